Source: an optimization exercise on an open RTL-to-GDS flow (aim: small area). Production flows keep margins and buffers that such runs may drop. Only simulation tests tie the RTL to the original design; equivalence was not proved. Order is by start time. A run may have started before the one above it ended, and the first run may already hold edits. Not every run is shown, and edits may drop behaviour that the tests do not exercise. No driver is modelled on the clock port, so clocking that relies on it looks cheaper here than on a real chip.

==> flow/run.sh <==
#!/bin/bash
# synth_recipe.tcl (not shown) runs the flow's synth.tcl, then flattens the netlist and writes it again
# the make line also repeats each setting of config.mk as NAME=value (left out here)
make -C /OpenROAD-flow-scripts/flow DESIGN_CONFIG=/design/flow/config.mk WORK_HOME=/design/flow/orfs CLKGATE_MAP_FILE= SYNTH_SCRIPT=/design/flow/synth_recipe.tcl finish
==> flow/config.mk <==
export PLATFORM = sky130hd
export DESIGN_NAME = keyboard
export DESIGN_NICKNAME = keyboard
export VERILOG_FILES = /design/flow/design.v
export SDC_FILE = /design/flow/constraint.sdc
export NUM_CORES = 4
export LEC_CHECK = 0
export CAP_MARGIN = 20
export CORE_MARGIN = 2
export CORE_UTILIZATION = 40
export SLEW_MARGIN = 20
==> flow/design.v <==
`timescale 1ns / 1ps
 module keyboard(
    input clk,
	 input rst,
	 input semitone,
    input [3:0] row,
    output [3:0] col,
    output [7:0] diods,
	 output waveR,
	 output waveL
    );
	wire slow_clk;
	clockdiv clkdiv(.rst(rst), .clk(clk), .slow_clk(slow_clk));
	keypad kypd(.clk(clk), .rst(rst), .en(slow_clk), .row(row), .col(col), .diods(diods));
	wavegen wavgn(.clk(clk), .semitone(semitone), .diods(diods), .rst(rst), .wave(waveR));
	assign waveL = waveR;
endmodule
`timescale 1ns / 1ps
module clockdiv #(parameter div = 10000)(
    input clk,
    input rst,
    output reg slow_clk
    );
    localparam nbits = clogb2(div);
    reg [nbits-1:0] cnt;
    wire comp;
    assign comp = (cnt == div-1);
    always @(posedge clk, posedge rst)
        if(rst)
                cnt <= {nbits{1'b0}};
        else if(comp)
                cnt <= {nbits{1'b0}};
        else
                cnt <= cnt + 1;
    always @(posedge clk, posedge rst)
        if(rst)
                slow_clk <= 1'b0;
        else if(comp)
                slow_clk <= 1'b1;
			 else
				slow_clk <= 1'b0;
    function integer clogb2;
        input reg [31:0] val;
        begin
                val = val-1;
                for(clogb2 = 0; val > 0;  clogb2 = clogb2+1)
                        val = val >> 1;
        end
    endfunction
endmodule
`timescale 1ns / 1ps
module keypad(
	 input clk,
	 input rst,
	 input en,
	 input [3:0] row,
	 output [3:0] col,
    output reg [7:0] diods
    );
	 localparam [3:0] C1 = 4'b0111, C2 = 4'b1011, C3 = 4'b1101, C4 = 4'b1110, idle = 4'b1111;
	 (*fsm_encoding = "user"*)
	 reg [3:0] st, nst;
	 always @(posedge clk, posedge rst)
		if(rst)
			st <= C1;
		else if(en)
			st <= nst;
	 always @(posedge clk, posedge rst)
	 begin
		if(rst)
			diods <= ~{idle, idle};
		else if(en)
		begin
		if(row == C1 || row == C2 || row == C3 || row == C4)
			diods <= ~{row, col};
		else
			diods <= ~{idle, idle};
		end
	 end
	 always @*
	 begin
		case(st)
			C1: 
				nst = C2;
			C2: 
				nst = C3;
			C3: 
				nst = C4;
			C4: 
				nst = C1;
			default:
				nst = C1;
		endcase
	 end
	assign col = st;
endmodule
`timescale 1ns / 1ps
module wavegen(
	input clk,
	input rst,
	input semitone,
	input [7:0] diods,
   output reg wave
   );
	localparam 	c = 500000000/(2626*2),
					cis = 500000000/(2771*2),
					d = 500000000/(2947*2), 
					dis = 500000000/(3111*2),
					e = 500000000/(3306*2),
					f = 500000000/(3492*2),
					fis = 500000000/(3700*2),
					g = 500000000/(3920*2),
					gis = 500000000/(4153*2),
					a = 500000000/(4400*2),
					ais = 500000000/(4662*2),
					h = 500000000/(4949*2),
					C = 500000000/(5232*2),
					Cis = 500000000/(5544*2),
					D = 500000000/(5873*2),
					Dis = 500000000/(6223*2),
					E = 500000000/(6593*2),
					F = 500000000/(6985*2),
					Fis = 500000000/(7400*2),
					G = 500000000/(7840*2),
					Gis = 500000000/(8306*2),
					A = 500000000/(8800*2),
					Ais = 500000000/(9323*2),
					H = 500000000/(9888*2),
					C3 = 500000000/(10465*2),
					C3is = 500000000/(11087*2);
	reg [25:0] counter;
	reg [25:0] counter2;
	reg [25:0] counter3;
	reg [25:0] div;
	reg make_semitone;
	always @(posedge rst or posedge clk)
	if(rst)
	begin
		make_semitone <= 1'b0;
		counter3 <= 0;
	end
	else
		if(semitone)
		begin
			make_semitone <= 1'b1;
			counter3 <= 0;
		end
		else
		begin
			counter3 <= counter3 + 1;
			if(counter3 >= 2500000)
			begin
				counter3 <= 0;
				make_semitone <= 1'b0;
			end
		end
	always @(posedge rst or posedge clk)
	begin
		if (rst)
		begin
            div <= 0;
			counter2 <= 0;
		end
		else
		begin
			case(~diods)
				8'b11101110:
				begin
					if(make_semitone)
						div <= cis;
					else
						div <= c;
					counter2 <= 0;
				end
				8'b11101101:
				begin
					if(make_semitone)
						div <= dis;
					else
						div <= d;
					counter2 <= 0;
				end
				8'b11101011:
				begin
					div <= e;
					counter2 <= 0;
				end
				8'b11100111:
				begin
					if(make_semitone)
						div <= fis;
					else
						div <= f;
					counter2 <= 0;
				end
				8'b11011110:
				begin
					if(make_semitone)
						div <= gis;
					else
						div <= g;
					counter2 <= 0;
				end
				8'b11011101:
				begin
					if(make_semitone)
						div <= ais;
					else
						div <= a;
					counter2 <= 0;
				end
				8'b11011011:
				begin
					div <= h;
					counter2 <= 0;
				end
				8'b11010111:
				begin
					if(make_semitone)
						div <= Cis;
					else
						div <= C;
					counter2 <= 0;
				end
				8'b10111110:
				begin
					if(make_semitone)
						div <= Cis;
					else
						div <= C;
					counter2 <= 0;
				end
				8'b10111101:
				begin
					if(make_semitone)
						div <= Dis;
					else
						div <= D;
					counter2 <= 0;
				end
				8'b10111011:
				begin
					div <= E;
					counter2 <= 0;
				end
				8'b10110111:
				begin
					if(make_semitone)
						div <= Fis;
					else
						div <= F;
					counter2 <= 0;
				end
				8'b01111110:
				begin
					if(make_semitone)
						div <= Gis;
					else
						div <= G;
					counter2 <= 0;
				end
				8'b01111101:
				begin
					if(make_semitone)
						div <= Ais;
					else
						div <= A;
					counter2 <= 0;
				end
				8'b01111011:
				begin
					div <= H;
					counter2 <= 0;
				end
				8'b01110111:
				begin
					if(make_semitone)
						div <= C3is;
					else
						div <= C3;
					counter2 <= 0;
				end
				default:
				begin
					counter2 <= counter2 + 1;
					if(counter2 >= 2500000)
					begin
						counter2 <= 0;
						div <= 25'b1111111111111111111111111;
					end
				end
			endcase
		end
	end	
	always@(posedge rst or posedge clk)
	begin
		if (rst)
		begin
			wave <= 0;
			counter <= 0;
		end
		else
		begin
			counter <= counter + 1;
         if (counter >= div)
         begin
				counter <= 0;
            wave <= ~wave;
         end
		end
	end
endmodule
==> flow/constraint.sdc <==
create_clock -name core_clock -period 20.0 [get_ports {clk}]
set_input_delay 4.0000 -clock core_clock [delete_from_list [all_inputs] [get_ports {clk}]]
set_output_delay 4.0000 -clock core_clock [all_outputs]
set_load 0.01 [all_outputs]
==> metrics.md, run 1 <==
| Metric | Value |
|---|---|
| Status | no timing/DRC/antenna violations |
| Postcts setup bufs | 0 |
| Reg2reg end | wavgn.div[1] |
| Maximum clock path buffer count | 2 |
| WHS Path Cells | 1 |
| Hold path endpoint | clkdiv.cnt[0] |
| Cell count after synthesis | around 760 |
| Die width | about 140 um |
| Core area | 0.0172 mm2 |
| Top cell type's share of synthesized area | 43.9% |
| Max-slew violations | 0 |
| FF-to-FF path depth | 6 |
| Antenna Cells | 0 |
| Number of enable flip-flop cells after synthesis | 0 |
| R2R setup slack | 16850 ps |
| Critical path cell sequence | clkdlybuf4s50_1 |
| Routed Antenna Nets | 0 |
| Vias in the first global route | between 5000 and 6000 |
| Clock slew at reported path FFs | 60 ps |
| Area leader, netlist | dfrtp_1 |
| Synth Flop Type | dfrtp_1 |
| Worst path required time | between 15000 and 20000 ps |
| # resized after CTS | 0 |
| CTS hold repair buffers | 0 |
| Proportion of layout cells with a drive suffix above 1 | 6.60% |
| Clock buffer count from CTS | 17 |
| Measured slew at the worst slew-check pin | approximately 1100 ps |
| DPL Wire Length | between 10 and 15 mm |
| Drc violations | 0 |
| Largest net degree at the start of global routing | 65 |
| RSZ-0062 raised after global routing | no |
| Nets | ~820 |
| Synthesized flop and latch total | around 130 |
| Tcrit/Tclk final | 28.6% |
| Worst hold start | clkdiv.cnt[0] |
| CP Class | flop to output pin |
| First-pass GRT wire length | between 20 and 30 mm |
| Die Y | 136 um |
| Commonest cells post-synth | nor2_1, dfrtp_1, nand2_1 |
| Area growth from synthesis to layout | 15.0% |
| Layout Skew | 5.54 ps |
| Largest cells by area after synthesis | dfrtp_1, nor2_1, xor2_1 |
| Final min period | 5730 ps |
| RR Startpoint | kypd.diods[7] |
| Clk sinks | around 130 |
| I/O pins | 21 |
| Sum of buffers and inverters on the critical path | 1 |
| CP delay by family, top | flip-flops |
| Max FO, Critical Path | 15 |
| Setup-failing EPs final | 0 |
| Ys async rst share | 100% |
| DR vias | 5503 |
| PortBufs | 20 |
| GR Util All Layers | between 15 and 20% |
| CP max stage delay | 670 ps |
| Effective utilization at floorplan | 40.5% |
| Synthesized cell area | 0.00696 mm2 |
| Die ar. | 0.0185 mm2 |
| Vias/cell | 5.43 |
| Critical Path Sink Type | output pin |
| Hold Vio Cnt, Final | 0 |
| Slew headroom | 25.3% |
| Clock latency (worst-skew pair) | 410 ps |
| Router iterations before antenna repair | 5 |
| Initial DRC count | ~500 |
| CP Launch Type | flop |
| Yosys Warn Count | 3 |
| Mean routed wirelength per cell | roughly 15 um |
| Library cells used by synthesis | 61 |
| Post-Route Setup TNS | 0 ps |
| H-Tree Depth | 4 |
| Top-count cell post-synth | nor2_1 |
| Routed WL | about 15 mm |
| Mapped Avg Cell Area | 9.22 um2 |
| Slowest cell on the critical path | dfrtp_1 |
| Max Clk Rate | approximately 170 MHz |
| Rows | 48 |
| Initial antenna violation count | 0 |
| Root Driver | clkbuf_16 |
| Routability congestion estimate | 0.862 |
| Total grt overflow | 0 |
| Worst EP arrival | 1730 ps |
| Max Cap Viol | 0 |
| Sequential area share after synthesis | between 40 and 50% |
| Hold Path Class | flop to flop |
| CTS tree | done |
cell families (layout without fill, tap and decap cells):
family	count (synthesis)	after routing	share of synthesized area, %
and+or+nand+nor	321	321	22.7
AOI/OAI and AO/OA	125	125	12.1
DFF	125	125	45.0
xor gates and xnor gates	80	80	10.1
buffers and inverters	71	97	4.41
adders and majority gates	31	31	5.57
other	1	8	0.0539
muxes	1	1	0.144
per-layer routing:
metal	wire [um]	GRT usage (%)	vias up
met3	638	4.14	28
met2	7100	27.4	139
met5	0	0	-
met4	363	7.41	0
li1	-	-	2673
met1	7270	24.5	2663
sequential cells by signal (all words and copies together), names as in the netlist:
name,flops
wavgn.counter,26
wavgn.div,18
wavgn.counter2,26
kypd.st,4
clkdiv.cnt,14
clkdiv.slow_clk,1
wavgn.wave,1
wavgn.counter3,26
kypd.diods,8
wavgn.make_semitone,1
area by class of cell:
| type | count | area, um2 |
|---|---|---|
| repair buffers | 24 | 230 |
| inverters | 43 | 164 |
| flip-flops and latches | 125 | 3130 |
| multi-input cells | 566 | 3570 |
| clock inverters | 8 | 130 |
| well taps | 225 | 282 |
| clock buffers | 22 | 494 |
| fillers | 1682 | 9170 |
per-stage QoR:
step	area (um2)	hold WS, ps	instances	worst slack (ps)	utilization (%)
after global routing	8000	523	1013	14180	46.6
after floorplan	6980	455	762	12680	-
after global placement	7350	475	983	14140	42.8
after detailed placement	7360	482	983	14060	42.8
final	8000	489	1013	14270	46.6
after CTS	7980	490	1013	14250	46.5
cells in the final DEF (no fill, tap or decap), types with 4 or more instances in the layout:
| master | synthesis | layout |
|---|---|---|
| nand3_1 | 42 | 41 |
| conb_1 | 1 | 8 |
| ha_1 | 31 | 31 |
| nor4_1 | 5 | 5 |
| o32a_1 | 6 | 6 |
| nor4b_2 | 7 | 7 |
| a31oi_1 | 7 | 7 |
| clkdlybuf4s50_1 | 0 | 20 |
| xor2_1 | 51 | 51 |
| nor3_1 | 16 | 15 |
| o22ai_1 | 13 | 13 |
| o22a_1 | 5 | 5 |
| a22oi_1 | 4 | 4 |
| a2111oi_0 | 4 | 4 |
| buf_4 | 2 | 4 |
| nand2_1 | 61 | 61 |
| o21ai_0 | 24 | 24 |
| inv_1 | 43 | 42 |
| nand4_1 | 20 | 20 |
| clkbuf_8 | 0 | 5 |
| and4_1 | 8 | 8 |
| nor2_1 | 123 | 123 |
| a21oi_1 | 28 | 28 |
| nor2b_1 | 9 | 9 |
| xnor2_1 | 29 | 29 |
| dfrtp_1 | 122 | 122 |
| clkbuf_16 | 0 | 17 |
| and3_1 | 17 | 17 |
worst max path at each step:
stage                  start               end  depth (start not counted)
4_1_cts        kypd.diods[1]          diods[1]                          1
5_1_grt        kypd.diods[1]          diods[1]                          1
6_report       kypd.diods[1]          diods[1]                          1
3_3_place_gp             rst        kypd.st[3]                          3
3_5_place_dp             rst  wavgn.counter[0]                          3
2_1_floorplan            rst     clkdiv.cnt[0]                          1
worst reg2reg max path: stages, from the launching register on:
cell,delay [ps]
dfrtp_1,670
nor4b_2,990
a32o_1,250
a32oi_1,80
and3_1,410
nor4_1,540
a31oi_1,80
Power of run 1 is not shown: the default activity estimate is doubtful for this run.
==> inputs of run 2 (changes only) <==
==> flow/design.v (replaced) <==
module keyboard (
    input        clk,
    input        rst,
    input        semitone,
    input  [3:0] row,
    output [3:0] col,
    output [7:0] diods,
    output       waveR,
    output       waveL
    );
    wire       slow_clk;
    wire [1:0] q, ri;
    wire       valid;
    clockdiv clkdiv (.clk(clk), .rst(rst), .slow_clk(slow_clk));
    keypad kypd (.clk(clk), .rst(rst), .en(slow_clk), .row(row), .col(col),
                 .diods(diods), .q(q), .valid(valid), .ri(ri));
    wavegen wavgn (.clk(clk), .rst(rst), .semitone(semitone), .p(slow_clk),
                   .valid(valid), .ri(ri), .q(q), .wave(waveR));
    assign waveL = waveR;
endmodule
module clockdiv (
    input  clk,
    input  rst,
    output slow_clk
    );
    reg [13:0] s;
    assign slow_clk = (s == 14'h21b5);
    always @(posedge clk, posedge rst)
        if (rst)
            s <= 14'h2000;
        else if (slow_clk)
            s <= 14'h0000;
        else
            s <= {s[12:0], ~(s[13] ^ s[12] ^ s[11] ^ s[1])};
endmodule
module keypad (
    input        clk,
    input        rst,
    input        en,
    input  [3:0] row,
    output [3:0] col,
    output [7:0] diods,
    output reg [1:0] q,
    output reg       valid,
    output reg [1:0] ri
    );
    wire onecold = (row == 4'b0111) | (row == 4'b1011) |
                   (row == 4'b1101) | (row == 4'b1110);
    always @(posedge clk, posedge rst)
        if (rst) begin
            q     <= 2'd3;
            valid <= 1'b0;
        end else if (en) begin
            q     <= q - 2'd1;
            valid <= onecold;
        end
    always @(posedge clk)
        if (en)
            ri <= {~(row[2] & row[3]), ~(row[1] & row[3])};
    wire [1:0] qp = q + 2'd1;
    assign col = ~(4'b0001 << q);
    assign diods[7:4] = {4{valid}} & (4'b0001 << ri);
    assign diods[3:0] = {4{valid}} & (4'b0001 << qp);
endmodule
module wavegen (
    input        clk,
    input        rst,
    input        semitone,
    input        p,
    input        valid,
    input  [1:0] ri,
    input  [1:0] q,
    output reg   wave
    );
    reg [21:0] c3;
    reg        make_semitone;
    always @(posedge clk)
        if (semitone)
            c3 <= 22'd0;
        else
            c3 <= {c3[20:0], ~(c3[21] ^ c3[20])};
    always @(posedge clk, posedge rst)
        if (rst)
            make_semitone <= 1'b0;
        else if (semitone)
            make_semitone <= 1'b1;
        else if (c3 == 22'h378139)
            make_semitone <= 1'b0;
    reg       pd;
    reg [7:0] k;
    reg       z, sil;
    wire ev = z ? p : pd;
    wire fire = ~valid & ev & (k == 8'd250);
    always @(posedge clk)
        pd <= p;
    always @(posedge clk, posedge rst)
        if (rst)
            k <= 8'd1;
        else if (valid)
            k <= 8'd0;
        else if (ev)
            k <= k + 8'd1;
    always @(posedge clk, posedge rst)
        if (rst) begin
            z   <= 1'b1;
            sil <= 1'b0;
        end else if (valid) begin
            z   <= 1'b0;
            sil <= 1'b0;
        end else if (fire) begin
            z   <= 1'b0;
            sil <= 1'b1;
        end
    reg [1:0] dv_ri, dv_q;
    reg       dv_sh;
    always @(posedge clk)
        if (valid) begin
            dv_ri <= ri;
            dv_q  <= q;
            dv_sh <= make_semitone;
        end
    wire [4:0] sel = {dv_ri, dv_q, dv_sh};
    wire [16:0] lim =
        ({17{sel == 5'b00000}} & 17'd84832) |   
        ({17{sel == 5'b00001}} & 17'd80360) |   
        ({17{sel == 5'b00010}} & 17'd75620) |   
        ({17{sel == 5'b00011}} & 17'd75620) |   
        ({17{sel == 5'b00100}} & 17'd71592) |   
        ({17{sel == 5'b00101}} & 17'd67567) |   
        ({17{sel == 5'b00110}} & 17'd95201) |   
        ({17{sel == 5'b00111}} & 17'd90220) |   
        ({17{sel == 5'b01000}} & 17'd56818) |   
        ({17{sel == 5'b01001}} & 17'd53625) |   
        ({17{sel == 5'b01010}} & 17'd50515) |   
        ({17{sel == 5'b01011}} & 17'd50515) |   
        ({17{sel == 5'b01100}} & 17'd47782) |   
        ({17{sel == 5'b01101}} & 17'd45093) |   
        ({17{sel == 5'b01110}} & 17'd63775) |   
        ({17{sel == 5'b01111}} & 17'd60197) |   
        ({17{sel == 5'b10000}} & 17'd42567) |   
        ({17{sel == 5'b10001}} & 17'd40173) |   
        ({17{sel == 5'b10010}} & 17'd37919) |   
        ({17{sel == 5'b10011}} & 17'd37919) |   
        ({17{sel == 5'b10100}} & 17'd35790) |   
        ({17{sel == 5'b10101}} & 17'd33783) |   
        ({17{sel == 5'b10110}} & 17'd47782) |   
        ({17{sel == 5'b10111}} & 17'd45093) |   
        ({17{sel == 5'b11000}} & 17'd28409) |   
        ({17{sel == 5'b11001}} & 17'd26815) |   
        ({17{sel == 5'b11010}} & 17'd25283) |   
        ({17{sel == 5'b11011}} & 17'd25283) |   
        ({17{sel == 5'b11100}} & 17'd23889) |   
        ({17{sel == 5'b11101}} & 17'd22548) |   
        ({17{sel == 5'b11110}} & 17'd31887) |   
        ({17{sel == 5'b11111}} & 17'd30098);   
    reg [24:0] counter;
    wire ge = z | (sil ? (&counter) : ((|counter[24:17]) | (counter[16:0] >= lim)));
    always @(posedge clk)
        if (ge)
            counter <= 25'd0;
        else
            counter <= counter + 25'd1;
    always @(posedge clk, posedge rst)
        if (rst)
            wave <= 1'b0;
        else if (ge)
            wave <= ~wave;
endmodule
==> run 2 against run 1 <==
Synthesized area down 40%. Global-route usage decreased by 2.6 points. Core utilization decreased by 1.4 points. Worst setup slack worse by 300 ps. Still clean. Synthesized cell count decreased by 39%. Critical path type unchanged. Register-to-register slack got worse by 880 ps. Flip-flop and latch count shrank 41.
==> metrics.md, run 2 <==
| Metric | Value |
|---|---|
| Die width | 106 um |
| Clock buffer count from CTS | 9 |
| Sequential area share after synthesis | ~45% |
| Slowest cell on the critical path | dfrtp_1 |
| Routability congestion estimate | 0.818 |
| Layout Skew | 10.0 ps |
| Slew headroom | a little over a third |
| Ys async rst share | around a third |
| Total grt overflow | 0 |
| Status | no timing/DRC/antenna violations |
| Die Y | 106 um |
| Mean routed wirelength per cell | approximately 13 um |
| Hold Vio Cnt, Final | 0 |
| Worst hold start | clkdiv.s[9] |
| Root Driver | clkbuf_8 |
| Rows | 37 |
| Top flop regs | wavgn.counter: 25 flops, wavgn.c3: 22 flops, clkdiv.s: 14 flops |
| Initial DRC count | 114 |
| Yosys Warn Count | 3 |
| Routed Antenna Nets | 0 |
| Max FO, Critical Path | 24 |
| Clock slew at reported path FFs | 80 ps |
| Compound-Gate Fraction of Synth Area | 10.7% |
| CP Launch Type | flop |
| I/O pins | 21 |
| Worst EP arrival | a little over 2000 ps |
| Nets | 496 |
| Measured slew at the worst slew-check pin | 955 ps |
| Max-slew violations | 0 |
| Synth Flop Type | dfxtp_1 |
| Core area | 0.0102 mm2 |
| Max Clk Rate | 166 MHz |
| Mux cell area share after synthesis | less than 1% |
| RSZ-0062 raised after global routing | no |
| Cell count after synthesis | 459 |
| Effective utilization at floorplan | roughly 41% |
| Most frequent cells in the layout | nor2_1, dfxtp_1, nand2_1, a21oi_1, ha_1 |
| Clk sinks | 84 |
| DR vias | 3055 |
| CP delay by family, top | flip-flops |
| Initial antenna violation count | 0 |
| Postcts setup bufs | 0 |
| Clock latency (worst-skew pair) | 360 ps |
| H-Tree Depth | 3 |
| RR Startpoint | wavgn.dv_sh |
| Top reg by flops | wavgn.counter |
| Largest family of logic cells by synthesized area | simple AND/OR/NAND/NOR gates |
| Maximum clock path buffer count | 2 |
| # resized after CTS | 0 |
| Final min period | 6020 ps |
| Critical path cell sequence | and3_1 > clkdlybuf4s50_1 |
| Router iterations before antenna repair | 4 |
| Post-Route Setup TNS | 0 ps |
| Synthesized cell area | roughly 0.0042 mm2 |
| Area growth from synthesis to layout | 10.4% |
| Worst path required time | 16000 ps |
| Hold Path Class | flop to flop |
| CTS tree | done |
| Antenna Cells | 0 |
| Area leader, netlist | dfxtp_1 |
| Max reg flops | 25 |
| Simple-gate share of the synthesized area | 23.0% |
| Library cells used by synthesis | 54 |
| Beginning of the critical path | kypd.valid |
| Max Cap Viol | 0 |
| Proportion of layout cells with a drive suffix above 1 | 5.98% |
| Synth Area in XOR/XNOR | around 7.5% |
| Adder-cell share of the synthesized area | ~7.8% |
| Commonest cells post-synth | nor2_1, dfxtp_1, nand2_1 |
| Synthesized flop and latch total | 84 |
| Top-count cell post-synth | nor2_1 |
| Setup-failing EPs final | 0 |
| Flip-flop and latch area | 0.00190 mm2 |
| Drc violations | 0 |
| Vias in the first global route | between 2000 and 3000 |
| Largest net degree at the start of global routing | 29 |
| CTS hold repair buffers | 0 |
| Vias/cell | about 5 |
| Multi-input logic area | 0.00207 mm2 |
| DPL Wire Length | 5.49 mm |
| First-pass GRT wire length | 13.8 mm |
| Number of enable flip-flop cells after synthesis | 7 |
| GR Util All Layers | 15.2% |
| Die ar. | 0.0113 mm2 |
| PortBufs | 20 |
| Sum of buffers and inverters on the critical path | 1 |
| Largest cells by area after synthesis | dfxtp_1, dfrtp_1, ha_1 |
| CP max stage delay | 850 ps |
| Routed WL | about 8 mm |
| Commonest non-fill, non-tap cell in the layout | nor2_1 |
| Mapped Avg Cell Area | between 9 and 10 um2 |
| Tcrit/Tclk final | approximately 30% |
| Critical Path Sink Type | output pin |
| CP Class | flop to output pin |
| Top cell type's share of synthesized area | 23.0% |
| Fillers | between 900 and 1000 |
-- run 2: logic make-up after synthesis --
group / after synthesis
multiplexers: 2
XOR/XNOR: 36
adder cells (fa/ha/maj): 26
buffers and inverters: 48
AND/OR/NAND/NOR: 188
AO/OA/AOI/OAI: 75
flip-flops: 84
-- run 2: worst paths after layout --
check                                to  slack (ps)  cells past startpoint
max                            diods[7]       13980                      2
min                        clkdiv.s[10]         390                      0
max reg2reg                  wavgn.wave       15970                     12
min reg2reg                clkdiv.s[10]         390                      0
max in group asynchronous     kypd.q[1]       15390                      3
min in group asynchronous    wavgn.k[2]        4010                      2
-- run 2: final cells by class --
| type | instances | area share (%) |
|---|---|---|
| tap | 136 | 3.68 |
| timing repair buffer | 21 | 4.66 |
| clock buffer | 9 | 2.68 |
| inverter | 20 | 1.63 |
| clock inverter | 7 | 1.27 |
| sequential | 84 | 41.2 |
| multi-input combinational | 327 | 44.9 |
-- run 2: metrics by stage --
stage,area [um2],hold WS (ps),utilization [%],instances,worst slack [ps]
after floorplan,4180,426,-,459,14820
after global placement,4420,366,43.2,587,14380
after detailed placement,4440,366,43.4,588,14340
after CTS,4620,387,45.2,604,13930
after global routing,4620,399,45.2,604,13850
final,4620,387,45.2,604,13980
-- run 2: metal layers --
layer	track usage [%]	share of wire, %	vias up
met4	6.58	1.4	0
met1	20.4	50	1432
met3	3.31	3.2	6
met2	23.8	45	44
li1	-	-	1573
met5	0	0	-
Power of run 2 is not shown: the default activity estimate is doubtful for this run.
==> inputs of run 3 (changes only) <==
--- a/flow/design.v
+++ b/flow/design.v
@@ -24,14 +24,12 @@
     output slow_clk
     );
     reg [13:0] s;
-    assign slow_clk = (s == 14'h21b5);
+    assign slow_clk = (s == 14'h02a0);
     always @(posedge clk, posedge rst)
         if (rst)
-            s <= 14'h2000;
-        else if (slow_clk)
-            s <= 14'h0000;
+            s <= 14'h22a0;
         else
-            s <= {s[12:0], ~(s[13] ^ s[12] ^ s[11] ^ s[1])};
+            s <= {s[12:0], ~(s[13] ^ s[12]) ^ slow_clk};
 endmodule
 module keypad (
     input        clk,
@@ -78,27 +76,30 @@
         if (semitone)
             c3 <= 22'd0;
         else
-            c3 <= {c3[20:0], ~(c3[21] ^ c3[20])};
+            c3 <= {~c3[20:0], ~(c3[21] ^ c3[20])};
     always @(posedge clk, posedge rst)
         if (rst)
             make_semitone <= 1'b0;
         else if (semitone)
             make_semitone <= 1'b1;
-        else if (c3 == 22'h378139)
+        else if (c3 == 22'h1280e8)
             make_semitone <= 1'b0;
-    reg       pd;
-    reg [7:0] k;
-    reg       z, sil;
-    wire ev = z ? p : pd;
-    wire fire = ~valid & ev & (k == 8'd250);
+    reg        pd;
+    reg  [7:0] k;
+    reg        z, sil, hz;
+    reg [16:0] lo;
+    wire ev   = z ? p : pd;
+    wire fire = ~sil & ~valid & ev & (k == 8'd250);
+    wire lo1  = &lo;
+    wire ge;
     always @(posedge clk)
         pd <= p;
     always @(posedge clk, posedge rst)
         if (rst)
             k <= 8'd1;
-        else if (valid)
+        else if (valid | fire | (sil & ge))
             k <= 8'd0;
-        else if (ev)
+        else if (sil ? lo1 : ev)
             k <= k + 8'd1;
     always @(posedge clk, posedge rst)
         if (rst) begin
@@ -111,6 +112,8 @@
             z   <= 1'b0;
             sil <= 1'b1;
         end
+    always @(posedge clk)
+        hz <= sil & ~ge & ((|k) | lo1);
     reg [1:0] dv_ri, dv_q;
     reg       dv_sh;
     always @(posedge clk)
@@ -153,13 +156,12 @@
         ({17{sel == 5'b11101}} & 17'd22548) |   
         ({17{sel == 5'b11110}} & 17'd31887) |   
         ({17{sel == 5'b11111}} & 17'd30098);   
-    reg [24:0] counter;
-    wire ge = z | (sil ? (&counter) : ((|counter[24:17]) | (counter[16:0] >= lim)));
+    assign ge = z | (sil ? ((&k) & lo1) : (hz | (lo >= lim)));
     always @(posedge clk)
         if (ge)
-            counter <= 25'd0;
+            lo <= 17'd0;
         else
-            counter <= counter + 25'd1;
+            lo <= lo + 17'd1;
     always @(posedge clk, posedge rst)
         if (rst)
             wave <= 1'b0;
==> run 3 against run 2 <==
Still clean. Synthesized cell count shrank 5.9%. Cell count shrank 4.0%. Routed wire length grew 6.2%. Count of clock-buffer cells in the layout grew 2. Flip-flop and latch count shrank 7. Via count grew 1.8%. First-iteration DRC count grew 29%. Critical path depth grew 2. Worst setup slack gained 170 ps. Core utilization grew 0.82 points. Worst hold slack lost 5.6 ps. Final area shrank 2.7%. Critical endpoint is now diods[3]. Largest cell class unchanged.
==> metrics.md, run 3 <==
| Metric | Value |
|---|---|
| Status | no timing/DRC/antenna violations |
| RR Startpoint | wavgn.dv_ri[1] |
| Met2 wire length | 3.65 mm |
| Critical Path Sink Type | output pin |
| FF-to-FF path depth | 11 |
| Drc violations | 0 |
| # resized after CTS | 0 |
| Die Y | between 100 and 150 um |
| Mean routed wirelength per cell | 14.4 um |
| Hold path endpoint | clkdiv.s[7] |
| Clock latency (worst-skew pair) | 350 ps |
| CTS tree | done |
| Core area | 0.00977 mm2 |
| I/O pins | 21 |
| Largest net degree at the start of global routing | 30 |
| Total grt overflow | 0 |
| Synthesized cell area | 0.00402 mm2 |
| PortBufs | 20 |
| Sequential area share after synthesis | 44.0% |
| Postcts setup bufs | 0 |
| Max FO, Critical Path | 4 |
| Max reg flops | 22 |
| Reg2reg end | wavgn.lo[11] |
| Max-slew violations | 0 |
| DR vias | 3110 |
| Routability congestion estimate | around 0.85 |
| Effective utilization at floorplan | 41.1% |
| Proportion of layout cells with a drive suffix above 1 | 8.28% |
| Fillers | 970 |
| Routed Antenna Nets | 0 |
| Top cell type's share of synthesized area | roughly 20% |
| Commonest cells post-synth | dfxtp_1, nor2_1, a21oi_1 |
| GR Util All Layers | ~16% |
| Top reg by flops | wavgn.c3 |
| Root Driver | clkbuf_8 |
| Cell count after synthesis | 432 |
| Vias/cell | 5.36 |
| Max Cap Viol | 0 |
| Ys async rst share | 37.7% |
| Number of enable flip-flop cells after synthesis | 7 |
| Critical path cell sequence | inv_1 > ha_1 > and2_1 > clkdlybuf4s50_1 |
| Maximum clock path buffer count | 2 |
| Layout Skew | 13.2 ps |
| Worst EP arrival | 1850 ps |
| Library cells used by synthesis | between 60 and 70 |
| Top-count cell post-synth | dfxtp_1 |
| WL met3 | around 320 um |
| Most frequent cells in the layout | dfxtp_1, nor2_1, a21oi_1, o21ai_0 |
| Hold Path Class | flop to flop |
| R2R setup slack | approximately 16000 ps |
| Routed WL | roughly 8.3 mm |
| Tcrit/Tclk final | 29.3% |
| Top flop regs | wavgn.c3: 22 flops, wavgn.lo: 17 flops, clkdiv.s: 14 flops |
| Initial antenna violation count | 0 |
| Synth Flop Type | dfxtp_1 |
| Clock slew at reported path FFs | 90 ps |
| Slowest cell on the critical path | dfstp_2 |
| Mapped Avg Cell Area | 9.30 um2 |
| Slew headroom | 48.2% |
| Final min period | 5850 ps |
| Initial DRC count | between 100 and 150 |
| Multi-input logic area | 0.00206 mm2 |
| Yosys Warn Count | 3 |
| Measured slew at the worst slew-check pin | between 700 and 800 ps |
| Clk sinks | 77 |
| CTS hold repair buffers | 0 |
| Max Clk Rate | 171 MHz |
| Antenna Cells | 0 |
| Commonest non-fill, non-tap cell in the layout | dfxtp_1 |
| First-pass GRT wire length | 14.4 mm |
| Die ar. | 0.0109 mm2 |
| WHS Path Cells | 0 |
| Worst hold start | clkdiv.s[6] |
| DPL Wire Length | 5.95 mm |
| RSZ-0062 raised after global routing | no |
| H-Tree Depth | 3 |
| Flip-flop and latch area | approximately 0.0018 mm2 |
| Clock buffer count from CTS | 9 |
| Vias in the first global route | 2975 |
| Top layer in use | met4 |
| CP Launch Type | flop |
| Worst path required time | ~16000 ps |
| CP max stage delay | ~560 ps |
| Post-Route Setup TNS | 0 ps |
| DRT met1 WL | around 4.2 mm |
| Rows | 36 |
| Area leader, netlist | dfxtp_1 |
| Synthesized flop and latch total | just under 80 |
| Die width | 104 um |
| Largest cells by area after synthesis | dfxtp_1, dfrtp_1, ha_1 |
| Nets | 477 |
| Hold Vio Cnt, Final | 0 |
| Setup-failing EPs final | 0 |
| CP Class | flop to output pin |
| Area growth from synthesis to layout | 11.8% |
| Beginning of the critical path | kypd.q[0] |
| Router iterations before antenna repair | 4 |
==> run 3: cell count changes in the layout (fill, tap and decap cells not counted), sizes merged, moves of 6 or more <==
cell | previous run | this run
nor3 | 12 | 25
nor2b | 25 | 7
nor2 | 56 | 40
o21ai | 23 | 30
dfxtp | 48 | 41
xnor2 | 19 | 8
nand2 | 34 | 28
and2 | 11 | 5
==> run 3: worst max-delay path by stage <==
stage,to,slack (ps),cells after the start
floorplan,diods[4],14980,2
global placement,diods[3],14560,4
detailed placement,diods[3],14520,4
CTS,diods[3],14120,4
global route,diods[3],14060,4
finish,diods[3],14150,4
==> run 3: worst max-delay path, delay by kind of cell (launching register included) <==
kind | cells | cell delay [ps]
buf+inv | 2 | 560
flops | 1 | 560
simple gates | 1 | 160
fa+ha+maj | 1 | 220
==> run 3: logic make-up (layout without fill, tap and decap cells) <==
| kind of cell | Yosys count | after routing | share of synthesized area, % |
|---|---|---|---|
| DFF | 77 | 77 | 44.0 |
| buffers and inverters | 47 | 62 | 4.70 |
| adders and majority gates | 28 | 28 | 8.72 |
| and+or+nand+nor | 162 | 162 | 21.9 |
| AOI/OAI and AO/OA | 98 | 98 | 16.4 |
| xor gates and xnor gates | 20 | 20 | 4.36 |
==> run 3: metrics by stage <==
step                      setup WS [ps]  area (um2)  hold slack, ps  util (%)  cells
after floorplan                   14980        4020             348         -    432
after global placement            14560        4300             354      44.0    564
after detailed placement          14520        4300             360      44.0    564
after CTS                         14120        4490             382      46.0    580
after global routing              14060        4490             392      46.0    580
final                             14150        4490             382      46.0    580
==> run 3: layout make-up <==
type / count / share of cell area (%)
multi-input combinational: 308 / 45.9
clock inverter: 5 / 0.835
sequential: 77 / 39.3
tap: 133 / 3.70
timing repair buffer: 21 / 4.62
inverter: 25 / 2.20
clock buffer: 11 / 3.40
==> run 3: metal layers <==
metal  track usage, %  vias to the layer above
li1                 -                     1567
met1             23.4                     1455
met2             23.5                       75
met3             3.63                       13
met4             7.92                        0
met5                0                        -
Power of run 3 is not shown: the default activity estimate is doubtful for this run.
==> inputs of run 4 (changes only) <==
==> flow/flow/run.sh (new file) <==
#!/bin/bash
# Layout: the standard flow, with two changes:
#  - ports are buffered with buf_1 instead of the default buffer;
#  - the clock tree is four clkbuf_8, each at the centre of a quarter of
#    the flip-flops (flow/clock.tcl), in place of TritonCTS's H-tree, and cells
#    are sized down where timing allows.
# Each tool's output goes to a log file of its own in this folder.
set -euo pipefail
R=$PWD/orfs/results/$FLOW_PLATFORM/keyboard/base
PORTBUF="BUFFER_PORTS_ARGS=-buffer_cell sky130_fd_sc_hd__buf_1"
bash standard.sh synth > synth.log 2>&1
bash standard.sh "$PORTBUF" place > place.log 2>&1
CLKBUF=sky130_fd_sc_hd__clkbuf_8 RESULTS=$R PLATFORM_DIR=$FLOW_HOME/platforms/$FLOW_PLATFORM LIB=$FLOW_HOME/platforms/$FLOW_PLATFORM/lib/sky130_fd_sc_hd__tt_025C_1v80.lib \
  openroad -no_init -exit flow/clock.tcl > clock.log 2>&1
bash standard.sh "$PORTBUF" finish > finish.log 2>&1
==> flow/flow/clock.tcl (new file) <==
# Four clock buffers, fed by the clock port, each drive a quarter of the
# flip-flops (split by x, then y) and sit at their centre. Cells are then sized down where
# timing allows. Writes the CTS step's results.
read_db $::env(RESULTS)/3_place.odb
read_liberty $::env(LIB)
read_sdc $::env(RESULTS)/3_place.sdc
source $::env(PLATFORM_DIR)/setRC.tcl
set block [ord::get_db_block]
set dbu [$block getDbUnitsPerMicron]
# flip-flops with their clock pins and centres
set ffs {}
foreach inst [$block getInsts] {
  if { [[$inst getMaster] isSequential] } {
    set box [$inst getBBox]
    set pin [$inst findITerm CLK]
    lappend ffs [list [expr {([$box xMin] + [$box xMax]) / 2}] [expr {([$box yMin] + [$box yMax]) / 2}] [$inst getName]/CLK]
  }
}
# split them in four: halves by x, then each half by y
proc halves { l idx } {
  set l [lsort -integer -index $idx $l]
  set h [expr {[llength $l] / 2}]
  return [list [lrange $l 0 [expr {$h - 1}]] [lrange $l $h end]]
}
set groups {}
foreach half [halves $ffs 0] {
  foreach q [halves $half 1] { lappend groups $q }
}
set i 0
foreach g $groups {
  set sx 0; set sy 0; set pins {}
  foreach f $g {
    set sx [expr {$sx + [lindex $f 0]}]
    set sy [expr {$sy + [lindex $f 1]}]
    lappend pins [get_pins [lindex $f 2]]
  }
  set x [expr {double($sx) / [llength $g] / $dbu}]
  set y [expr {double($sy) / [llength $g] / $dbu}]
  puts "clock buffer $i: [llength $g] flip-flops, at $x $y"
  insert_buffer -buffer_cell $::env(CLKBUF) -net clk -load_pins $pins -location [list $x $y] -buffer_name clkbuf_$i -net_name clk_$i
  incr i
}
set_propagated_clock [all_clocks]
estimate_parasitics -placement
set_dont_use {sky130_fd_sc_hd__probe_p_8 sky130_fd_sc_hd__probec_p_8 sky130_fd_sc_hd__lpflow_*}
# with this much slack, give back the area that synthesis spent on speed:
# every logic cell goes to the smallest size of its kind, then repair_design
# fixes any slew or capacitance this breaks, and repair_timing any timing
set smallest {}
foreach inst [$block getInsts] {
  set m [[$inst getMaster] getName]
  if { [[$inst getMaster] isSequential] || [string match clkbuf_* [$inst getName]] } { continue }
  if { ![regexp {^(sky130_fd_sc_hd__\w+)_(\d+)$} $m -> base size] } { continue }
  if { [string match *tap* $base] || [string match *fill* $base] || [string match *decap* $base] || [string match *conb* $base] } { continue }
  set best $m
  set best_area [[$inst getMaster] getArea]
  foreach cand [list ${base}_0 ${base}_1 ${base}_2] {
    set lc [get_lib_cells -quiet $cand]
    if { $lc == "" } { continue }
    set mm [[ord::get_db] findMaster $cand]
    if { $mm == "NULL" } { continue }
    if { [$mm getArea] < $best_area } { set best $cand; set best_area [$mm getArea] }
  }
  if { $best != $m } {
    replace_cell [$inst getName] $best
    lappend smallest "[$inst getName] $m -> $best"
  }
}
puts "sized down: [llength $smallest]"
foreach l $smallest { puts "  $l" }
estimate_parasitics -placement
repair_design
repair_timing -setup -hold
detailed_placement
check_placement -verbose
estimate_parasitics -placement
report_clock_min_period
report_checks -path_delay min_max
write_db $::env(RESULTS)/4_1_cts.odb
write_sdc $::env(RESULTS)/4_cts.sdc
==> flow/standard.sh (new file) <==
#!/bin/bash
# synth_recipe.tcl (not shown) runs the flow's synth.tcl, then flattens the netlist and writes it again
# the make line also repeats each setting of config.mk as NAME=value (left out here)
make -C /OpenROAD-flow-scripts/flow DESIGN_CONFIG=/design/flow/config.mk WORK_HOME=/design/flow/orfs CLKGATE_MAP_FILE= SYNTH_SCRIPT=/design/flow/synth_recipe.tcl "${@:-finish}"
removed: flow/run.sh
==> run 4 against run 3 <==
Routed wire length shrank 5.5%. Non-clock buffer count is 1 lower. Register-to-register slack worse by 490 ps. Critical path type unchanged. Critical endpoint is now diods[1]. Largest cell class unchanged.
==> metrics.md, run 4 <==
| Metric | Value |
|---|---|
| Mux cell area share after synthesis | 0% |
| CP delay by family, top | flip-flops |
| Final min period | 5300 ps |
| Mapped Avg Cell Area | slightly above 9 um2 |
| Vias in the first global route | between 2000 and 3000 |
| Critical Path Sink Type | output pin |
| Hold path endpoint | clkdiv.s[7] |
| Nets | 471 |
| Largest cells by area after synthesis | dfxtp_1, dfrtp_1, ha_1 |
| Die width | around 100 um |
| Multi-input logic area | 0.00197 mm2 |
| Routability congestion estimate | a little over 0.8 |
| Number of enable flip-flop cells after synthesis | 7 |
| Met1 usage | 21.4% |
| Most frequent cells in the layout | dfxtp_1, nor2_1, a21oi_1, o21ai_0 |
| Adder-cell share of the synthesized area | under 10% |
| Max Cap Viol | 0 |
| Hold Path Class | flop to flop |
| Tcrit/Tclk final | 26.5% |
| Sum of buffers and inverters on the critical path | 2 |
| Layout Skew | 16.5 ps |
| Hold Vio Cnt, Final | 0 |
| Die Y | between 100 and 150 um |
| Initial antenna violation count | 0 |
| Max FO, Critical Path | 4 |
| Library cells used by synthesis | 66 |
| PortBufs | 20 |
| Max reg flops | 22 |
| RSZ-0062 raised after global routing | no |
| Effective utilization at floorplan | between 40 and 50% |
| Busiest grt layer | met2 |
| CP max stage delay | 570 ps |
| Top reg by flops | wavgn.c3 |
| Simple-gate share of the synthesized area | 21.9% |
| Router iterations before antenna repair | 4 |
| Worst path required time | 16000 ps |
| Commonest non-fill, non-tap cell in the layout | dfxtp_1 |
| Fillers | 965 |
| Status | no timing/DRC/antenna violations |
| CP Launch Type | flop |
| Reg2reg end | wavgn.lo[1] |
| Compound-Gate Fraction of Synth Area | between 10% and 20% |
| Worst EP arrival | 1300 ps |
| Cell count after synthesis | between 400 and 500 |
| Clock latency (worst-skew pair) | 170 ps |
| Proportion of layout cells with a drive suffix above 1 | 4.15% |
| Mean routed wirelength per cell | 13.9 um |
| Ys async rst share | 37.7% |
| Die ar. | 0.0109 mm2 |
| Synth Area in XOR/XNOR | under 10% |
| Antenna Cells | 0 |
| Met3 GRT Util | 0.627% |
| Critical path cell sequence | inv_1 > ha_1 > and2_1 > buf_1 |
| Post-Route Setup TNS | 0 ps |
| Synth Flop Type | dfxtp_1 |
| Flip-flop and latch area | 0.00177 mm2 |
| M2 GR Usage | 23.5% |
| Area leader, netlist | dfxtp_1 |
| Initial DRC count | 185 |
| Routed Antenna Nets | 0 |
| Setup-failing EPs final | 0 |
| Commonest cells post-synth | dfxtp_1, nor2_1, a21oi_1 |
| CP Class | flop to output pin |
| Rows | 36 |
| Drc violations | 0 |
| Worst hold start | clkdiv.s[6] |
| DPL Wire Length | 5.78 mm |
| Max-slew violations | 0 |
| Slew headroom | 27.9% |
| GR Util All Layers | 14.3% |
| I/O pins | 21 |
| FF-to-FF path depth | 11 |
| RR Startpoint | wavgn.dv_ri[1] |
| DR vias | 3029 |
| Slowest cell on the critical path | dfstp_2 |
| Max Clk Rate | 189 MHz |
| R2R setup slack | between 15000 and 20000 ps |
| Synthesized flop and latch total | 77 |
| Total grt overflow | 0 |
| WHS Path Cells | 0 |
| Yosys Warn Count | 3 |
| Area growth from synthesis to layout | 2.71% |
| Vias/cell | 5.34 |
| Synthesized cell area | 0.00402 mm2 |
| Clock slew at reported path FFs | 110 ps |
| First-pass GRT wire length | 13.5 mm |
| Largest family of logic cells by synthesized area | simple AND/OR/NAND/NOR gates |
| Top cell type's share of synthesized area | 20.4% |
| Measured slew at the worst slew-check pin | 1070 ps |
| Top flop regs | wavgn.c3: 22 flops, wavgn.lo: 17 flops, clkdiv.s: 14 flops |
| Top-count cell post-synth | dfxtp_1 |
| Routed WL | 7.88 mm |
| Core area | 0.00977 mm2 |
| Largest net degree at the start of global routing | 30 |
| Sequential area share after synthesis | 44.0% |
[run 4: cell types whose count changed in the layout (fill, tap and decap cells not counted), sizes merged]
cell / change
clkbuf: -7
clkdlybuf4s50: -20
clkinv: -1
inv: -3
buf: +19
clkinvlp: -1
[run 4: worst max path at each step]
stage,start,end,slack (ps),cells after the start
finish,kypd.q[0],diods[1],14700,4
global placement,kypd.q[0],diods[1],14920,4
detailed placement,kypd.q[0],diods[3],14890,4
global route,kypd.q[0],diods[3],14630,4
floorplan,kypd.valid,diods[4],14980,2
[run 4: metrics by stage]
stage	hold slack (ps)	instance area, um2	setup WS, ps	instances	utilization (%)
final	380	4130	14700	567	42.2
after global routing	398	4130	14630	567	42.2
after detailed placement	360	4170	14890	563	42.7
after global placement	355	4170	14920	563	42.7
after floorplan	348	4020	14980	432	-
[run 4: kinds of logic after synthesis]
family | after synthesis
buffers and inverters | 47
xor gates and xnor gates | 20
adders and majority gates | 28
and+or+nand+nor | 162
DFF | 77
AOI/OAI and AO/OA | 98
[run 4: metal layers]
| metal | part of all wire [%] | vias to the layer above | wire length [um] |
|---|---|---|---|
| met5 | 0 | - | 0 |
| met4 | 1.3 | 0 | 106 |
| met3 | 2.3 | 9 | 183 |
| met2 | 45 | 45 | 3540 |
| met1 | 51 | 1431 | 4040 |
| li1 | - | 1544 | - |
[run 4: cell type report]
class / count / share of cell area [%]
clock buffer: 4 / 1.33
inverter: 25 / 2.27
tap: 133 / 4.03
timing repair buffer: 20 / 1.82
multi-input combinational: 308 / 47.7
sequential: 77 / 42.8
Power of run 4 is not shown: the default activity estimate is doubtful for this run.
==> inputs of run 5 (changes only) <==
==> flow/design.v (replaced) <==
module keyboard (
    input        clk,
    input        rst,
    input        semitone,
    input  [3:0] row,
    output [3:0] col,
    output [7:0] diods,
    output       waveR,
    output       waveL
    );
    wire       slow_clk;
    wire [1:0] ri, ci;
    wire       valid;
    clockdiv clkdiv (.clk(clk), .rst(rst), .slow_clk(slow_clk));
    keypad kypd (.clk(clk), .rst(rst), .en(slow_clk), .row(row), .col(col),
                 .diods(diods), .valid(valid), .ri(ri), .ci(ci));
    wavegen wavgn (.clk(clk), .rst(rst), .semitone(semitone), .p(slow_clk),
                   .valid(valid), .ri(ri), .ci(ci), .wave(waveR));
    assign waveL = waveR;
endmodule
module clockdiv (
    input  clk,
    input  rst,
    output slow_clk
    );
    reg [13:0] s;
    assign slow_clk = (s == 14'h02a0);
    always @(posedge clk, posedge rst)
        if (rst)
            s <= 14'h22a0;
        else
            s <= {s[12:0], ~(s[13] ^ s[12]) ^ slow_clk};
endmodule
module keypad (
    input        clk,
    input        rst,
    input        en,
    input  [3:0] row,
    output [3:0] col,
    output [7:0] diods,
    output reg       valid,
    output reg [1:0] ri,
    output reg [1:0] ci
    );
    reg [1:0] q;
    wire onecold = (row == 4'b0111) | (row == 4'b1011) |
                   (row == 4'b1101) | (row == 4'b1110);
    always @(posedge clk, posedge rst)
        if (rst) begin
            q     <= 2'd3;
            valid <= 1'b0;
        end else if (en) begin
            q     <= q - 2'd1;
            valid <= onecold;
        end
    always @(posedge clk)
        if (en & onecold) begin
            ri <= {~(row[2] & row[3]), ~(row[1] & row[3])};
            ci <= q;
        end
    assign col = ~(4'b0001 << q);
    assign diods[7:4] = {4{valid}} & (4'b0001 << ri);
    assign diods[3:0] = {4{valid}} & (4'b0001 << ci);
endmodule
module wavegen (
    input        clk,
    input        rst,
    input        semitone,
    input        p,
    input        valid,
    input  [1:0] ri,
    input  [1:0] ci,
    output reg   wave
    );
    reg [21:0] c3;
    reg        make_semitone;
    always @(posedge clk)
        if (semitone)
            c3 <= 22'd0;
        else
            c3 <= {~c3[20:0], ~(c3[21] ^ c3[20])};
    always @(posedge clk, posedge rst)
        if (rst)
            make_semitone <= 1'b0;
        else if (semitone)
            make_semitone <= 1'b1;
        else if (c3 == 22'h1280e8)
            make_semitone <= 1'b0;
    reg        ge;
    reg        pd;
    reg  [7:0] k;
    reg        z, sil, hz, sh;
    reg [16:0] lo;
    wire ev   = z ? p : pd;
    wire fire = ~sil & ~valid & ev & (k == 8'd250);
    wire lo1  = &lo;
    wire        k_clr = valid | fire | (sil & ge);
    wire        k_inc = sil ? lo1 : ev;
    wire  [7:0] k_n   = k_clr ? 8'd0 : k + {7'd0, k_inc};
    wire        z_n   = z & ~valid & ~fire;
    wire        sil_n = ~valid & (sil | fire);
    wire        hz_n  = sil & ~ge & (hz | lo1);
    wire [16:0] lo_n  = ge ? 17'd0 : lo + 17'd1;
    wire        shn   = valid ? make_semitone : sh;
    wire [4:0] sel = {ri, ci, shn};
    wire [16:0] lim1 =
        ({17{sel == 5'b00000}} & 17'd95200) |
        ({17{sel == 5'b00001}} & 17'd90219) |
        ({17{sel == 5'b00010}} & 17'd84831) |
        ({17{sel == 5'b00011}} & 17'd80359) |
        ({17{sel == 5'b00100}} & 17'd75619) |
        ({17{sel == 5'b00101}} & 17'd75619) |
        ({17{sel == 5'b00110}} & 17'd71591) |
        ({17{sel == 5'b00111}} & 17'd67566) |
        ({17{sel == 5'b01000}} & 17'd63774) |
        ({17{sel == 5'b01001}} & 17'd60196) |
        ({17{sel == 5'b01010}} & 17'd56817) |
        ({17{sel == 5'b01011}} & 17'd53624) |
        ({17{sel == 5'b01100}} & 17'd50514) |
        ({17{sel == 5'b01101}} & 17'd50514) |
        ({17{sel == 5'b01110}} & 17'd47781) |
        ({17{sel == 5'b01111}} & 17'd45092) |
        ({17{sel == 5'b10000}} & 17'd47781) |
        ({17{sel == 5'b10001}} & 17'd45092) |
        ({17{sel == 5'b10010}} & 17'd42566) |
        ({17{sel == 5'b10011}} & 17'd40172) |
        ({17{sel == 5'b10100}} & 17'd37918) |
        ({17{sel == 5'b10101}} & 17'd37918) |
        ({17{sel == 5'b10110}} & 17'd35789) |
        ({17{sel == 5'b10111}} & 17'd33782) |
        ({17{sel == 5'b11000}} & 17'd31886) |
        ({17{sel == 5'b11001}} & 17'd30097) |
        ({17{sel == 5'b11010}} & 17'd28408) |
        ({17{sel == 5'b11011}} & 17'd26814) |
        ({17{sel == 5'b11100}} & 17'd25282) |
        ({17{sel == 5'b11101}} & 17'd25282) |
        ({17{sel == 5'b11110}} & 17'd23888) |
        ({17{sel == 5'b11111}} & 17'd22547);
    wire ge_n = z_n | (sil_n ? (~ge & (&k) & (lo == 17'h1fffe))
                             : (hz_n | (~ge & (lo >= lim1))));
    always @(posedge clk)
        pd <= p;
    always @(posedge clk, posedge rst)
        if (rst) begin
            k   <= 8'd1;
            z   <= 1'b1;
            sil <= 1'b0;
            ge  <= 1'b1;
        end else begin
            k   <= k_n;
            z   <= z_n;
            sil <= sil_n;
            ge  <= ge_n;
        end
    always @(posedge clk) begin
        hz <= hz_n;
        lo <= lo_n;
        sh <= shn;
    end
    always @(posedge clk, posedge rst)
        if (rst)
            wave <= 1'b0;
        else if (ge)
            wave <= ~wave;
endmodule
==> run 5 against run 4 <==
Still clean. Sequential share of layout area fell by 0.37 points. Count of clock-buffer cells in the layout did not move. Via count fell by 3.6%. Cell count fell by 1.6%. Worst setup slack got worse by 840 ps. Worst hold slack improved by 2.6 ps. Global-route usage rose by 0.16 points. Routed wire length fell by 4.6%.
==> metrics.md, run 5 <==
| Metric | Value |
|---|---|
| RR Startpoint | kypd.valid |
| Routed Antenna Nets | 0 |
| CP Class | flop to output pin |
| Routed WL | roughly 7.5 mm |
| Hold Vio Cnt, Final | 0 |
| I/O pins | 21 |
| Clock slew at reported path FFs | 110 ps |
| Slew headroom | 39.2% |
| Setup-failing EPs final | 0 |
| Routability congestion estimate | 0.846 |
| Area growth from synthesis to layout | 4.88% |
| Ys async rst share | around two fifths |
| Nets | 470 |
| DR vias | 2919 |
| Die Y | 102 um |
| Number of enable flip-flop cells after synthesis | 4 |
| Effective utilization at floorplan | 41.5% |
| Synthesized cell area | 0.00387 mm2 |
| Sequential area share after synthesis | 44.5% |
| Max FO, Critical Path | 27 |
| Total grt overflow | 0 |
| Commonest non-fill, non-tap cell in the layout | nor2_1 |
| Most frequent cells in the layout | nor2_1, dfxtp_1, ha_1, nand2_1, a21oi_1 |
| Cell count after synthesis | 424 |
| Initial DRC count | about 100 |
| Status | no timing/DRC/antenna violations |
| Initial antenna violation count | 0 |
| Synthesized flop and latch total | 76 |
| Measured slew at the worst slew-check pin | approximately 910 ps |
| DPL Wire Length | approximately 5.5 mm |
| Top cell type's share of synthesized area | ~22% |
| Top flop regs | wavgn.c3: 22 flops, wavgn.lo: 17 flops, clkdiv.s: 14 flops |
| Commonest cells post-synth | nor2_1, dfxtp_1, ha_1 |
| PortBufs | 20 |
| Synth Flop Type | dfxtp_1 |
| Antenna Cells | 0 |
| Clock latency (worst-skew pair) | 170 ps |
| Final min period | 6140 ps |
| Layout Skew | around 10 ps |
| Drc violations | 0 |
| M2 GR Usage | between 20% and 30% |
| Beginning of the critical path | kypd.ri[0] |
| GR Util All Layers | approximately 14% |
| Setup crit end | diods[4] |
| Hold Path Class | flop to flop |
| Proportion of layout cells with a drive suffix above 1 | 4.66% |
| Worst EP arrival | about 2100 ps |
| Vias in the first global route | 2653 |
| Max reg flops | 22 |
| Flip-flop and latch area | 0.00172 mm2 |
| Max Clk Rate | 163 MHz |
| FF-to-FF path depth | 14 |
| Met3 GRT Util | 0.821% |
| Critical Path Sink Type | output pin |
| Router iterations before antenna repair | 4 |
| Post-Route Setup TNS | 0 ps |
| Die ar. | 0.0105 mm2 |
| Vias/cell | between 5 and 6 |
| Area leader, netlist | dfxtp_1 |
| R2R setup slack | around 16000 ps |
| Die width | 102 um |
| Mapped Avg Cell Area | about 9.1 um2 |
| First-pass GRT wire length | 12.7 mm |
| Yosys Warn Count | 3 |
| RSZ-0062 raised after global routing | no |
| Rows | 35 |
| Tcrit/Tclk final | approximately 31% |
| Library cells used by synthesis | between 50 and 60 |
| Core area | 0.00933 mm2 |
| Mean routed wirelength per cell | 13.5 um |
| Met1 usage | between 20% and 30% |
| Max Cap Viol | 0 |
| Top reg by flops | wavgn.c3 |
| Largest net degree at the start of global routing | 39 |
| Reg2reg end | wavgn.ge |
| Multi-input logic area | 0.00194 mm2 |
| Fillers | 923 |
| Worst path required time | 16000 ps |
| CP Launch Type | flop |
| Busiest grt layer | met2 |
| Top-count cell post-synth | nor2_1 |
| Largest cells by area after synthesis | dfxtp_1, dfrtp_1, ha_1 |
| Max-slew violations | 0 |
[run 5: final cells by class]
cell class                 count  area share [%]
timing repair buffer          24            2.31
clock buffer                   4            1.36
sequential                    76            42.4
tap                          129            3.98
multi-input combinational    303            47.9
inverter                      22            2.03
[run 5: logic make-up after synthesis]
| family | Yosys count | share of synthesized area [%] |
|---|---|---|
| simple gates | 164 | 20.5 |
| compound gates | 77 | 12.6 |
| flops | 76 | 44.5 |
| buf+inv | 45 | 4.62 |
| fa+ha+maj | 32 | 10.3 |
| xor+xnor | 26 | 5.88 |
| mux | 4 | 1.52 |
[run 5: worst min path at each step]
stage | cells after the start | startpoint | slack, ps | to
2_1_floorplan | 0 | clkdiv.s[6] | 350 | clkdiv.s[7]
3_3_place_gp | 0 | clkdiv.s[8] | 360 | clkdiv.s[9]
3_5_place_dp | 0 | clkdiv.s[6] | 360 | clkdiv.s[7]
5_1_grt | 0 | clkdiv.s[12] | 390 | clkdiv.s[13]
6_report | 0 | clkdiv.s[12] | 380 | clkdiv.s[13]
[run 5: through the flow]
stage	cells	instance area (um2)	worst slack, ps	hold WS (ps)	utilization, %
2_1_floorplan	424	3870	14660	348	-
3_3_place_gp	554	4040	14090	359	43.3
3_5_place_dp	554	4040	14070	359	43.3
5_1_grt	558	4060	13730	395	43.5
6_report	558	4060	13860	383	43.5
[run 5: critical path, cell delays in order (launching register included)]
cell,delay (ps)
edfxtp_1,910
inv_1,440
ha_1,340
and2_1,150
buf_1,120
[run 5: metal layers]
layer / part of all wire [%] / vias to the layer above
li1: - / 1484
met1: 50 / 1389
met5: 0 / -
met2: 46 / 37
met3: 2.3 / 9
met4: 1.5 / 0
Power of run 5 is not shown: the default activity estimate is doubtful for this run.
==> inputs of run 6 (changes only) <==
--- a/flow/design.v
+++ b/flow/design.v
@@ -8,23 +8,25 @@
     output       waveR,
     output       waveL
     );
-    wire       slow_clk;
+    wire       slow_clk, slow_clk_d;
     wire [1:0] ri, ci;
     wire       valid;
-    clockdiv clkdiv (.clk(clk), .rst(rst), .slow_clk(slow_clk));
+    clockdiv clkdiv (.clk(clk), .rst(rst), .slow_clk(slow_clk), .slow_clk_d(slow_clk_d));
     keypad kypd (.clk(clk), .rst(rst), .en(slow_clk), .row(row), .col(col),
                  .diods(diods), .valid(valid), .ri(ri), .ci(ci));
-    wavegen wavgn (.clk(clk), .rst(rst), .semitone(semitone), .p(slow_clk),
+    wavegen wavgn (.clk(clk), .rst(rst), .semitone(semitone), .p(slow_clk), .pd(slow_clk_d),
                    .valid(valid), .ri(ri), .ci(ci), .wave(waveR));
     assign waveL = waveR;
 endmodule
 module clockdiv (
     input  clk,
     input  rst,
-    output slow_clk
+    output slow_clk,
+    output slow_clk_d
     );
     reg [13:0] s;
     assign slow_clk = (s == 14'h02a0);
+    assign slow_clk_d = (s == 14'h0540);
     always @(posedge clk, posedge rst)
         if (rst)
             s <= 14'h22a0;
@@ -67,6 +69,7 @@
     input        rst,
     input        semitone,
     input        p,
+    input        pd,
     input        valid,
     input  [1:0] ri,
     input  [1:0] ci,
@@ -87,9 +90,8 @@
         else if (c3 == 22'h1280e8)
             make_semitone <= 1'b0;
     reg        ge;
-    reg        pd;
     reg  [7:0] k;
-    reg        z, sil, hz, sh;
+    reg        z, sil, sh;
     reg [16:0] lo;
     wire ev   = z ? p : pd;
     wire fire = ~sil & ~valid & ev & (k == 8'd250);
@@ -99,7 +101,7 @@
     wire  [7:0] k_n   = k_clr ? 8'd0 : k + {7'd0, k_inc};
     wire        z_n   = z & ~valid & ~fire;
     wire        sil_n = ~valid & (sil | fire);
-    wire        hz_n  = sil & ~ge & (hz | lo1);
+    wire        hz_n  = sil & ~ge & ((|k) | lo1);
     wire [16:0] lo_n  = ge ? 17'd0 : lo + 17'd1;
     wire        shn   = valid ? make_semitone : sh;
     wire [4:0] sel = {ri, ci, shn};
@@ -138,8 +140,6 @@
         ({17{sel == 5'b11111}} & 17'd22547);
     wire ge_n = z_n | (sil_n ? (~ge & (&k) & (lo == 17'h1fffe))
                              : (hz_n | (~ge & (lo >= lim1))));
-    always @(posedge clk)
-        pd <= p;
     always @(posedge clk, posedge rst)
         if (rst) begin
             k   <= 8'd1;
@@ -153,7 +153,6 @@
             ge  <= ge_n;
         end
     always @(posedge clk) begin
-        hz <= hz_n;
         lo <= lo_n;
         sh <= shn;
     end
==> flow/flow/run.sh (replaced) <==
#!/bin/bash
# Layout: the standard flow, with these changes:
#  - ports are buffered with buf_1 instead of the default buffer;
#  - in place of TritonCTS's H-tree, four clock buffers fed by the clock
#    port each drive a quarter of the flip-flops (flow/clock.tcl), and
#    logic cells are sized down where timing allows;
set -euo pipefail
R=$PWD/orfs/results/$FLOW_PLATFORM/keyboard/base
export RESULTS=$R
export PLATFORM_DIR=$FLOW_HOME/platforms/$FLOW_PLATFORM
export LIB=$PLATFORM_DIR/lib/sky130_fd_sc_hd__tt_025C_1v80.lib
PORTBUF="BUFFER_PORTS_ARGS=-buffer_cell sky130_fd_sc_hd__buf_1"
bash standard.sh synth > synth.log 2>&1
bash standard.sh "$PORTBUF" place > place.log 2>&1
sizes=(8 8 8 8)
for attempt in 1 2 3; do
  CLKBUFS="${sizes[*]}" openroad -no_init -exit flow/clock.tcl > clock_$attempt.log 2>&1
  bash standard.sh "$PORTBUF" finish > finish_$attempt.log 2>&1
  openroad -no_init -exit flow/slew.tcl > slew_$attempt.log 2>&1
  changed=0
  while read -r tag g s; do
    [[ $tag == SLEW && $g =~ ^[0-3]$ ]] || continue
    if awk -v s="$s" 'BEGIN { exit !(s > 0.115) }' && [[ ${sizes[$g]} != 16 ]]; then
      sizes[$g]=16; changed=1
    fi
  done < slew_$attempt.log
  [[ $changed == 1 ]] || break
done
--- a/flow/flow/clock.tcl
+++ b/flow/flow/clock.tcl
@@ -1,5 +1,6 @@
 # Four clock buffers, fed by the clock port, each drive a quarter of the
-# flip-flops (split by x, then y) and sit at their centre. Cells are then sized down where
+# flip-flops (split by x, then y) and sit at their centre. CLKBUFS gives the
+# size of each (clkbuf_N). Cells are then sized down where
 # timing allows. Writes the CTS step's results.
 read_db $::env(RESULTS)/3_place.odb
 read_liberty $::env(LIB)
@@ -26,6 +27,7 @@
 foreach half [halves $ffs 0] {
   foreach q [halves $half 1] { lappend groups $q }
 }
+set sizes $::env(CLKBUFS)
 set i 0
 foreach g $groups {
   set sx 0; set sy 0; set pins {}
@@ -36,8 +38,8 @@
   }
   set x [expr {double($sx) / [llength $g] / $dbu}]
   set y [expr {double($sy) / [llength $g] / $dbu}]
-  puts "clock buffer $i: [llength $g] flip-flops, at $x $y"
-  insert_buffer -buffer_cell $::env(CLKBUF) -net clk -load_pins $pins -location [list $x $y] -buffer_name clkbuf_$i -net_name clk_$i
+  puts "clock buffer $i (clkbuf_[lindex $sizes $i]): [llength $g] flip-flops, at $x $y"
+  insert_buffer -buffer_cell sky130_fd_sc_hd__clkbuf_[lindex $sizes $i] -net clk -load_pins $pins -location [list $x $y] -buffer_name clkbuf_$i -net_name clk_$i
   incr i
 }
 set_propagated_clock [all_clocks]
==> flow/flow/slew.tcl (new file) <==
# Worst flip-flop clock-pin slew (ns) of the final layout, per clock
# buffer group: prints "SLEW <group> <slew>".
read_db $::env(RESULTS)/6_final.odb
read_liberty $::env(LIB)
read_sdc $::env(RESULTS)/6_final.sdc
read_spef $::env(RESULTS)/6_final.spef
set_propagated_clock [all_clocks]
array set w {}
foreach pin [get_pins -hierarchical */CLK] {
  set net [get_full_name [get_nets -of_objects $pin]]
  if { ![regexp {^clk_(\d)} $net -> g] } { set g root }
  set s [get_property $pin slew_max]
  if { ![info exists w($g)] || $s > $w($g) } { set w($g) $s }
}
foreach g [lsort [array names w]] { puts "SLEW $g $w($g)" }
==> run 6 against run 5 <==
Cell count is 0.36% lower. Critical path depth stayed put. Worst hold slack improved by 3.4 ps. Synthesized cell count down 0.47%. Count of clock-buffer cells in the layout did not move. Synthesized area fell by 0.61%. First-iteration DRC count up 40%. Highest routed layer unchanged. Still clean. Flip-flop and latch count shrank 2. Critical path type unchanged. Sequential share of layout area fell by 0.22 points. Clock skew increased by 8.3 ps. Maximum frequency is 5.5% higher. Routed wire length is 5.2% higher.
==> metrics.md, run 6 <==
| Metric | Value |
|---|---|
| Commonest non-fill, non-tap cell in the layout | nor2_1 |
| CP Class | flop to output pin |
| Core Util, Final | 42.9% |
| Routability congestion estimate | 0.921 |
| Hold Vio Cnt, Final | 0 |
| Total grt overflow | 0 |
| Sequential area share after synthesis | 43.7% |
| Top flop regs | wavgn.c3: 22 flops, wavgn.lo: 17 flops, clkdiv.s: 14 flops |
| Initial DRC count | 141 |
| Compound-Gate Fraction of Synth Area | 13.2% |
| Sum of buffers and inverters on the critical path | 3 |
| Area growth from synthesis to layout | 3.61% |
| Commonest cells post-synth | nor2_1, dfxtp_1, nand2_1 |
| Largest family of logic cells by synthesized area | simple AND/OR/NAND/NOR gates |
| Max Cap Viol | 0 |
| RR Startpoint | kypd.valid |
| Synth Flop Type | dfxtp_1 |
| Synthesized cell area | 0.00385 mm2 |
| Slew headroom | 34.6% |
| Met3 GRT Util | approximately 1.0% |
| Simple-gate share of the synthesized area | 23.3% |
| Measured slew at the worst slew-check pin | 953 ps |
| Top reg by flops | wavgn.c3 |
| Proportion of layout cells with a drive suffix above 1 | 3.98% |
| Die ar. | 0.0104 mm2 |
| Core area | 0.00928 mm2 |
| Status | no timing/DRC/antenna violations |
| Number of enable flip-flop cells after synthesis | 4 |
| Mux cell area share after synthesis | 0.260% |
| R2R setup slack | between 15000 and 20000 ps |
| Routed Antenna Nets | 0 |
| M2 GR Usage | 26.0% |
| Reg2reg end | wavgn.ge |
| Max reg flops | 22 |
| Library cells used by synthesis | 63 |
| CP delay by family, top | buffers and inverters |
| Tcrit/Tclk final | 29.1% |
| DR vias | 2943 |
| Clock slew at reported path FFs | 110 ps |
| Final min period | 5820 ps |
| CP Launch Type | flop |
| Most frequent cells in the layout | nor2_1, dfxtp_1, nand2_1, ha_1 |
| DPL Wire Length | 5.70 mm |
| Critical path cell sequence | clkbuf_2 > clkinv_1 > nor3_1 > buf_1 |
| Drc violations | 0 |
| Largest cells by area after synthesis | dfxtp_1, dfrtp_1, ha_1 |
| Hold path endpoint | clkdiv.s[4] |
| Antenna Cells | 0 |
| PortBufs | 20 |
| Nets | 464 |
| Effective utilization at floorplan | 41.4% |
| Routed WL | 7.90 mm |
| Vias/cell | between 5 and 6 |
| Setup-failing EPs final | 0 |
| Max-slew violations | 0 |
| Rows | 35 |
| Busiest grt layer | met2 |
| Yosys Warn Count | 3 |
| Max Clk Rate | 172 MHz |
| Max FO, Critical Path | 31 |
| Router iterations before antenna repair | 4 |
| Largest net degree at the start of global routing | 40 |
| Hold Path Class | flop to flop |
| Layout Skew | 18.1 ps |
| First-pass GRT wire length | 13.4 mm |
| I/O pins | 21 |
| Critical Path Sink Type | output pin |
| Synthesized flop and latch total | 74 |
| Synth Area in XOR/XNOR | between 5 and 6% |
| Cell count after synthesis | 422 |
| Die Y | 102 um |
| Post-Route Setup TNS | 0 ps |
| RSZ-0062 raised after global routing | no |
| FF-to-FF path depth | 13 |
| Mapped Avg Cell Area | 9.12 um2 |
| Worst EP arrival | 1820 ps |
| Mean routed wirelength per cell | 14.2 um |
| GR Util All Layers | 15.4% |
| CP max stage delay | 460 ps |
| Slowest cell on the critical path | clkbuf_2 |
| Top cell type's share of synthesized area | 20.8% |
| Clock latency (worst-skew pair) | 170 ps |
| Adder-cell share of the synthesized area | 9.11% |
| Vias in the first global route | about 2800 |
| Worst hold start | clkdiv.s[3] |
| Die width | just over 100 um |
| Area leader, netlist | dfxtp_1 |
| Met1 usage | 22.0% |
| Worst path required time | 16000 ps |
| Ys async rst share | between 40% and 50% |
| WHS Path Cells | 0 |
| Initial antenna violation count | 0 |
| Top-count cell post-synth | nor2_1 |
## run 6: cell count changes after synthesis, moves of 4 or more
cell     change
nand4_1      -6
o21ai_1      +7
inv_1        -4
and2_1       -4
a21oi_1      -4
nand2_1      +4
ha_1         -4
## run 6: kinds of logic (layout without fill, tap and decap cells)
group	Yosys count	in the layout
buf+inv	40	45
fa+ha+maj	28	28
compound gates	78	78
simple gates	175	175
flops	74	74
mux	1	1
xor+xnor	26	26
## run 6: how the worst max path moves through the flow
stage	from	endpoint	slack (ps)	cells after the start
detailed placement	kypd.ci[0]	diods[1]	14430	3
floorplan	kypd.ri[1]	diods[6]	14530	5
finish	kypd.ri[0]	diods[5]	14180	4
global placement	kypd.ci[0]	diods[1]	14500	3
global route	kypd.ri[0]	diods[5]	14020	4
## run 6: layer usage
layer	vias to the layer above	wire length (um)
li1	1481	-
met1	1393	3710
met2	58	3740
met3	11	279
met4	0	176
met5	-	0
## run 6: through the flow
step / instance area [um2] / setup WS (ps) / hold slack [ps] / cells
final: 3990 / 14180 / 386 / 556
after global routing: 3990 / 14020 / 395 / 556
after detailed placement: 4020 / 14430 / 372 / 552
after global placement: 4000 / 14500 / 358 / 551
after floorplan: 3850 / 14530 / 355 / 422
## run 6: cell type report
class,count,area [um2]
fill,957,5300
multi-input combinational,308,1920
sequential,74,1680
tap,129,161
timing repair buffer,23,90.1
inverter,18,67.6
clock buffer,4,66.3
Power of run 6 is not shown: the default activity estimate is doubtful for this run.
==> inputs of run 7 (changes only) <==
--- a/flow/flow/run.sh
+++ b/flow/flow/run.sh
@@ -2,7 +2,8 @@
 # Layout: the standard flow, with these changes:
 #  - ports are buffered with buf_1 instead of the default buffer;
 #  - in place of TritonCTS's H-tree, four clock buffers fed by the clock
-#    port each drive a quarter of the flip-flops (flow/clock.tcl), and
+#    port each drive a group of the flip-flops, found by k-means from a
+#    split in quarters (flow/clock.tcl), and
 #    logic cells are sized down where timing allows;
 set -euo pipefail
 R=$PWD/orfs/results/$FLOW_PLATFORM/keyboard/base
--- a/flow/flow/clock.tcl
+++ b/flow/flow/clock.tcl
@@ -1,5 +1,6 @@
 # Four clock buffers, fed by the clock port, each drive a quarter of the
-# flip-flops (split by x, then y) and sit at their centre. CLKBUFS gives the
+# flip-flops (split by x, then y, then refined by k-means) and sit at
+# their centre. CLKBUFS gives the
 # size of each (clkbuf_N). Cells are then sized down where
 # timing allows. Writes the CTS step's results.
 read_db $::env(RESULTS)/3_place.odb
@@ -26,6 +27,29 @@
 set groups {}
 foreach half [halves $ffs 0] {
   foreach q [halves $half 1] { lappend groups $q }
+}
+# then a few rounds of k-means from that start, for compact groups
+for {set it 0} {$it < 20} {incr it} {
+  set cs {}
+  foreach g $groups {
+    set sx 0; set sy 0
+    foreach f $g { set sx [expr {$sx + [lindex $f 0]}]; set sy [expr {$sy + [lindex $f 1]}] }
+    lappend cs [list [expr {double($sx) / [llength $g]}] [expr {double($sy) / [llength $g]}]]
+  }
+  set new {{} {} {} {}}
+  foreach f $ffs {
+    set best 0; set bd 1e30
+    for {set j 0} {$j < 4} {incr j} {
+      set c [lindex $cs $j]
+      set d [expr {abs([lindex $f 0] - [lindex $c 0]) + abs([lindex $f 1] - [lindex $c 1])}]
+      if {$d < $bd} { set bd $d; set best $j }
+    }
+    lset new $best [concat [lindex $new $best] [list $f]]
+  }
+  set ok 1
+  foreach g $new { if {[llength $g] == 0 || [llength $g] > 24} { set ok 0 } }
+  if {!$ok} break
+  set groups $new
 }
 set sizes $::env(CLKBUFS)
 set i 0
==> run 7 against run 6 <==
Synthesized area stayed put. Core utilization is 0.12 points lower. Flip-flop and latch count stayed put. Synthesized cell count stayed put. Sequential share of layout area is 0.12 points higher. Non-clock buffer count stayed put. Critical path type unchanged. Highest routed layer unchanged.
==> metrics.md, run 7 <==
| Metric | Value |
|---|---|
| Status | no timing/DRC/antenna violations |
| Total grt overflow | 0 |
| Setup crit end | diods[5] |
| Router iterations before antenna repair | 7 |
| Number of enable flip-flop cells after synthesis | 4 |
| Beginning of the critical path | kypd.ri[0] |
| Largest cells by area after synthesis | dfxtp_1, dfrtp_1, ha_1 |
| Cell count after synthesis | 422 |
| Post-place setup slack | 14430 ps |
| Setup-failing EPs final | 0 |
| Post-Route Setup TNS | 0 ps |
| Design area | a little under 0.004 mm2 |
| Die width | 102 um |
| DR vias | 2952 |
| CP Launch Type | flop |
| Top reg by flops | wavgn.c3 |
| Ys async rst share | about two fifths |
| Top flop regs | wavgn.c3: 22 flops, wavgn.lo: 17 flops, clkdiv.s: 14 flops |
| Flip-flop and latch area | 0.00168 mm2 |
| Core area | 0.00928 mm2 |
| Max Clk Rate | 172 MHz |
| RSZ-0062 raised after global routing | no |
| Most frequent cells in the layout | nor2_1, dfxtp_1, nand2_1, ha_1 |
| Proportion of layout cells with a drive suffix above 1 | between 3 and 4% |
| Max reg flops | 22 |
| Initial antenna violation count | 0 |
| Initial DRC count | 140 |
| Commonest non-fill, non-tap cell in the layout | nor2_1 |
| Reg2reg end | wavgn.ge |
| Top cell type's share of synthesized area | 20.8% |
| Clock slew at reported path FFs | roughly 90 ps |
| Top-count cell post-synth | nor2_1 |
| Effective utilization at floorplan | between 40% and 50% |
| Max Cap Viol | 0 |
| Critical Path Sink Type | output pin |
| Commonest cells post-synth | nor2_1, dfxtp_1, nand2_1 |
| Slew headroom | 36.4% |
| Mapped Avg Cell Area | slightly above 9 um2 |
| PnR worst setup slack | 14180 ps |
| Hold Path Class | flop to flop |
| Largest net degree at the start of global routing | 40 |
| Hold Vio Cnt, Final | 0 |
| Routed WL | 7.84 mm |
| Area leader, netlist | dfxtp_1 |
| Synthesized flop and latch total | 74 |
| Drc violations | 0 |
| Die ar. | 0.0104 mm2 |
| R2R setup slack | 16320 ps |
| Clock latency (worst-skew pair) | about 170 ps |
| Synthesized cell area | 0.00385 mm2 |
| Tcrit/Tclk final | 29.1% |
| FF-to-FF path depth | 13 |
| First-pass GRT wire length | between 10 and 15 mm |
| Rows | 35 |
| Mean routed wirelength per cell | 14.1 um |
| Routed Antenna Nets | 0 |
| Measured slew at the worst slew-check pin | 928 ps |
| Fillers | 961 |
| Layout Skew | about 14 ps |
| Vias/cell | 5.31 |
| Yosys Warn Count | 3 |
| Max FO, Critical Path | 31 |
| Area growth from synthesis to layout | 3.32% |
| DPL Wire Length | 5.70 mm |
| I/O pins | 21 |
| Antenna Cells | 0 |
| Routability congestion estimate | a little over 0.9 |
| Nets | 464 |
| Library cells used by synthesis | 63 |
| Vias in the first global route | 2750 |
| Multi-input logic area | 0.00192 mm2 |
| CP Class | flop to output pin |
| PortBufs | 20 |
| Core Util, Final | a little over two fifths |
| Synth Flop Type | dfxtp_1 |
| Die Y | 102 um |
| Max-slew violations | 0 |
| RR Startpoint | kypd.valid |
| Final min period | 5820 ps |
| DP Area | 0.00402 mm2 |
| GR Util All Layers | 15.3% |
| Worst path required time | 16000 ps |
| Worst EP arrival | 1820 ps |
| Sequential area share after synthesis | 43.7% |
==> run 7: cell counts after synthesis <==
Identical to the previous run, type by type.
==> run 7: layer usage <==
layer / global-route usage (%) / wire length [um]
met2: 25.7 / 3740
met1: 22.0 / 3700
met4: 2.56 / 138
met5: 0 / 0
met3: 1.30 / 266
==> run 7: through the flow <==
stage	hold slack, ps	cells
6_report	392	556
5_1_grt	393	556
3_5_place_dp	372	552
3_3_place_gp	358	551
2_1_floorplan	355	422
==> run 7: logic make-up after synthesis <==
| logic type | synth area share, % |
|---|---|
| xor gates and xnor gates | 5.92 |
| AOI/OAI and AO/OA | 13.2 |
| buffers and inverters | 4.45 |
| and+or+nand+nor | 23.3 |
| adders and majority gates | 9.11 |
| DFF | 43.7 |
| muxes | 0.260 |
==> run 7: layout make-up <==
| type | count | area share, % |
|---|---|---|
| Sequential cell | 74 | 42.3 |
| Tap cell | 129 | 4.06 |
| Clock buffer | 4 | 1.38 |
| Multi-Input combinational cell | 308 | 48.3 |
| Inverter | 18 | 1.70 |
| Timing Repair Buffer | 23 | 2.27 |
==> run 7: critical path, stage by stage, from the launching register on <==
cell and delay, ps:
edfxtp_1 330, clkbuf_2 460, clkinv_1 420, nor3_1 270, buf_1 180
==> run 7: worst min path at each step <==
stage                 start      endpoint  cells past startpoint
6_report       clkdiv.s[12]  clkdiv.s[13]                      0
5_1_grt         clkdiv.s[4]   clkdiv.s[5]                      0
3_5_place_dp   clkdiv.s[12]  clkdiv.s[13]                      0
3_3_place_gp   clkdiv.s[12]  clkdiv.s[13]                      0
2_1_floorplan  clkdiv.s[12]  clkdiv.s[13]                      0
Power of run 7 is not shown: the default activity estimate is doubtful for this run.

-- what the ideal ports hide --
In the flow no input, the clock included, has a driving cell. The finished layouts below were timed again as built, in two steps.
Step 1 (the two cells are an assumption about what drives the block):
set clk [get_ports {clk}]
set_driving_cell -lib_cell sky130_fd_sc_hd__clkbuf_16 $clk
set_driving_cell -lib_cell sky130_fd_sc_hd__buf_2 [delete_from_list [all_inputs] $clk]
Step 2 times the ports against the registers' clock, not the clock port: input delays grow and output delays shrink by t, the midpoint of the rising clock arrivals with the driver on.
Slacks: ideal ports / drivers / drivers and shift; pairs: ideal ports / drivers.
run | t, ns | setup WS [ns] | worst data-port slew with drivers (ns)
run 1 | 0.452 | 14.273 / 14.234 / 14.162 | 0.03
run 2 | 0.389 | 13.977 / 13.944 / 14.332 | 0.03
run 3 | 0.380 | 14.147 / 14.114 / 14.493 | 0.04
run 4 | 0.223 | 14.699 / 14.638 / 14.861 | 0.04
run 5 | 0.218 | 13.859 / 13.805 / 14.023 | 0.03
run 6 | 0.221 | 14.182 / 14.118 / 14.339 | 0.03
run 7 | 0.220 | 14.177 / 14.118 / 14.338 | 0.03
After both steps every run listed still meets setup and hold. For run 1, which loses most, drivers alone change the setup slack by -0.039 ns; drivers and shift together by -0.111 ns. The worst setup slack also covers recovery checks on asynchronous resets.
